Source: an optimization exercise on an open RTL-to-GDS flow (aim: small area). Production flows keep margins and buffers that such runs may drop.
Only simulation tests tie the RTL to the original design; equivalence was not proved.
Order is by start time. A run may have started before the one above it ended, and the first run may already hold edits.
Some runs may be left out. An edit can pass the tests and still lose a function that they never use.

==> design.v <==
module PC (
    input clk,               
    input rst,               
    input [31:0] pc_i,       
    output reg [31:0] pc_o   
);
    always @(posedge clk or negedge rst) begin
        if (!rst) 
            pc_o <= 32'b0;   
        else 
            pc_o<= pc_i;
    end
endmodule
module Adder (
    input signed [31:0] a,
    input signed [31:0] b,
    output signed [31:0] sum
);
    assign sum = a + b;
endmodule
module Mux2to1 #(
    parameter size = 32
) 
(
    input sel,                       
    input signed [size-1:0] s0,      
    input signed [size-1:0] s1,      
    output signed [size-1:0] out     
);
    assign out = (sel) ? s1 : s0;
endmodule
module Mux3to1 #(
    parameter size = 32
) 
(
    input [1:0] sel,                 
    input signed [size-1:0] s0,      
    input signed [size-1:0] s1,      
    input signed [size-1:0] s2,      
    output signed [size-1:0] out     
);
    assign out = (sel == 2'b00) ? s0 : (sel == 2'b01) ? s1 : (sel == 2'b10) ? s2 : 0;
endmodule
module Control (
    input [6:0] opcode,          
    output reg memRead,          
    output reg [1:0] memtoReg,   
    output reg [2:0] ALUOp,      
    output reg memWrite,         
    output reg ALUSrc1,          
    output reg ALUSrc2,          
    output reg regWrite,         
    output reg PCSel             
);
    always @(*) begin
        memRead = 0;
        memtoReg = 2'b00;
        ALUOp = 3'b000;
        memWrite = 0;
        ALUSrc1 = 0;
        ALUSrc2 = 0;
        regWrite = 0;
        PCSel = 0;
        if (opcode == 7'b0110011) begin
            memRead = 0;
            memtoReg = 2'b00;
            ALUOp = 3'b000;
            memWrite = 0;
            ALUSrc1 = 0;
            ALUSrc2 = 0;
            regWrite = 1;
            PCSel = 0;
        end else if (opcode == 7'b0010011) begin
            memRead = 0;
            memtoReg = 2'b00;
            ALUOp = 3'b001;
            memWrite = 0;
            ALUSrc1 = 0;
            ALUSrc2 = 1;
            regWrite = 1;
            PCSel = 0;
        end else if (opcode == 7'b0000011) begin
            memRead = 1;
            memtoReg = 2'b01;
            ALUOp = 3'b010;
            memWrite = 0;
            ALUSrc1 = 0;
            ALUSrc2 = 1;
            regWrite = 1;
            PCSel = 0;
        end else if (opcode == 7'b0100011) begin
            memRead = 0;
            ALUOp = 3'b011;
            memWrite = 1;
            ALUSrc1 = 0;
            ALUSrc2 = 1;
            regWrite = 0;
            PCSel = 0;
        end else if (opcode == 7'b1100011) begin
            memRead = 0;
            memWrite = 0;
            ALUOp = 3'b100;
            ALUSrc1 = 1;
            ALUSrc2 = 1;
            regWrite = 0;
            PCSel = 1;
        end else if (opcode == 7'b1101111) begin
            memRead = 0;
            memtoReg = 2'b10;
            ALUOp = 3'b101;
            memWrite = 0;
            ALUSrc1 = 1;
            ALUSrc2 = 1;
            regWrite = 1;
            PCSel = 1;
        end else if (opcode == 7'b1100111) begin
            memRead = 0;
            memtoReg = 2'b10;
            ALUOp = 3'b110;
            memWrite = 0;
            ALUSrc1 = 0;
            ALUSrc2 = 1;
            regWrite = 1;
            PCSel = 1;
        end
    end
endmodule
module ALUCtrl (
    input [2:0] ALUOp,           
    input funct7,                
    input [2:0] funct3,          
    output reg [3:0] ALUCtl      
);
    always @(*) begin
        case (ALUOp)
            3'b000: begin  
                case (funct3)
                    3'b000: ALUCtl = funct7 ? 4'b0001 : 4'b0000;  
                    3'b111: ALUCtl = 4'b0010;  
                    3'b110: ALUCtl = 4'b0011;  
                    3'b010: ALUCtl = 4'b0100;  
                    default: ALUCtl = 4'b1111;  
                endcase
            end
            3'b001: begin  
                case (funct3)
                    3'b000: ALUCtl = 4'b0000;  
                    3'b111: ALUCtl = 4'b0010;  
                    3'b110: ALUCtl = 4'b0011;  
                    3'b010: ALUCtl = 4'b0100;  
                    default: ALUCtl = 4'b1111;  
                endcase
            end
            3'b010, 3'b011: ALUCtl = 4'b0000;  
            3'b100: begin  
                case (funct3)
                    3'b000: ALUCtl = 4'b0101;  
                    3'b001: ALUCtl = 4'b0110;  
                    3'b100: ALUCtl = 4'b0111;  
                    3'b101: ALUCtl = 4'b1000;  
                    default: ALUCtl = 4'b1111;  
                endcase
            end
            3'b101: ALUCtl = 4'b0000;  
            3'b110: ALUCtl = 4'b1001;  
            default: ALUCtl = 4'b1111;  
        endcase
    end
endmodule
module ALU (
    input [3:0] ALUctl,                      
    input brLt,                              
    input brEq,                              
    input signed [31:0] A, B,                
    output reg signed [31:0] ALUOut          
);
    always @(*) begin
        case (ALUctl)
            4'b0101: begin   
                if (brEq) 
                    ALUOut = A + B;
                else 
                    ALUOut = A + 32'd4;
            end
            4'b0110: begin   
                if (!brEq) 
                    ALUOut = A + B;
                else 
                    ALUOut = A + 32'd4;
            end
            4'b0111: begin   
                if (brLt) 
                    ALUOut = A + B;
                else 
                    ALUOut = A + 32'd4;
            end
            4'b1000: begin   
                if (!brLt) 
                    ALUOut = A + B;
                else 
                    ALUOut = A + 32'd4;
            end
            4'b0000: ALUOut = A + B;        
            4'b0001: ALUOut = A - B;        
            4'b0010: ALUOut = A & B;        
            4'b0011: ALUOut = A | B;        
            4'b1001: ALUOut = (A + B) & (~1);  
            4'b0100: ALUOut = (A < B) ? 32'd1 : 32'd0;  
            default: ALUOut = 32'd0;        
        endcase
    end
endmodule
module ImmGen (
    input [31:0] inst,                   
    output reg signed [31:0] imm         
);
    wire [6:0] opcode = inst[6:0];
    always @(*) begin
        case(opcode)
            7'b0110111: imm = {inst[31:12], 12'b0};
            7'b0010111: imm = {inst[31:12], 12'b0};
            7'b1101111: imm = { {12{inst[31]}}, inst[19:12], inst[20], inst[30:21], 1'b0 };
            7'b1100111: imm = { {20{inst[31]}}, inst[31:20] };
            7'b1100011: imm = { {19{inst[31]}}, inst[31], inst[7], inst[30:25], inst[11:8], 1'b0 };
            7'b0000011: imm = { {20{inst[31]}}, inst[31:20] };
            7'b0100011: imm = { {20{inst[31]}}, inst[31:25], inst[11:7] };
            7'b0010011: imm = { {20{inst[31]}}, inst[31:20] };
            default: imm = 32'd0;
        endcase
    end
endmodule
module BranchComp(
    input [31:0] rs1,        
    input [31:0] rs2,        
    output brLt,             
    output brEq              
);
    assign brLt = ($signed(rs1) < $signed(rs2));
    assign brEq = (rs1 == rs2); 
endmodule
module Register (
    input clk,                   
    input rst,                   
    input regWrite,              
    input [4:0] readReg1,        
    input [4:0] readReg2,        
    input [4:0] writeReg,        
    input [31:0] writeData,      
    output [31:0] readData1,     
    output [31:0] readData2,     
    output [31:0] reg5Data       
);
    reg [31:0] regs [0:31];
    assign readData1 = regs[readReg1];
    assign readData2 = regs[readReg2];
    assign reg5Data = regs[5];
    always @(posedge clk, negedge rst) begin
        if(~rst) begin
            regs[0] <= 0; regs[1] <= 0; regs[2] <= 32'd128; regs[3] <= 0; 
            regs[4] <= 0; regs[5] <= 0; regs[6] <= 0; regs[7] <= 0; 
            regs[8] <= 0; regs[9] <= 0; regs[10] <= 0; regs[11] <= 0; 
            regs[12] <= 0; regs[13] <= 0; regs[14] <= 0; regs[15] <= 0; 
            regs[16] <= 0; regs[17] <= 0; regs[18] <= 0; regs[19] <= 0; 
            regs[20] <= 0; regs[21] <= 0; regs[22] <= 0; regs[23] <= 0; 
            regs[24] <= 0; regs[25] <= 0; regs[26] <= 0; regs[27] <= 0; 
            regs[28] <= 0; regs[29] <= 0; regs[30] <= 0; regs[31] <= 0;        
        end
        else if(regWrite)
            regs[writeReg] <= (writeReg == 0) ? 0 : writeData;
    end
endmodule
module DataMemory(
	input rst,					 
	input clk,					 
	input memWrite,				 
	input memRead,				 
	input [31:0] address,		 
	input [31:0] writeData,		 
	output reg [31:0] readData	 
);
	reg [7:0] bank0 [0:31];
	reg [7:0] bank1 [0:31];
	reg [7:0] bank2 [0:31];
	reg [7:0] bank3 [0:31];
	wire [1:0] off = address[1:0];
	wire [4:0] row = address[6:2];
	wire [4:0] row0 = row + {4'd0, (off > 2'd0)};
	wire [4:0] row1 = row + {4'd0, (off > 2'd1)};
	wire [4:0] row2 = row + {4'd0, (off > 2'd2)};
	wire [4:0] row3 = row;
	reg [7:0] wb0, wb1, wb2, wb3;
	always @(*) begin
		case (off)
			2'd0: begin wb0 = writeData[7:0];   wb1 = writeData[15:8];  wb2 = writeData[23:16]; wb3 = writeData[31:24]; end
			2'd1: begin wb0 = writeData[31:24]; wb1 = writeData[7:0];   wb2 = writeData[15:8];  wb3 = writeData[23:16]; end
			2'd2: begin wb0 = writeData[23:16]; wb1 = writeData[31:24]; wb2 = writeData[7:0];   wb3 = writeData[15:8];  end
			default: begin wb0 = writeData[15:8]; wb1 = writeData[23:16]; wb2 = writeData[31:24]; wb3 = writeData[7:0]; end
		endcase
	end
	integer i;
	always @(posedge clk, negedge rst) begin
		if (!rst) begin
			for (i = 0; i < 32; i = i + 1) begin
				bank0[i] <= 8'b0;
				bank1[i] <= 8'b0;
				bank2[i] <= 8'b0;
				bank3[i] <= 8'b0;
			end
		end else if (memWrite) begin
			bank0[row0] <= wb0;
			bank1[row1] <= wb1;
			bank2[row2] <= wb2;
			bank3[row3] <= wb3;
		end
	end
	wire [7:0] rb0 = bank0[row0];
	wire [7:0] rb1 = bank1[row1];
	wire [7:0] rb2 = bank2[row2];
	wire [7:0] rb3 = bank3[row3];
	always @(*) begin
		if (memRead) begin
			case (off)
				2'd0: readData = {rb3, rb2, rb1, rb0};
				2'd1: readData = {rb0, rb3, rb2, rb1};
				2'd2: readData = {rb1, rb0, rb3, rb2};
				default: readData = {rb2, rb1, rb0, rb3};
			endcase
		end else begin
			readData = 32'b0;
		end
	end
endmodule
module Multiplexer (
    input  wire [15:0] DataIn,
    input  wire [1:0]  Selector,
    output reg  [3:0]  DataOut
);
    always @(*) begin
        case (Selector)
            2'b00: DataOut = DataIn[3:0];
            2'b01: DataOut = DataIn[7:4];
            2'b10: DataOut = DataIn[11:8];
            default: DataOut = DataIn[15:12];
        endcase
    end
endmodule
`timescale 1ns / 1ps
module SevenSegmentController #(
    parameter ControllerClockCycle   = 100000,  
    parameter ControllerCounterWidth = 16       
) (
    input  wire       Reset,
    input  wire       Clk,
    output reg  [3:0] AN,       
    output reg  [1:0] Selector  
);
    reg [ControllerCounterWidth-1:0] RefreshCounter;  
    reg [1:0] DigitCounter;  
    always @(posedge Clk or posedge Reset) begin
        if (Reset) begin  
            RefreshCounter <= 0;
            DigitCounter <= 0;
            AN <= 4'b1111;      
            Selector <= 2'b00;  
        end else begin  
            if (RefreshCounter == ControllerClockCycle - 1) begin  
                RefreshCounter <= 0;
                DigitCounter <= (DigitCounter == 2'b11) ? 2'b00 : DigitCounter + 1;
            end else begin
                RefreshCounter <= RefreshCounter + 1;
            end
            case (DigitCounter)
                2'b00: begin AN <= 4'b1110; Selector <= 2'b00; end
                2'b01: begin AN <= 4'b1101; Selector <= 2'b01; end
                2'b10: begin AN <= 4'b1011; Selector <= 2'b10; end
                2'b11: begin AN <= 4'b0111; Selector <= 2'b11; end
                default: begin AN <= 4'b1111; Selector <= 2'b00; end
            endcase
        end
    end
endmodule
`timescale 1ns / 1ps
module SevenSegmentDecodar(
    input  wire [3:0] DataIn,  
    output wire [7:0] Segments
);
  reg [7:0] segments;
  assign Segments = segments;
  always @(*) begin
    case (DataIn)
      4'b0000: segments = 8'b00000011;
      4'b0001: segments = 8'b10011111;
      4'b0010: segments = 8'b00100101;
      4'b0011: segments = 8'b00001101;
      4'b0100: segments = 8'b10011001;
      4'b0101: segments = 8'b01001001;
      4'b0110: segments = 8'b01000001;
      4'b0111: segments = 8'b00011111;
      4'b1000: segments = 8'b00000001;
      4'b1001: segments = 8'b00001001;
      4'b1010: segments = 8'b00010001;
      4'b1011: segments = 8'b11000001;
      4'b1100: segments = 8'b01100011;
      4'b1101: segments = 8'b10000101;
      4'b1110: segments = 8'b01100001;
      4'b1111: segments = 8'b01110001;
      default: segments = 8'b11111111;
    endcase
  end
endmodule
`timescale 1ns / 1ps
module SevenSegmentDisplay #(
    parameter ControllerClockCycle   = 1,
    parameter ControllerCounterWidth = 1
) (
    input wire [15:0] DataIn,
    input wire Clk,
    input wire Reset,
    output wire [7:0] Segments,
    output wire [3:0] AN
);
    wire [1:0] Selector;        
    wire [3:0] Digit;            
    SevenSegmentController #(
        .ControllerClockCycle(ControllerClockCycle),
        .ControllerCounterWidth(ControllerCounterWidth)
    ) Controller (
        .Reset(Reset),
        .Clk(Clk),
        .AN(AN),
        .Selector(Selector)
    );
    Multiplexer Mux (
        .DataIn(DataIn),
        .Selector(Selector),
        .DataOut(Digit)
    );
    SevenSegmentDecodar Decoder (
        .DataIn(Digit),
        .Segments(Segments)
    );
endmodule
module SingleCycleCPU (
    input   wire        clk,
    input   wire        start,
    output  wire [31:0] pc,          
    input   wire [31:0] inst,        
    output  wire        wb_we,       
    output  wire [4:0]  wb_rd,       
    output  wire [31:0] wb_data,     
    output  wire [7:0]  segments,
    output  wire [3:0]  an
);
wire [31:0] Result_mumpc;
wire [31:0] Result_mumwrite;
wire [31:0] Result_frombrother;
wire brLt;
wire brEq;
wire [31:0] Read_addr;
wire [31:0] Instruction;
wire memRead;          
wire [1:0] memtoReg;   
wire [2:0] ALUOp;      
wire memWrite;         
wire PCSel;             
wire ALUSrc1;          
wire ALUSrc2;          
wire regWrite;         
wire [31:0] for_sevenSegDis;
wire [31:0] Result_adder1;
PC m_PC(
    .clk(clk),
    .rst(start),
    .pc_i(Result_mumpc),
    .pc_o(Read_addr)
);
Adder m_Adder_1(
    .a(Read_addr),
    .b(32'd4),
    .sum(Result_adder1)
);
assign pc = Read_addr;
assign Instruction = inst;
assign wb_we = regWrite & (Instruction[11:7] != 5'd0);
assign wb_rd = Instruction[11:7];
assign wb_data = Result_mumwrite;
Control m_Control(
    .opcode(Instruction[6:0]),
    .memRead(memRead),
    .memtoReg(memtoReg),
    .ALUOp(ALUOp),
    .memWrite(memWrite),
    .ALUSrc1(ALUSrc1),
    .ALUSrc2(ALUSrc2),
    .regWrite(regWrite),
    .PCSel(PCSel)
);
wire [31:0] rd1;
wire [31:0] rd2;
Register m_Register(
    .clk(clk),
    .rst(start),
    .regWrite(regWrite),
    .readReg1(Instruction[19:15]),
    .readReg2(Instruction[24:20]),
    .writeReg(Instruction[11:7]),
    .writeData(Result_mumwrite),
    .readData1(rd1),
    .readData2(rd2),
    .reg5Data(for_sevenSegDis)  
);
SevenSegmentDisplay sevenSegDis(
    .DataIn(for_sevenSegDis[15:0]),  
    .Clk(clk),
    .Reset(!start),  
    .Segments(segments),
    .AN(an)
);
wire [31:0] Read_frommem;
DataMemory m_DataMemory(
    .rst(start),
    .clk(clk),
    .memWrite(memWrite),
    .memRead(memRead),
    .address(Result_frombrother),
    .writeData(rd2),
    .readData(Read_frommem)
);
wire [31:0] imm_val;
ImmGen m_ImmGen(
    .inst(Instruction),
    .imm(imm_val)
);
Mux2to1 #(.size(32)) m_Mux_PC(
    .sel(PCSel),
    .s0(Result_adder1),
    .s1(Result_frombrother),
    .out(Result_mumpc)
);
wire [31:0] Result_alu1;
Mux2to1 #(.size(32)) m_Mux_ALU_1(
    .sel(ALUSrc1),
    .s0(rd1),
    .s1(Read_addr),
    .out(Result_alu1)
);
wire [31:0] Result_alu2;
Mux2to1 #(.size(32)) m_Mux_ALU_2(
    .sel(ALUSrc2),
    .s0(rd2),
    .s1(imm_val),
    .out(Result_alu2)
);
wire [3:0] result_aluctrl;
ALUCtrl m_ALUCtrl(
    .ALUOp(ALUOp),
    .funct7(Instruction[30]),
    .funct3(Instruction[14:12]),
    .ALUCtl(result_aluctrl)
);
ALU m_ALU(
    .ALUctl(result_aluctrl),
    .brLt(brLt),
    .brEq(brEq),
    .A(Result_alu1),
    .B(Result_alu2),
    .ALUOut(Result_frombrother)
);
Mux3to1 #(.size(32)) m_Mux_WriteData(
    .sel(memtoReg),
    .s0(Result_frombrother),
    .s1(Read_frommem),
    .s2(Result_adder1),
    .out(Result_mumwrite)
);
BranchComp m_BranchComp(
    .rs1(rd1),
    .rs2(rd2),
    .brLt(brLt),
    .brEq(brEq)
);
endmodule
==> run.sh <==
#!/bin/bash
# synth_recipe.tcl (not shown) runs the flow's synth.tcl, then flattens the netlist and writes it again
# the make line also repeats each setting of config.mk as NAME=value (left out here)
make -C /OpenROAD-flow-scripts/flow DESIGN_CONFIG=/design/flow/config.mk WORK_HOME=/design/flow/orfs CLKGATE_MAP_FILE= SYNTH_SCRIPT=/design/flow/synth_recipe.tcl finish
==> config.mk <==
export PLATFORM = sky130hd
export DESIGN_NAME = SingleCycleCPU
export DESIGN_NICKNAME = SingleCycleCPU
export VERILOG_FILES = /design/flow/design.v
export SDC_FILE = /design/flow/constraint.sdc
export NUM_CORES = 4
export LEC_CHECK = 0
export CAP_MARGIN = 20
export CORE_MARGIN = 2
export CORE_UTILIZATION = 30
export PLACE_DENSITY = 0.5
export SLEW_MARGIN = 20
==> constraint.sdc <==
create_clock -name core_clock -period 25.0 [get_ports {clk}]
set_input_delay 5.0000 -clock core_clock [delete_from_list [all_inputs] [get_ports {clk}]]
set_output_delay 5.0000 -clock core_clock [all_outputs]
set_load 0.01 [all_outputs]
==> results.txt, run 1 <==
- RSZ-0062 raised after global routing: false
- Final Core Density: 34.6%
- Final net count: 12300
- Fin Clk Skew: 104 ps
- Rows: 225
- Yosys cell types: 111
- Cts hold-fix bufs: 0
- RePlAce Congestion: 1.06
- Worst Path Arrival: 19600 ps
- Fin crit period: 24600 ps
- Status: timing/DRC/antenna clean
- DR iter-0 viols: 17800
- Clock Root Buffer: clkbuf_16
- Critical path launch point type: input port
- Ys flop type: dfrtp_1
- Post-CTS sizing: 0
- CTS tree: yes
- Worst Path Max Fanout: 24
- Commonest non-fill, non-tap cell in the layout: dfrtp_1
- Final Slew Violations: 0
- Area Growth Syn to Fin: 14.7%
- Post-synthesis register bit count: 2088
- Crit path capture type: output port
- Clk slew on worst S/H paths: 60 ps
- Vias in the first global route: 103000
- Core ar.: 0.376 mm2
- Initial core utilization: 30.2%
- Antenna viol nets, final: 0
- Setup CP Type: in -> out
- Avg Synthesized Cell Area: 9.19 um2
- Commonest cells after routing, fill and taps aside: dfrtp_1, nand2_1, o21ai_0
- Fillers: 38600
- Die W: 619 um
- Placed cell count: 16900
- Setup bufs post-CTS: 0
- Hpwl dp: 433000 um
- Die Span Y: 619 um
- Largest net degree at the start of global routing: 172
- Clock tree buffer depth: 4
- Inserted Clock Buffers: 234
- Critical path's top delay family: compound AO/OA/AOI/OAI gates
- Via density: 6.31
- Fmax: 0.0406 GHz
- CP bufs+invs: 8
- DRT Pass-1 Iters: 10
- Clock sinks: 2088
- Hold Path Class: reg -> reg
- Ys Warns: 15
- CP required: 20000 ps
- Final setup viols: 0
- DIE AREA: 0.384 mm2
- Period utilization: 98.4%
- Max-cap violations: 0
- Hold Vio Cnt, Final: 0
- Synthesized area: 0.114 mm2
- DRC: 0
- Slowest-stage cell, CP: clkdlybuf4s50_1
- Worst slew pin tran: 1340 ps
- Gr usage total: 31.9%
- Setup TNS: 0 ps
- Share of cells above drive strength 1: 15.1%
- Worst skew pair latency: 1000 ps
- H-tree depth: 4
- Grt ovf: 0
- Seq/Total Area, Yosys: 46.0%
- Routed WL: 630000 um
- Slew HR: 10.6%
- WL per Instance: 36.3 um
- Crit-path max cell delay: 810 ps
- Post-synth EDFFs: 0
- Synth Instances: 12400
- DR vias: 110000
- Non-filler cells, final: 17400
- First-pass GRT wire length: 869000 um
- Asr flop ratio synth: 100%
- IO Port Bufs: 114
- I/O pin cnt: 116
- Initial antenna violation count: 40
==> final cells by class <==
class / instances / area (um2) / area share (%)
clock buffers: 331 / 6810 / 5.23
diodes: 23 / 57.6 / 0.0442
well taps: 4994 / 6250 / 4.80
repair buffers: 671 / 5570 / 4.27
inverters: 298 / 1120 / 0.858
multi-input cells: 8863 / 57100 / 43.8
flip-flops and latches: 2088 / 52300 / 40.1
clock inverters: 103 / 1120 / 0.859
==> sequential cells by signal (all words and copies together) (netlist names) <==
name / count
m_DataMemory.bank1: 256
sevenSegDis.Controller.DigitCounter: 2
m_DataMemory.bank0: 256
m_Register.regs: 1024
sevenSegDis.Controller.AN: 4
m_DataMemory.bank3: 256
m_DataMemory.bank2: 256
sevenSegDis.Controller.Selector: 2
m_PC.pc_o: 32
==> per-layer routing <==
metal	vias to the layer above	global-route usage (%)	part of all wire, %
met3	2190	9.35	11
met1	54500	40.4	39
met2	7504	46.8	42
li1	45300	-	-
met5	-	0	0.040
met4	36	21.9	8.4
==> synthesized netlist by cell type, types with 46 or more instances <==
master     number  area share, %
nor2_1        650            2.1
o22ai_1        54           0.30
inv_1         292           0.96
and2_1         65           0.36
mux2_2        571            5.7
ha_1          149            1.6
nand3_1       700            3.1
a22o_1        214            1.6
a211oi_1       63           0.42
a31oi_1       103           0.57
o211ai_1       90           0.59
xnor2_1        46           0.35
clkbuf_1      865            2.9
nand2_1      1740            5.7
nor4_1         94           0.52
dfrtp_1      2083             46
a32oi_1        65           0.50
a221oi_1      212            1.6
buf_2         132           0.58
o31ai_1       339            2.2
buf_1          75           0.25
and3_1        162           0.89
a2111oi_0      51           0.39
or3_1          52           0.29
nor3_1        168           0.74
mux2i_1       267            2.4
a21oi_1       453            2.0
a22oi_1       443            2.9
o21ai_0      1193            5.3
nand4_1       264            1.5
==> per-stage QoR <==
step           instance area, um2  setup slack (ps)  hold WS [ps]
2_1_floorplan              114000              4960           442
3_5_place_dp               122000              1080           462
3_3_place_gp               122000              1110           454
6_report                   130000               398           477
4_1_cts                    130000              1070           476
5_1_grt                    130000               198           496
==> path summary, 6_finish.rpt <==
check / startpoint / endpoint / slack (ps) / cells past startpoint
worst max register to register: m_Register.regs[11][3] / m_Register.regs[5][27] / 11680 / 35
worst min register to register: m_DataMemory.bank1[10][0] / m_DataMemory.bank1[10][0] / 480 / 2
max in group asynchronous: start / m_DataMemory.bank0[2][4] / 16350 / 6
worst max-delay path: inst[23] / wb_data[31] / 400 / 38
min in group asynchronous: start / sevenSegDis.Controller.DigitCounter[1] / 3940 / 1
worst min-delay path: m_DataMemory.bank1[10][0] / m_DataMemory.bank1[10][0] / 480 / 2
==> worst reg2reg max path: cells and delay by family, from the launching register on <==
kind,cells,cell delay [ps]
multiplexers,1,520
flip-flops,1,480
AND/OR/NAND/NOR,12,4030
adder cells (fa/ha/maj),3,1360
AO/OA/AOI/OAI,16,5850
buffers and inverters,3,930
==> kinds of logic after synthesis <==
group,Yosys count,share of synthesized area (%)
adders and majority gates,151,1.68
muxes,858,8.39
AOI/OAI and AO/OA,3718,22.0
and+or+nand+nor,4060,16.4
DFF,2088,46.0
xor gates and xnor gates,75,0.591
buffers and inverters,1415,4.98
other,1,0.00330
Power of run 1 is not shown: the default activity estimate is doubtful for this run.
==> inputs of run 2 (changes only) <==
==> design.v (replaced) <==
module SingleCycleCPU (
    input   wire        clk,
    input   wire        start,
    output  wire [31:0] pc,
    input   wire [31:0] inst,
    output  wire        wb_we,
    output  wire [4:0]  wb_rd,
    output  wire [31:0] wb_data,
    output  wire [7:0]  segments,
    output  wire [3:0]  an
);
    integer i;
    genvar g, k;
    wire [4:0] op  = inst[6:2];
    wire [2:0] f3  = inst[14:12];
    wire [4:0] rd  = inst[11:7];
    wire [4:0] rs1 = inst[19:15];
    wire [4:0] rs2 = inst[24:20];
    wire is_alu  = op[2];                    
    wire is_r    = op[2] & op[3];
    wire is_sw   = ~op[4] & op[3] & ~op[2];
    wire is_br   = op[4] & ~op[0];
    wire is_jal  = op[1];
    wire is_jalr = op[4] & op[0] & ~op[1];
    wire is_jmp  = op[4];                    
    wire is_lw   = ~op[4] & ~op[2];          
    wire reg_write = op[2] | ~op[3] | op[0];
    wire [31:0] imm_i = {{20{inst[31]}}, inst[31:20]};
    wire [31:0] imm_s = {{20{inst[31]}}, inst[31:25], inst[11:7]};
    wire [31:0] imm_b = {{20{inst[31]}}, inst[7], inst[30:25], inst[11:8], 1'b0};
    wire [31:0] imm_j = {{12{inst[31]}}, inst[19:12], inst[20], inst[30:21], 1'b0};
    reg  [31:0] rf [1:31];
    reg  [31:1] rv;
    wire [31:0] wbd;
    assign wb_we = reg_write & (rd != 5'd0);
    always @(posedge clk or negedge start)
        if (!start) rv <= 31'd0;
        else if (wb_we) rv[rd] <= 1'b1;
    generate for (g = 1; g < 32; g = g + 1) begin : rfw
        always @(posedge clk)
            if (reg_write && rd == g) rf[g] <= wbd;
    end endgenerate
    reg [31:0] rs1v, rs2v;
    always @(*) begin
        rs1v = 32'd0;
        rs2v = 32'd0;
        for (i = 1; i < 32; i = i + 1) begin
            rs1v = rs1v | ({32{rs1 == i && rv[i]}} & rf[i]);
            rs2v = rs2v | ({32{rs2 == i && rv[i]}} & rf[i]);
        end
        rs1v[7] = rs1v[7] | (rs1 == 5'd2 && !rv[2]);
        rs2v[7] = rs2v[7] | (rs2 == 5'd2 && !rv[2]);
    end
    wire [31:0] bop = (is_r | is_br) ? rs2v : (is_sw ? imm_s : imm_i);
    wire sub = is_br | (is_alu & (f3[1] | (op[3] & inst[30])));
    wire [31:0] sum = rs1v + (bop ^ {32{sub}}) + {31'd0, sub};
    wire lt = (rs1v[31] ^ bop[31]) ? rs1v[31] : sum[31];
    wire eq = (sum == 32'd0);
    wire taken = (f3[2] ? lt : eq) ^ f3[0];
    wire [31:0] alu = f3[2] ? (f3[0] ? (rs1v & bop) : (rs1v | bop))
                            : (f3[1] ? {31'd0, lt} : sum);
    reg  [31:1] pcr;
    assign pc = {pcr, 1'b0};
    wire [31:0] pc4 = {pcr[31:2] + 30'd1, pcr[1], 1'b0};
    wire [31:0] pcimm = pc + (is_jal ? imm_j : imm_b);
    wire [31:1] npc = is_jalr ? sum[31:1]
                    : (is_jal | (is_br & taken)) ? pcimm[31:1] : pc4[31:1];
    always @(posedge clk or negedge start)
        if (!start) pcr <= 31'd0;
        else pcr <= npc;
    wire [1:0] off = sum[1:0];
    wire [4:0] row = sum[6:2];
    wire [31:0] dec = 32'd1 << row;
    wire [31:0] rsel [0:3];
    assign rsel[3] = dec;
    assign rsel[2] = (off > 2'd2) ? {dec[30:0], dec[31]} : dec;
    assign rsel[1] = (off > 2'd1) ? {dec[30:0], dec[31]} : dec;
    assign rsel[0] = (off > 2'd0) ? {dec[30:0], dec[31]} : dec;
    wire [7:0] wbyte [0:3];      
    wire [63:0] rs2x = {rs2v, rs2v} >> ({off, 3'b000});
    wire [63:0] rs2y = {rs2v, rs2v} << ({off, 3'b000});
    assign wbyte[0] = rs2y[39:32];
    assign wbyte[1] = rs2y[47:40];
    assign wbyte[2] = rs2y[55:48];
    assign wbyte[3] = rs2y[63:56];
    reg  [7:0] mem [0:127];      
    reg  [127:0] mv;
    wire [7:0] rbyte [0:3];
    generate for (k = 0; k < 4; k = k + 1) begin : bank
        for (g = 0; g < 32; g = g + 1) begin : row_
            always @(posedge clk)
                if (is_sw && rsel[k][g]) mem[32*k+g] <= wbyte[k];
            always @(posedge clk or negedge start)
                if (!start) mv[32*k+g] <= 1'b0;
                else if (is_sw && rsel[k][g]) mv[32*k+g] <= 1'b1;
        end
        reg [7:0] rb;
        always @(*) begin
            rb = 8'd0;
            for (i = 0; i < 32; i = i + 1)
                rb = rb | ({8{rsel[k][i] & mv[32*k+i]}} & mem[32*k+i]);
        end
        assign rbyte[k] = rb;
    end endgenerate
    wire [63:0] rw = {rbyte[3], rbyte[2], rbyte[1], rbyte[0],
                      rbyte[3], rbyte[2], rbyte[1], rbyte[0]} >> ({off, 3'b000});
    wire [31:0] ld = rw[31:0];
    assign wbd = is_lw ? ld : (is_jmp ? pc4 : alu);
    assign wb_rd = rd;
    assign wb_data = wbd;
    reg [1:0] sel;
    reg run;
    always @(posedge clk or negedge start)
        if (!start) begin sel <= 2'd0; run <= 1'b0; end
        else begin sel <= run ? sel + 2'd1 : 2'd0; run <= 1'b1; end
    assign an = run ? ~(4'b0001 << sel) : 4'b1111;
    wire [15:0] x5 = rv[5] ? rf[5][15:0] : 16'd0;
    wire [3:0] nib = x5[4*sel +: 4];
    reg [7:0] seg;
    always @(*) begin
        case (nib)
            4'h0: seg = 8'b00000011;
            4'h1: seg = 8'b10011111;
            4'h2: seg = 8'b00100101;
            4'h3: seg = 8'b00001101;
            4'h4: seg = 8'b10011001;
            4'h5: seg = 8'b01001001;
            4'h6: seg = 8'b01000001;
            4'h7: seg = 8'b00011111;
            4'h8: seg = 8'b00000001;
            4'h9: seg = 8'b00001001;
            4'hA: seg = 8'b00010001;
            4'hB: seg = 8'b11000001;
            4'hC: seg = 8'b01100011;
            4'hD: seg = 8'b10000101;
            4'hE: seg = 8'b01100001;
            default: seg = 8'b01110001;
        endcase
    end
    assign segments = seg;
endmodule
==> run 2 against run 1 <==
Effect of this change:
- still clean on timing, DRC and antenna
- final cell count shrank 34%
- synthesized cell count down 45%
- via count decreased by 32%
- register-to-register slack improved by 2500 ps
- critical path depth shrank 6
- die area shrank 16%
- flip-flop and latch count grew 121
- first-iteration DRC count shrank 13%
- fmax rose by 13%
- setup slack better by 2800 ps
- critical path type unchanged
- largest cell class is now registers
==> results.txt, run 2 <==
- Status: timing/DRC/antenna clean
- DRC: 0 (unchanged)
- Via density: 6.51 (+3.2%)
- Avg Synthesized Cell Area: 14.0 um2 (+52%)
- Fin Clk Skew: 150 ps (+46.0 ps)
- Dpl ws: 3450 ps (+2370 ps)
- DR vias: 74600 (-32%)
- I/O pin cnt: 116 (unchanged)
- Worst Path Arrival: 16790 ps (-2810 ps)
- H-tree depth: 4 (unchanged)
- Regs by FF count: mem x1024, rf x992, mv x128
- CP required: 20000 ps (about the same)
- Worst setup margin: 3210 ps (+2810 ps)
- Max reg flops: 1024 (unchanged)
- Worst Path Max Fanout: 32 (+33%)
- Critical path launch point type: input port
- Gr usage total: 26.8% (-5.1 points)
- Worst slew pin tran: 1350 ps (+13.5 ps)
- Initial core utilization: 30.1% (-0.080 points)
- Commonest cells after routing, fill and taps aside: edfxtp_1, a22oi_1, nand2_1
- Area Growth Syn to Fin: 17.0%
- Ranking of synthesized cells by area: edfxtp_1, a22oi_1, dfrtp_1
- Synthesized area: 0.0957 mm2 (-16%)
- Setup TNS: 0 ps (unchanged)
- Final net count: 7195 (-42%)
- Slew HR: 9.95% (-0.69 points)
- Hold Path Class: reg -> reg
- Final setup viols: 0 (unchanged)
- Die W: 569 um (-8.2%)
- CTS tree: yes
- Setup CP Type: in -> out
- Ys flop type: edfxtp_1
- Cts hold-fix bufs: 0 (unchanged)
- Final Slew Violations: 0 (unchanged)
- Seq/Total Area, Yosys: 68.3% (+22 points)
- Synth top area share: 63.3% (+17 points)
- Initial antenna violation count: 24 (-40%)
- DRT Pass-1 Iters: 11 (+1)
- Rows: 207 (-8.0%)
- Synth Instances: 6835 (-45%)
- Largest net degree at the start of global routing: 57 (-67%)
- First-pass GRT wire length: 602000 um (-31%)
- Fin crit period: 21790 ps (-2810 ps)
- Commonest non-fill, non-tap cell in the layout: edfxtp_1
- Asr flop ratio synth: 8.74% (-91 points)
- Post-synth EDFFs: 2016 (+2016)
- Post-synthesis register bit count: 2209 (+5.8%)
- Slowest-stage cell, CP: a2111oi_0
- Hpwl dp: 280000 um (-35%)
- Post-synth top cells: edfxtp_1, a22oi_1, nand2_1
- Non-filler cells, final: 11500 (-34%)
- RSZ-0062 raised after global routing: false
- Die Span Y: 569 um (-8.2%)
- Clock tree buffer depth: 4 (unchanged)
- Ys Warns: 3 (-12)
- Clock Root Buffer: clkbuf_16
- Fmax: 0.0459 GHz (+13%)
- Core ar.: 0.318 mm2 (-16%)
- Vias in the first global route: 69400 (-32%)
- Crit path capture type: output port
- Yosys cell types: 105 (-5.4%)
- DIE AREA: 0.323 mm2 (-16%)
- RePlAce Congestion: 0.980 (-8.0%)
- Synth area leader: edfxtp_1
- Setup bufs post-CTS: 0 (unchanged)
- Clock sinks: 2209 (+5.8%)
- Most Frequent Cell on Critical Path: buf_4
- Most flop-heavy register: mem
- Clk slew on worst S/H paths: 60 ps (about the same)
- WL per Instance: 39.4 um (+8.6%)
- Placed cell count: 11000 (-35%)
- Inserted Clock Buffers: 234 (unchanged)
- Max-cap violations: 0 (unchanged)
- Grt ovf: 0 (unchanged)
- Antenna viol nets, final: 0 (unchanged)
- Hold Vio Cnt, Final: 0 (unchanged)
- Period utilization: 87.2% (-11 points)
- Cell with the most instances after synthesis: edfxtp_1
- Share of cells above drive strength 1: 14.2% (-0.96 points)
- Post-CTS sizing: 0 (unchanged)
- IO Port Bufs: 111 (-2.6%)
- Crit-path max cell delay: 1090 ps (+280 ps)
- DR iter-0 viols: 15500 (-13%)
- Worst hold slack: 457 ps (-19.2 ps)
- Routed WL: 451000 um (-28%)
- Worst skew pair latency: 950 ps (-50 ps)
- Fillers: 30500 (-21%)
run 2: cell count changes in the layout (fill, tap and decap cells not counted), moves of 294 or more:
cell      delta
edfxtp_1  +2016
a21oi_1    -324
o21ai_0   -1082
o31ai_1    -330
nor2_1     -294
nand3_1    -435
mux2_2     -558
dfrtp_1   -1890
nand2_1   -1271
run 2: kinds of logic (layout without fill, tap and decap cells):
group,after synthesis,count (layout),synth area share (%)
other cells,2,15,0.00785
compound gates,1940,1940,16.0
fa+ha+maj,111,111,1.40
flops,2209,2209,68.3
mux,100,100,1.13
buf+inv,503,936,2.05
xor+xnor,114,114,1.05
simple gates,1856,1856,10.0
run 2: final timing paths:
check	start	to	slack, ps	cells past startpoint
min reg2reg	mv[89]	mv[89]	460	1
max reg2reg	rv[30]	rf[7][20]	14130	28
max in group asynchronous	start	rv[10]	19070	3
min in group asynchronous	start	mv[71]	4040	1
max	inst[21]	wb_data[20]	3210	32
min	mv[89]	mv[89]	460	1
run 2: area by class of cell:
class                      count  area (um2)  share of cell area (%)
timing repair buffer         430        3790                    3.39
antenna                       12        30.0                  0.0268
sequential                  2209       65400                    58.4
multi-input combinational   4124       29600                    26.4
tap                         4180        5230                    4.67
clock buffer                 286        6150                    5.50
inverter                      75         282                   0.251
clock inverter               145        1520                    1.36
run 2: per-layer routing:
layer	wire length, um	up-vias	GRT usage, %
met5	96	-	0.119
met4	28600	8	13.5
met3	62600	1518	9.02
met2	191000	6415	39.7
met1	169000	37900	34.7
li1	-	28700	-
run 2: metrics by stage:
step / utilization [%] / area (um2)
2_1_floorplan: - / 95700
3_3_place_gp: 32.7 / 104000
3_5_place_dp: 32.7 / 104000
4_1_cts: 35.1 / 112000
5_1_grt: 35.2 / 112000
6_report: 35.2 / 112000
run 2: critical path: cells and delay by family:
kind	cells	cell delay, ps
compound gates	7	2810
xor+xnor	2	830
fa+ha+maj	1	520
buf+inv	7	2570
mux	1	430
simple gates	14	4460
Power of run 2 is not shown: the default activity estimate is doubtful for this run.
==> inputs of run 3 (changes only) <==
==> design.v (replaced) <==
module SingleCycleCPU (
    input   wire        clk,
    input   wire        start,
    output  wire [31:0] pc,
    input   wire [31:0] inst,
    output  wire        wb_we,
    output  wire [4:0]  wb_rd,
    output  wire [31:0] wb_data,
    output  wire [7:0]  segments,
    output  wire [3:0]  an
);
    genvar g, k, b;
    wire [4:0] op  = inst[6:2];
    wire [2:0] f3  = inst[14:12];
    wire [4:0] rd  = inst[11:7];
    wire [4:0] rs1 = inst[19:15];
    wire [4:0] rs2 = inst[24:20];
    wire is_alu  = op[2];                    
    wire is_r    = op[2] & op[3];
    wire is_sw   = ~op[4] & op[3] & ~op[2];
    wire is_br   = op[4] & ~op[0];
    wire is_jal  = op[1];
    wire is_jalr = op[4] & op[0] & ~op[1];
    wire is_jmp  = op[4];                    
    wire is_lw   = ~op[4] & ~op[2];          
    wire reg_write = op[2] | ~op[3] | op[0];
    wire [31:0] imm_i = {{20{inst[31]}}, inst[31:20]};
    wire [31:0] imm_s = {{20{inst[31]}}, inst[31:25], inst[11:7]};
    wire [31:0] imm_b = {{20{inst[31]}}, inst[7], inst[30:25], inst[11:8], 1'b0};
    wire [31:0] imm_j = {{12{inst[31]}}, inst[19:12], inst[20], inst[30:21], 1'b0};
    wire [31:0] wbd;
    wire [31:0] rf [1:31];
    reg  [31:1] rv;
    assign wb_we = reg_write & (rd != 5'd0);
    wire [3:0] wlo = 4'd1 << rd[1:0];
    wire [7:0] whi = {8{reg_write}} & (8'd1 << rd[4:2]);
    wire [31:0] rwe;
    generate for (g = 1; g < 32; g = g + 1) begin : rfw
        assign rwe[g] = wlo[g % 4] & whi[g / 4];
        reg [31:0] q;
        always @(posedge clk)
            if (rwe[g]) q <= wbd;
        assign rf[g] = q;
    end endgenerate
    assign rwe[0] = 1'b0;
    always @(posedge clk or negedge start)
        if (!start) rv <= 31'd0;
        else rv <= rv | rwe[31:1];
    wire [3:0] lo1 = 4'd1 << rs1[1:0];
    wire [7:0] hi1 = 8'd1 << rs1[4:2];
    wire [3:0] lo2 = 4'd1 << rs2[1:0];
    wire [7:0] hi2 = 8'd1 << rs2[4:2];
    wire [31:1] s1, s2;
    generate for (g = 1; g < 32; g = g + 1) begin : rsel_
        assign s1[g] = rv[g] & lo1[g % 4] & hi1[g / 4];
        assign s2[g] = rv[g] & lo2[g % 4] & hi2[g / 4];
    end endgenerate
    wire x2r1 = ~rv[2] & lo1[2] & hi1[0];
    wire x2r2 = ~rv[2] & lo2[2] & hi2[0];
    wire [31:0] rs1v, rs2v;
    generate for (b = 0; b < 32; b = b + 1) begin : rport
        wire [31:1] d;
        for (g = 1; g < 32; g = g + 1) begin : col
            assign d[g] = rf[g][b];
        end
        if (b == 7) begin : r7
            wire o1, o2;
            sel31 p1 (.d(d), .s(s1), .o(o1));
            sel31 p2 (.d(d), .s(s2), .o(o2));
            assign rs1v[b] = o1 | x2r1;
            assign rs2v[b] = o2 | x2r2;
        end else begin : rn
            sel31 p1 (.d(d), .s(s1), .o(rs1v[b]));
            sel31 p2 (.d(d), .s(s2), .o(rs2v[b]));
        end
    end endgenerate
    wire [31:0] bop = (is_r | is_br) ? rs2v : (is_sw ? imm_s : imm_i);
    wire sub = is_br | (is_alu & (f3[1] | (op[3] & inst[30])));
    wire [31:0] bx = bop ^ {32{sub}};
    wire [31:0] sum;
    wire [32:0] cy;
    wire [31:20] s0;
    wire [32:21] c0;
    wire [31:20] ones;
    assign cy[0] = sub;
    generate for (g = 0; g < 20; g = g + 1) begin : add_
        fadd fa (.a(rs1v[g]), .b(bx[g]), .c(cy[g]), .s(sum[g]), .co(cy[g+1]));
    end endgenerate
    hadd ha20 (.a(rs1v[20]), .b(bx[20]), .s(s0[20]), .co(c0[21]));
    generate for (g = 21; g < 32; g = g + 1) begin : addh_
        fadd fa (.a(rs1v[g]), .b(bx[g]), .c(c0[g]), .s(s0[g]), .co(c0[g+1]));
    end endgenerate
    assign ones[20] = 1'b1;
    generate for (g = 21; g < 32; g = g + 1) begin : inc_
        assign ones[g] = ones[g-1] & s0[g-1];
    end endgenerate
    assign sum[31:20] = s0 ^ ({12{cy[20]}} & ones);
    wire lt = (rs1v[31] ^ bop[31]) ? rs1v[31] : sum[31];
    wire eq = (sum == 32'd0);
    wire taken = (f3[2] ? lt : eq) ^ f3[0];
    wire [31:0] alu = f3[2] ? (f3[0] ? (rs1v & bop) : (rs1v | bop))
                            : (f3[1] ? {31'd0, lt} : sum);
    reg  [31:1] pcr;
    assign pc = {pcr, 1'b0};
    wire [31:0] pimm = is_jal ? imm_j : imm_b;
    wire [31:1] pcimm;
    wire [31:1] pc4;
    wire [31:1] pcy;
    wire [31:3] icy;
    assign pcimm[1] = pcr[1] ^ pimm[1];
    assign pcy[2] = pcr[1] & pimm[1];
    assign pc4[1] = pcr[1];
    assign pc4[2] = ~pcr[2];
    assign icy[3] = pcr[2];
    generate for (g = 2; g < 32; g = g + 1) begin : padd_
        if (g < 31) begin : f
            fadd fa (.a(pcr[g]), .b(pimm[g]), .c(pcy[g]), .s(pcimm[g]), .co(pcy[g+1]));
        end else begin : l
            assign pcimm[g] = pcr[g] ^ pimm[g] ^ pcy[g];
        end
        if (g > 2 && g < 31) begin : h
            hadd ha (.a(pcr[g]), .b(icy[g]), .s(pc4[g]), .co(icy[g+1]));
        end else if (g == 31) begin : hl
            assign pc4[g] = pcr[g] ^ icy[g];
        end
    end endgenerate
    wire [31:1] npc = is_jalr ? sum[31:1]
                    : (is_jal | (is_br & taken)) ? pcimm : pc4;
    always @(posedge clk or negedge start)
        if (!start) pcr <= 31'd0;
        else pcr <= npc;
    wire [1:0] off = sum[1:0];
    wire [4:0] row = sum[6:2];
    wire [1:0] amt = is_sw ? (2'd0 - off) : off;
    wire [3:0] amtd = 4'd1 << amt;
    wire [31:0] x;               
    wire [31:0] rot;
    generate for (k = 0; k < 4; k = k + 1) begin : rot_
        for (b = 0; b < 8; b = b + 1) begin : bit_
            mux4h m (.d0(x[8*k+b]),             .d1(x[8*((k+1)%4)+b]),
                     .d2(x[8*((k+2)%4)+b]),     .d3(x[8*((k+3)%4)+b]),
                     .s(amtd), .o(rot[8*k+b]));
        end
    end endgenerate
    wire [31:0] wdat = rot;
    wire [31:0] ld = rot;
    reg  [127:0] mv;             
    wire [127:0] mwe;
    wire rd_en = ~is_sw;
    generate for (k = 0; k < 4; k = k + 1) begin : bank
        wire [4:0] rk = row + {4'd0, (off > k)};
        wire [3:0] lo = 4'd1 << rk[1:0];
        wire [7:0] hi = 8'd1 << rk[4:2];
        wire [3:0] wlo_ = {4{is_sw}} & lo;
        wire [3:0] rlo_ = {4{rd_en}} & lo;
        wire [32:0] s;
        assign s[32] = is_sw;
        for (g = 0; g < 32; g = g + 1) begin : row_
            assign mwe[32*k+g] = wlo_[g % 4] & hi[g / 4];
            assign s[g] = mv[32*k+g] & rlo_[g % 4] & hi[g / 4];
            reg [7:0] q;
            always @(posedge clk)
                if (mwe[32*k+g]) q <= wdat[8*k +: 8];
        end
        for (b = 0; b < 8; b = b + 1) begin : rb
            wire [32:0] d;
            assign d[32] = rs2v[8*k+b];
            for (g = 0; g < 32; g = g + 1) begin : col
                assign d[g] = row_[g].q[b];
            end
            sel33 p (.d(d), .s(s), .o(x[8*k+b]));
        end
    end endgenerate
    always @(posedge clk or negedge start)
        if (!start) mv <= 128'd0;
        else mv <= mv | mwe;
    assign wbd = is_lw ? ld : (is_jmp ? {pc4, 1'b0} : alu);
    assign wb_rd = rd;
    assign wb_data = wbd;
    reg [1:0] sel;
    reg run;
    always @(posedge clk or negedge start)
        if (!start) begin sel <= 2'd0; run <= 1'b0; end
        else begin sel <= run ? sel + 2'd1 : 2'd0; run <= 1'b1; end
    assign an = run ? ~(4'b0001 << sel) : 4'b1111;
    wire [15:0] x5 = rv[5] ? rf[5][15:0] : 16'd0;
    wire [3:0] nib = x5[4*sel +: 4];
    reg [7:0] seg;
    always @(*) begin
        case (nib)
            4'h0: seg = 8'b00000011;
            4'h1: seg = 8'b10011111;
            4'h2: seg = 8'b00100101;
            4'h3: seg = 8'b00001101;
            4'h4: seg = 8'b10011001;
            4'h5: seg = 8'b01001001;
            4'h6: seg = 8'b01000001;
            4'h7: seg = 8'b00011111;
            4'h8: seg = 8'b00000001;
            4'h9: seg = 8'b00001001;
            4'hA: seg = 8'b00010001;
            4'hB: seg = 8'b11000001;
            4'hC: seg = 8'b01100011;
            4'hD: seg = 8'b10000101;
            4'hE: seg = 8'b01100001;
            default: seg = 8'b01110001;
        endcase
    end
    assign segments = seg;
endmodule
module sel31 (
    input  wire [31:1] d,
    input  wire [31:1] s,
    output wire        o
);
    wire [10:0] y;
    genvar i;
    generate for (i = 0; i < 10; i = i + 1) begin : grp
        aoi222 a (.a0(d[3*i+1]), .s0(s[3*i+1]), .a1(d[3*i+2]), .s1(s[3*i+2]),
                  .a2(d[3*i+3]), .s2(s[3*i+3]), .y(y[i]));
    end endgenerate
    assign y[10] = ~(d[31] & s[31]);
    assign o = ~&y;
endmodule
module sel33 (
    input  wire [32:0] d,
    input  wire [32:0] s,
    output wire        o
);
    wire [10:0] y;
    genvar i;
    generate for (i = 0; i < 11; i = i + 1) begin : grp
        aoi222 a (.a0(d[3*i]), .s0(s[3*i]), .a1(d[3*i+1]), .s1(s[3*i+1]),
                  .a2(d[3*i+2]), .s2(s[3*i+2]), .y(y[i]));
    end endgenerate
    assign o = ~&y;
endmodule
module mux4h (
    input  wire d0, d1, d2, d3,
    input  wire [3:0] s,
    output wire o
);
    assign o = (d0 & s[0]) | (d1 & s[1]) | (d2 & s[2]) | (d3 & s[3]);
endmodule
module aoi222 (
    input  wire a0, s0, a1, s1, a2, s2,
    output wire y
);
    assign y = ~((a0 & s0) | (a1 & s1) | (a2 & s2));
endmodule
module fadd (
    input  wire a, b, c,
    output wire s, co
);
    assign s = a ^ b ^ c;
    assign co = (a & b) | (c & (a ^ b));
endmodule
module hadd (
    input  wire a, b,
    output wire s, co
);
    assign s = a ^ b;
    assign co = a & b;
endmodule
--- a/config.mk
+++ b/config.mk
@@ -7,6 +7,10 @@
 export LEC_CHECK = 0
 export CAP_MARGIN = 20
 export CORE_MARGIN = 2
-export CORE_UTILIZATION = 30
-export PLACE_DENSITY = 0.5
+export CORE_UTILIZATION = 45
+export CTS_BUF_LIST = sky130_fd_sc_hd__clkbuf_16
+export CTS_CLUSTER_DIAMETER = 60
+export CTS_CLUSTER_SIZE = 30
+export PLACE_DENSITY = 0.65
 export SLEW_MARGIN = 20
+export SYNTH_HIERARCHICAL = 1
==> run 3 against run 2 <==
Effect of this change:
- now fails the layout checks on antenna violations
- via count is 20% lower
- global-route usage increased by 2.1 points
- first-iteration DRC count down 10%
- clock skew decreased by 99 ps
- setup slack got worse by 2000 ps
- final cell count shrank 28%
- area after synthesis shrank 7.4%
- design area fell by 11%
- sequential share of layout area up 7.4 points
- routed wire length is 34% lower
- core utilization up 16 points
- largest cell class unchanged
- highest routed layer unchanged
==> results.txt, run 3 <==
- Placed cell count: 8043 (-27%)
- GRT busiest layer: met2
- Commonest cells after routing, fill and taps aside: edfxtp_1, a222oi_1, nor2_1
- Worst Path Max Fanout: 15 (-53%)
- Clock tree buffer depth: 3 (-1)
- Commonest non-fill, non-tap cell in the layout: edfxtp_1
- Fin crit period: 23810 ps (+2020 ps)
- Largest net degree at the start of global routing: 75 (+32%)
- Worst setup margin: 1190 ps (-2020 ps)
- Asr flop ratio synth: 8.74% (unchanged)
- Period utilization: 95.2% (+8.1 points)
- I/O pin cnt: 116 (unchanged)
- WHS Path Cells: 1 (unchanged)
- DR vias: 59800 (-20%)
- Crit-path max cell delay: 790 ps (-300 ps)
- Ranking of synthesized cells by area: edfxtp_1, a222oi_1, dfrtp_1
- First-pass GRT wire length: 415000 um (-31%)
- IO Port Bufs: 111 (unchanged)
- FF-to-FF setup slack: 11580 ps (-2550 ps)
- Synth top area share: 68.4% (+5.1 points)
- Area Growth Syn to Fin: 12.2%
- DRC: 0 (unchanged)
- Fillers: 15800 (-48%)
- Worst skew pair latency: 840 ps (-110 ps)
- Setup TNS: 0 ps (unchanged)
- Via density: 7.19 (+11%)
- Vias in the first global route: 56300 (-19%)
- Most flop-heavy register: bank.row_.q
- Core ar.: 0.195 mm2 (-39%)
- Seq/Total Area, Yosys: 73.8% (+5.5 points)
- Worst Path Arrival: 18810 ps (+2020 ps)
- Critical path launch point type: input port
- Max reg flops: 1024 (unchanged)
- Share of cells above drive strength 1: 12.5% (-1.7 points)
- CP required: 20000 ps (about the same)
- Hold Vio Cnt, Final: 0 (unchanged)
- CTS tree: yes
- Avg Synthesized Cell Area: 17.0 um2 (+21%)
- Cell with the most instances after synthesis: edfxtp_1
- Post-synthesis register bit count: 2209 (unchanged)
- Layout check failures: antenna violations
- H-tree depth: 4 (unchanged)
- Initial antenna violation count: 33 (+38%)
- Met2 usage: 43.4% (+3.6 points)
- Die W: 448 um (-21%)
- Inserted Clock Buffers: 136 (-42%)
- Clock Root Buffer: clkbuf_16
- Fmax: 0.0420 GHz (-8.5%)
- Setup CP Type: in -> out
- Slowest-stage cell, CP: clkdlybuf4s50_1
- Regs by FF count: bank.row_.q x1024, rfw.q x992, mv x128
- Synthesized area: 0.0886 mm2 (-7.4%)
- Non-filler cells, final: 8309 (-28%)
- Worst slew pin tran: 1230 ps (-121 ps)
- Yosys cell types: 73 (-30%)
- Dpl ws: 1530 ps (-1920 ps)
- Synth area leader: edfxtp_1
- RR Startpoint: rv[28]
- Final setup viols: 0 (unchanged)
- Cts hold-fix bufs: 0 (unchanged)
- DIE AREA: 0.200 mm2 (-38%)
- Hold Path Class: reg -> reg
- WL per Instance: 35.8 um (-9.1%)
- Antenna viol nets, final: 1 (+1)
- Post-synth EDFFs: 2016 (unchanged)
- RePlAce Congestion: 0.976 (-0.37%)
- Worst hold endpoint: mv[7]
- DRT Pass-1 Iters: 15 (+4)
- Ys Warns: 7 (+4)
- Worst hold start: mv[7]
- Most Frequent Cell on Critical Path: fa_1
- RSZ-0062 raised after global routing: false
- DR iter-0 viols: 13900 (-10%)
- Worst reg-to-reg path cell count: 33 (+18%)
- Crit path capture type: output port
- Status: failed layout checks
- Setup bufs post-CTS: 0 (unchanged)
- Synth Instances: 5217 (-24%)
- Final Slew Violations: 0 (unchanged)
- Rows: 162 (-22%)
- Max-cap violations: 0 (unchanged)
- Final net count: 5705 (-21%)
- Gr usage total: 28.9% (+2.1 points)
- M3 GR Usage: 8.58% (-0.44 points)
- Ys flop type: edfxtp_1
- R2R Path End: pcr[2]
- Global-route met1 utilization: 38.3% (+3.6 points)
- Fin Clk Skew: 50.7 ps (-99.1 ps)
- Post-route cell area: 0.0994 mm2 (-11%)
- Slew HR: 18.0% (+8.1 points)
- Initial core utilization: 45.4% (+15 points)
- Hpwl dp: 191000 um (-32%)
- Clk slew on worst S/H paths: 80 ps (+20 ps)
- Clock sinks: 2209 (unchanged)
- Post-synth top cells: edfxtp_1, a222oi_1, nor2_1
- Grt ovf: 0 (unchanged)
- Routed WL: 297000 um (-34%)
- Post-DP Area: 0.0946 mm2 (-9.0%)
- Post-CTS sizing: 0 (unchanged)
- Die Span Y: 448 um (-21%)
-- run 3: changes by cell type after synthesis, sizes merged, moves of 69 or more --
cell and change:
a21oi -86, a221oi -100, a222oi +758, a22o -153, a22oi -627, clkbuf -261
mux2i -69, nand2 -223, nand3 -207, nor3 -113, nor4 -80, o21ai -74
-- run 3: layer usage --
layer,routed length [um],share of wire (%),vias up
li1,-,-,24100
met1,107000,36,30400
met2,132000,44,4548
met3,40800,14,733
met4,17200,5.8,30
met5,366,0.12,-
-- run 3: worst max-delay path by stage --
stage                  start     endpoint  slack, ps  depth (start not counted)
finish              inst[23]  wb_data[26]       1190                         36
global route        inst[24]  wb_data[26]       1040                         37
CTS                 inst[23]  wb_data[26]       1480                         35
detailed placement  inst[23]  wb_data[26]       1530                         35
global placement    inst[23]  wb_data[26]       1630                         35
floorplan           inst[23]  wb_data[26]       3080                         34
-- run 3: per-module statistics from Yosys, one instance, submodules excluded, excerpt --
module | times used | cell area (um2) | cells | flip-flops and latches
hadd | 29 | 12.5 | 1 | 0
SingleCycleCPU | 1 | 73900 | 3656 | 2209
aoi222 | 992 | 10.0 | 1 | 0
sel31 | 64 | 27.5 | 4 | 0
fadd | 60 | 20.0 | 1 | 0
sel33 | 32 | 23.8 | 4 | 0
-- run 3: logic make-up after synthesis --
family	Yosys count	share of synthesized area, %
other	2	0.00848
muxes	27	0.376
buffers and inverters	177	0.869
adders and majority gates	131	2.31
AOI/OAI and AO/OA	1426	15.2
xor gates and xnor gates	45	0.445
and+or+nand+nor	1200	6.98
DFF	2209	73.8
-- run 3: metrics by stage --
step                      util [%]  hold slack, ps
after CTS                     50.9             457
after global routing          50.9             472
after global placement        48.4             431
after floorplan                  -             420
after detailed placement      48.5             435
final                         50.9             455
-- run 3: area by class of cell --
cell class	count	area, um2	share of cell area [%]
Tap cell	2624	3280	3.30
Timing Repair Buffer	311	2640	2.66
Sequential cell	2209	65400	65.8
Clock buffer	138	3450	3.47
Inverter	68	255	0.257
Antenna cell	18	45.0	0.0453
Multi-Input combinational cell	2832	23100	23.2
Clock inverter	109	1270	1.28
-- run 3: worst max-delay path, delay by kind of cell --
kind	cells	cell delay (ps)
AOI/OAI and AO/OA	5	2130
xor gates and xnor gates	2	230
adders and majority gates	20	8240
buffers and inverters	3	1670
muxes	1	280
and+or+nand+nor	5	1220
Power of run 3 is not shown: the default activity estimate is doubtful for this run.
==> inputs of run 4 (changes only) <==
==> flow/run.sh (new file) <==
#!/bin/bash
# The standard layout (standard.sh: ORFS synthesis to finish) with two
# changes to how it is built:
#  - ports are buffered with sky130_fd_sc_hd__buf_1 instead of the default
#    buffer cell chosen by buffer_ports;
#  - clock tree synthesis uses clkbuf_16 leaves over larger sink clusters and
#    inserts no dummy loads.
# Everything else (synthesis, floorplan, power grid, taps, placement,
# routing) is the standard flow. Full output goes to standard.log.
set -euo pipefail
export BUFFER_PORTS_ARGS="-buffer_cell sky130_fd_sc_hd__buf_1"
export CTS_ARGS="-sink_clustering_enable -repair_clock_nets -dont_use_dummy_load -sink_clustering_size 30 -sink_clustering_max_diameter 60 -buf_list sky130_fd_sc_hd__clkbuf_16"
bash standard.sh finish > standard.log 2>&1
==> standard.sh (new file) <==
#!/bin/bash
# synth_recipe.tcl (not shown) runs the flow's synth.tcl, then flattens the netlist and writes it again
# the make line also repeats each setting of config.mk as NAME=value (left out here)
make -C /OpenROAD-flow-scripts/flow DESIGN_CONFIG=/design/flow/config.mk WORK_HOME=/design/flow/orfs CLKGATE_MAP_FILE= SYNTH_SCRIPT=/design/flow/synth_recipe.tcl "${@:-finish}"
--- a/config.mk
+++ b/config.mk
@@ -8,9 +8,6 @@
 export CAP_MARGIN = 20
 export CORE_MARGIN = 2
 export CORE_UTILIZATION = 45
-export CTS_BUF_LIST = sky130_fd_sc_hd__clkbuf_16
-export CTS_CLUSTER_DIAMETER = 60
-export CTS_CLUSTER_SIZE = 30
 export PLACE_DENSITY = 0.65
 export SLEW_MARGIN = 20
 export SYNTH_HIERARCHICAL = 1
removed: run.sh
==> run 4 against run 3 <==
Effect of this change:
- count of clock-buffer cells in the layout is the same
- sequential share of layout area up 1.3 points
- die area did not move
- first-iteration DRC count up 1.5%
- now clean on timing, DRC and antenna
- final cell count fell by 1.3%
- non-clock buffer count up 1
- register-to-register slack got worse by 140 ps
- core utilization is 0.99 points lower
- via count down 0.53%
- hold slack barely moved
- clock skew rose by 48 ps
==> results.txt, run 4 <==
- Routed WL: 297000 um (-0.18%)
- Core ar.: 0.195 mm2 (unchanged)
- Asr flop ratio synth: 8.74% (unchanged)
- Area Growth Syn to Fin: 10.0%
- Via density: 7.25 (+0.80%)
- IO Port Bufs: 111 (unchanged)
- Worst hold slack: 455 ps (+0.0350 ps)
- Max-cap violations: 0 (unchanged)
- Avg Synthesized Cell Area: 17.0 um2 (unchanged)
- Regs by FF count: bank.row_.q x1024, rfw.q x992, mv x128
- Share of cells above drive strength 1: 10.9% (-1.6 points)
- Final setup viols: 0 (unchanged)
- Ys Warns: 7 (unchanged)
- Synth Instances: 5217 (unchanged)
- Ys flop type: edfxtp_1
- Worst Path Arrival: 18120 ps (-690 ps)
- Setup TNS: 0 ps (unchanged)
- DIE AREA: 0.200 mm2 (unchanged)
- Period utilization: 92.5% (-2.8 points)
- Clk slew on worst S/H paths: 80 ps (about the same)
- Grt ovf: 0 (unchanged)
- Post-synthesis register bit count: 2209 (unchanged)
- Post-Synth XOR/XNOR Area: 0.445% (unchanged)
- Setup CP Type: in -> out
- H-tree depth: 4 (unchanged)
- Met2 usage: 43.6% (+0.26 points)
- Synth top area share: 68.4% (unchanged)
- Largest family of logic cells by synthesized area: compound AO/OA/AOI/OAI gates
- Synth area leader: edfxtp_1
- Final net count: 5708 (+0.053%)
- DR vias: 59500 (-0.53%)
- Initial core utilization: 45.4% (unchanged)
- Worst skew pair latency: 850 ps (about the same)
- Seq/Total Area, Yosys: 73.8% (unchanged)
- Clock tree buffer depth: 3 (unchanged)
- Die W: 448 um (unchanged)
- Yosys cell types: 73 (unchanged)
- Rows: 162 (unchanged)
- Compound-gate portion of the synthesized area: 15.2% (unchanged)
- Initial antenna violation count: 31 (-6.1%)
- Crit path capture type: output port
- Inserted Clock Buffers: 138 (+1.5%)
- Post-synth EDFFs: 2016 (unchanged)
- Die Span Y: 448 um (unchanged)
- Largest net degree at the start of global routing: 70 (-6.7%)
- Max reg flops: 1024 (unchanged)
- Most flop-heavy register: bank.row_.q
- Slew HR: 22.9% (+4.9 points)
- Setup bufs post-CTS: 0 (unchanged)
- Ranking of synthesized cells by area: edfxtp_1, a222oi_1, dfrtp_1
- Cell with the most instances after synthesis: edfxtp_1
- Clock Root Buffer: clkbuf_16
- Post-DP Area: 0.0939 mm2 (-0.72%)
- I/O pin cnt: 116 (unchanged)
- Slowest-stage cell, CP: o31ai_4
- Mux share of post-synthesis cell area: 0.376% (unchanged)
- Fin Clk Skew: 99.0 ps (+48.3 ps)
- Most Frequent Cell on Critical Path: fa_1
- Critical path launch point type: input port
- Antenna viol nets, final: 0 (-1)
- DRC: 0 (unchanged)
- CP required: 20000 ps (about the same)
- Fin crit period: 23120 ps (-688 ps)
- Worst Path Max Fanout: 32 (+17)
- Hold Vio Cnt, Final: 0 (unchanged)
- Fillers: 16000 (+1.2%)
- Fmax: 0.0432 GHz (+3.0%)
- Cts hold-fix bufs: 0 (unchanged)
- Post-synth top cells: edfxtp_1, a222oi_1, nor2_1
- Clock sinks: 2209 (unchanged)
- First-pass GRT wire length: 414000 um (-0.17%)
- Hold Path Class: reg -> reg
- DRT Pass-1 Iters: 17 (+2)
- Post-route cell area: 0.0974 mm2 (-2.0%)
- Hpwl dp: 189000 um (-0.87%)
- Commonest cells after routing, fill and taps aside: edfxtp_1, a222oi_1, nor2_1
- Synthesized area: 0.0886 mm2 (unchanged)
- RSZ-0062 raised after global routing: false
- Global-route met1 utilization: 38.0% (-0.28 points)
- Simple-gate share of the synthesized area: 6.98% (unchanged)
- DR iter-0 viols: 14100 (+1.5%)
- GRT busiest layer: met2
- Post-CTS sizing: 0 (unchanged)
- CTS tree: yes
- Adder-cell share of the synthesized area: 2.31% (unchanged)
- RePlAce Congestion: 0.961 (-1.6%)
- Final Slew Violations: 0 (unchanged)
- Commonest non-fill, non-tap cell in the layout: edfxtp_1
- Gr usage total: 28.9% (about the same)
- M3 GR Usage: 8.59% (+0.016 points)
- WL per Instance: 36.2 um (+1.2%)
- Status: timing/DRC/antenna clean
- Crit-path max cell delay: 630 ps (-160 ps)
- Vias in the first global route: 56400 (+0.099%)
- Worst slew pin tran: 1150 ps (-75.6 ps)
[run 4: cell count changes in the layout (fill, tap and decap cells not counted), sizes merged]
cell           previous run  this run
inv                     123        67
clkinv                   42         1
buf                     203       309
clkinvlp                  9         0
clkbuf                  138       141
clkdlybuf4s50           108         0
diode                    18        16
bufinv                    3         0
[run 4: cells by family (layout without fill, tap and decap cells)]
logic type / count (synthesis) / count (layout)
other cells: 2 / 19
xor+xnor: 45 / 45
mux: 27 / 27
buf+inv: 177 / 518
fa+ha+maj: 131 / 131
flops: 2209 / 2209
compound gates: 1426 / 1426
simple gates: 1200 / 1200
[run 4: worst paths after layout]
kind | startpoint | end | slack (ps) | cells after the start
max in group asynchronous | start | pcr[8] | 18890 | 3
min in group asynchronous | start | run | 4400 | 2
hold reg to reg | mv[70] | mv[70] | 450 | 1
setup reg to reg | rv[24] | pcr[19] | 11440 | 34
setup / recovery | inst[22] | wb_data[27] | 1880 | 36
hold / removal | mv[70] | mv[70] | 450 | 1
[run 4: final cells by class]
type	instances	area (um2)	share of cell area [%]
antenna	16	40.0	0.0411
clock buffer	138	3450	3.54
inverter	68	255	0.262
multi-input combinational	2832	23100	23.7
sequential	2209	65400	67.1
tap	2624	3280	3.37
timing repair buffer	312	1990	2.04
[run 4: routing by layer]
layer  part of all wire (%)  routed length (um)
met5                   0.11                 332
met4                    5.8               17300
met2                     45              132000
met3                     14               41000
met1                     36              106000
[run 4: worst max-delay path, delay by kind of cell]
family	cells	cell delay, ps
mux	1	270
xor+xnor	2	380
compound gates	4	1750
buf+inv	3	1040
fa+ha+maj	20	8260
simple gates	6	1400
[run 4: per-stage QoR]
stage | utilization [%] | setup WS [ps] | cells
2_1_floorplan | - | 3080 | 5218
3_3_place_gp | 48.1 | 2080 | 8041
3_5_place_dp | 48.1 | 2000 | 8043
4_1_cts | 49.9 | 1950 | 8181
5_1_grt | 49.9 | 1640 | 8188
6_report | 49.9 | 1880 | 8199
[run 4: Yosys stat by module, one instance, submodules excluded]
module | cell area (um2) | times used
hadd | 12.5 | 29
SingleCycleCPU | 73900 | 1
aoi222 | 10.0 | 992
fadd | 20.0 | 60
sel31 | 27.5 | 64
sel33 | 23.8 | 32
mux4h | 18.8 | 32
Power of run 4 is not shown: the default activity estimate is doubtful for this run.
==> inputs of run 5 (changes only) <==
==> flow/run.sh (replaced) <==
#!/bin/bash
# The standard layout (standard.sh: ORFS synthesis to finish) with these
# changes to how it is built:
#  - ports are buffered with sky130_fd_sc_hd__buf_1 instead of the default
#    buffer cell chosen by buffer_ports;
#  - clock tree synthesis uses clkbuf_16 leaves over larger sink clusters and
#    inserts no dummy loads;
#  - extra antenna repair after global routing (30% ratio margin) and after
#    detailed routing if violations remain (flow/post_grt.tcl, post_drt.tcl).
# Everything else (synthesis, floorplan, power grid, taps, placement,
# routing) is the standard flow. Full output goes to standard.log.
set -euo pipefail
HERE=$(cd "$(dirname "$0")" && pwd)
export BUFFER_PORTS_ARGS="-buffer_cell sky130_fd_sc_hd__buf_1"
export CTS_ARGS="-sink_clustering_enable -repair_clock_nets -dont_use_dummy_load -sink_clustering_size 30 -sink_clustering_max_diameter 60 -buf_list sky130_fd_sc_hd__clkbuf_16"
export POST_GLOBAL_ROUTE_TCL="$HERE/post_grt.tcl"
export POST_DETAIL_ROUTE_TCL="$HERE/post_drt.tcl"
bash standard.sh finish > standard.log 2>&1
==> flow/post_drt.tcl (new file) <==
# After detailed routing and the standard antenna loop: if violations remain,
# repair with a ratio margin and route again, a few times at most.
set extra_tries 0
while { [check_antennas] > 0 && $extra_tries < 3 } {
  repair_antennas -ratio_margin 30 -allow_congestion
  detailed_route {*}$::all_args
  incr extra_tries
}
==> flow/post_grt.tcl (new file) <==
# After global routing: repair antennas once more with a 30% ratio margin, so
# that nets close to the limit are fixed (jumpers/diodes) before detailed
# routing, and rewrite the route guides the detailed router reads.
repair_antennas -iterations 5 -ratio_margin 30
check_placement -verbose
write_guides $::env(RESULTS_DIR)/route.guide
==> run 5 against run 4 <==
Effect of this change:
- register-to-register slack is essentially flat
- die area is the same
- design area barely moved
- fmax is 0.13% higher
- global-route usage did not move
- critical path depth stayed put
==> results.txt, run 5 <==
- Status: timing/DRC/antenna clean
- Fin crit period: 23090 ps (-30.6 ps)
- Worst skew pair latency: 850 ps (about the same)
- Post-synthesis register bit count: 2209 (unchanged)
- Ranking of synthesized cells by area: edfxtp_1, a222oi_1, dfrtp_1
- Crit path capture type: output port
- Ys Warns: 7 (unchanged)
- Synthesized area: 0.0886 mm2 (unchanged)
- Seq/Total Area, Yosys: 73.8% (unchanged)
- Setup CP Type: in -> out
- DR vias: 59600 (+0.22%)
- Hold Vio Cnt, Final: 0 (unchanged)
- Crit-path max cell delay: 630 ps (about the same)
- Gr usage total: 28.9% (unchanged)
- CTS tree: yes
- FF-to-FF setup slack: 11450 ps (about the same)
- Via density: 7.27 (+0.18%)
- Setup bufs post-CTS: 0 (unchanged)
- Rows: 162 (unchanged)
- Largest net degree at the start of global routing: 70 (unchanged)
- First-pass GRT wire length: 414000 um (unchanged)
- H-tree depth: 4 (unchanged)
- Clock tree buffer depth: 3 (unchanged)
- Critical Path Sink: wb_data[27]
- Clock sinks: 2209 (unchanged)
- Fmax: 0.0433 GHz (+0.13%)
- Fillers: 16000 (-0.037%)
- DIE AREA: 0.200 mm2 (unchanged)
- Slowest-stage cell, CP: o31ai_4
- Setup TNS: 0 ps (unchanged)
- Inserted Clock Buffers: 138 (unchanged)
- RePlAce Congestion: 0.961 (unchanged)
- Ys flop type: edfxtp_1
- IO Port Bufs: 111 (unchanged)
- Routed WL: 297000 um (about the same)
- Area of the multi-input gates: 0.0231 mm2 (unchanged)
- Clk slew on worst S/H paths: 80 ps (about the same)
- Worst reg-to-reg path cell count: 34 (unchanged)
- Antenna viol nets, final: 0 (unchanged)
- Synth top area share: 68.4% (unchanged)
- Post-synth EDFFs: 2016 (unchanged)
- Initial core utilization: 45.4% (unchanged)
- Final Slew Violations: 0 (unchanged)
- Avg Synthesized Cell Area: 17.0 um2 (unchanged)
- Period utilization: 92.4% (-0.12 points)
- Final net count: 5708 (unchanged)
- Regs by FF count: bank.row_.q x1024, rfw.q x992, mv x128
- Cts hold-fix bufs: 0 (unchanged)
- Most flop-heavy register: bank.row_.q
- Area Growth Syn to Fin: 10.0% (about the same)
- Max-cap violations: 0 (unchanged)
- DR iter-0 viols: 14200 (+1.0%)
- Hold Path Class: reg -> reg
- Post-CTS sizing: 0 (unchanged)
- Die W: 448 um (unchanged)
- WL per Instance: 36.2 um (-0.12%)
- Worst Path Arrival: 18090 ps (-30 ps)
- Synth area leader: edfxtp_1
- I/O pin cnt: 116 (unchanged)
- R2R Path End: pcr[19]
- Grt ovf: 0 (unchanged)
- Post-synth top cells: edfxtp_1, a222oi_1, nor2_1
- Commonest non-fill, non-tap cell in the layout: edfxtp_1
- CP required: 20000 ps (about the same)
- Vias in the first global route: 56400 (unchanged)
- Asr flop ratio synth: 8.74% (unchanged)
- Clock Root Buffer: clkbuf_16
- RR Startpoint: rv[25]
- Core ar.: 0.195 mm2 (unchanged)
- Commonest cells after routing, fill and taps aside: edfxtp_1, a222oi_1, nor2_1
- Fin Clk Skew: 97.0 ps (-2.03 ps)
- Max reg flops: 1024 (unchanged)
- DRC: 0 (unchanged)
- Initial antenna violation count: 31 (unchanged)
- Yosys cell types: 73 (unchanged)
- Hpwl dp: 189000 um (unchanged)
- Critical path launch point type: input port
- Worst slew pin tran: 1160 ps (+11.0 ps)
- FF+latch area: 0.0654 mm2 (unchanged)
- DRT Pass-1 Iters: 14 (-3)
- Share of cells above drive strength 1: 10.9% (unchanged)
- Final setup viols: 0 (unchanged)
- Critical path startpoint: inst[22]
- Slew HR: 22.2% (-0.73 points)
- Cell with the most instances after synthesis: edfxtp_1
- Die Span Y: 448 um (unchanged)
- Synth Instances: 5217 (unchanged)
- Most Frequent Cell on Critical Path: fa_1
- Worst Path Max Fanout: 32 (unchanged)
==> run 5: Yosys stat by module (local to each module, per instance) <==
module / area [um2] / times used
sel31: 27.5 / 64
mux4h: 18.8 / 32
sel33: 23.8 / 32
fadd: 20.0 / 60
aoi222: 10.0 / 992
SingleCycleCPU: 73900 / 1
hadd: 12.5 / 29
==> run 5: routing by layer <==
layer  global-route usage (%)  vias to the layer above  part of all wire (%)  wire, um
met5                        0                        -                 0.065       194
met4                     14.5                       26                   5.9     17500
met3                     8.59                      747                    14     40700
met2                     43.6                     4602                    45    132000
met1                     38.0                    30200                    36    106000
li1                         -                    24000                     -         -
==> run 5: worst min path at each step <==
stage | startpoint | cells past startpoint | to | slack [ps]
after detailed placement | mv[77] | 1 | mv[77] | 440
after global placement | mv[37] | 1 | mv[37] | 430
after CTS | mv[70] | 1 | mv[70] | 450
final | mv[70] | 1 | mv[70] | 460
after floorplan | mv[12] | 1 | mv[12] | 420
==> run 5: layout make-up <==
type,count,share of cell area [%]
Inverter,68,0.262
Clock buffer,138,3.54
Antenna cell,19,0.0488
Sequential cell,2209,67.1
Timing Repair Buffer,312,2.04
Tap cell,2624,3.37
Multi-Input combinational cell,2832,23.7
==> run 5: critical path, delay by kind of cell <==
family | cells | cell delay [ps]
AO/OA/AOI/OAI | 4 | 1730
XOR/XNOR | 2 | 380
adder cells (fa/ha/maj) | 20 | 8260
buffers and inverters | 3 | 1030
multiplexers | 1 | 270
AND/OR/NAND/NOR | 6 | 1390
==> run 5: logic make-up after synthesis <==
group / count (synthesis) / share of synthesized area (%)
AOI/OAI and AO/OA: 1426 / 15.2
xor gates and xnor gates: 45 / 0.445
adders and majority gates: 131 / 2.31
buffers and inverters: 177 / 0.869
DFF: 2209 / 73.8
muxes: 27 / 0.376
other: 2 / 0.00848
and+or+nand+nor: 1200 / 6.98
==> run 5: through the flow <==
stage / hold slack [ps] / setup slack (ps) / instance area, um2 / utilization, % / cells
floorplan: 420 / 3080 / 88600 / - / 5218
global placement: 431 / 2080 / 93900 / 48.1 / 8041
detailed placement: 436 / 2000 / 93900 / 48.1 / 8043
CTS: 454 / 1950 / 97400 / 49.9 / 8181
finish: 457 / 1910 / 97400 / 49.9 / 8202
Power of run 5 is not shown: the default activity estimate is doubtful for this run.
==> inputs of run 6 (changes only) <==
--- a/design.v
+++ b/design.v
@@ -37,9 +37,13 @@
     wire [31:0] rwe;
     generate for (g = 1; g < 32; g = g + 1) begin : rfw
         assign rwe[g] = wlo[g % 4] & whi[g / 4];
+        wire wn = ~(wlo[g % 4] & whi[g / 4]);
         reg [31:0] q;
-        always @(posedge clk)
-            if (rwe[g]) q <= wbd;
+        wire [31:0] nx;
+        for (b = 0; b < 32; b = b + 1) begin : m
+            wmux w (.we(rwe[g]), .wn(wn), .d(wbd[b]), .q(q[b]), .y(nx[b]));
+        end
+        always @(posedge clk) q <= nx;
         assign rf[g] = q;
     end endgenerate
     assign rwe[0] = 1'b0;
@@ -158,9 +162,13 @@
         for (g = 0; g < 32; g = g + 1) begin : row_
             assign mwe[32*k+g] = wlo_[g % 4] & hi[g / 4];
             assign s[g] = mv[32*k+g] & rlo_[g % 4] & hi[g / 4];
+            wire wn = ~(wlo_[g % 4] & hi[g / 4]);
             reg [7:0] q;
-            always @(posedge clk)
-                if (mwe[32*k+g]) q <= wdat[8*k +: 8];
+            wire [7:0] nx;
+            for (b = 0; b < 8; b = b + 1) begin : m
+                wmux w (.we(mwe[32*k+g]), .wn(wn), .d(wdat[8*k+b]), .q(q[b]), .y(nx[b]));
+            end
+            always @(posedge clk) q <= nx;
         end
         for (b = 0; b < 8; b = b + 1) begin : rb
             wire [32:0] d;
@@ -242,6 +250,12 @@
 );
     assign o = (d0 & s[0]) | (d1 & s[1]) | (d2 & s[2]) | (d3 & s[3]);
 endmodule
+module wmux (
+    input  wire we, wn, d, q,
+    output wire y
+);
+    assign y = (we & d) | (wn & q);
+endmodule
 module aoi222 (
     input  wire a0, s0, a1, s1, a2, s2,
     output wire y
==> run 6 against run 5 <==
Effect of this change:
- still clean on timing, DRC and antenna
- synthesized cell count is 41% higher
- register-to-register slack worse by 710 ps
- final cell count is 25% higher
- die area is 2.5% lower
- sequential share of layout area is 20 points lower
- design area is 2.3% lower
- clock skew is 13 ps higher
- global-route usage is 5.0 points higher
==> results.txt, run 6 <==
- Hold Vio Cnt, Final: 0 (unchanged)
- WL per Instance: 34.1 um (-5.6%)
- Synth area leader: dfxtp_1
- Period utilization: 93.5% (+1.2 points)
- DR vias: 77500 (+30%)
- Worst Path Max Fanout: 32 (unchanged)
- Inserted Clock Buffers: 152 (+10%)
- Fmax: 0.0428 GHz (-1.2%)
- H-tree depth: 4 (unchanged)
- Fin crit period: 23380 ps (+292 ps)
- Avg Synthesized Cell Area: 11.7 um2 (-31%)
- Area Growth Syn to Fin: 10.2%
- Synthesized area: 0.0863 mm2 (-2.5%)
- IO Port Bufs: 111 (unchanged)
- Largest net degree at the start of global routing: 66 (-5.7%)
- Final setup viols: 0 (unchanged)
- Ys Warns: 7 (unchanged)
- DRT Pass-1 Iters: 15 (+1)
- Worst skew pair latency: 870 ps (+20 ps)
- Status: timing/DRC/antenna clean
- Most Frequent Cell on Critical Path: fa_1
- I/O pin cnt: 116 (unchanged)
- CTS tree: yes
- Fin Clk Skew: 110 ps (+13.5 ps)
- Critical path launch point type: input port
- Asr flop ratio synth: 8.74% (unchanged)
- Routed WL: 351000 um (+18%)
- Post-synth EDFFs: 0 (-100%)
- Antenna viol nets, final: 0 (unchanged)
- DRC: 0 (unchanged)
- DR iter-0 viols: 16400 (+15%)
- Via density: 7.53 (+3.7%)
- Rows: 160 (-1.2%)
- Slew HR: 21.5% (-0.62 points)
- Initial antenna violation count: 30 (-3.2%)
- Cts hold-fix bufs: 0 (unchanged)
- Vias in the first global route: 73100 (+30%)
- Initial core utilization: 45.4% (about the same)
- Final Slew Violations: 0 (unchanged)
- Gr usage total: 33.9% (+5.0 points)
- Crit path capture type: output port
- Clock sinks: 2209 (unchanged)
- Final net count: 7899 (+38%)
- Setup bufs post-CTS: 0 (unchanged)
- Setup CP Type: in -> out
- CP required: 20000 ps (about the same)
- Hpwl dp: 224000 um (+19%)
- First-pass GRT wire length: 504000 um (+22%)
- Clock tree buffer depth: 3 (unchanged)
- DIE AREA: 0.195 mm2 (-2.5%)
- Worst slew pin tran: 1170 ps (+7.76 ps)
- Max reg flops: 1024 (unchanged)
- Post-synth top cells: a22o_1, dfxtp_1, a222oi_1
- Crit-path max cell delay: 990 ps (+360 ps)
- RePlAce Congestion: 1.00 (+4.5%)
- Clk slew on worst S/H paths: 60 ps (-20 ps)
- Post-synthesis register bit count: 2209 (unchanged)
- Ys flop type: dfxtp_1
- Synth top area share: 46.7% (-22 points)
- Share of cells above drive strength 1: 6.17% (-4.8 points)
- Most flop-heavy register: bank.row_.q
- Core ar.: 0.190 mm2 (-2.5%)
- Max-cap violations: 0 (unchanged)
- Yosys cell types: 69 (-5.5%)
- Cell with the most instances after synthesis: a22o_1
- Slowest-stage cell, CP: a22o_2
- Synth Instances: 7360 (+41%)
- Commonest cells after routing, fill and taps aside: a22o_1, dfxtp_1, a222oi_1
- Regs by FF count: bank.row_.q x1024, rfw.q x992, mv x128
- Setup TNS: 0 ps (unchanged)
- Seq/Total Area, Yosys: 52.3% (-21 points)
- Commonest non-fill, non-tap cell in the layout: a22o_1
- Grt ovf: 0 (unchanged)
- Ranking of synthesized cells by area: dfxtp_1, a22o_1, a222oi_1
- Post-CTS sizing: 0 (unchanged)
- Clock Root Buffer: clkbuf_16
- Die W: 442 um (-1.2%)
- Worst Path Arrival: 18380 ps (+290 ps)
- Die Span Y: 442 um (-1.2%)
- Hold Path Class: reg -> reg
[run 6: cell count changes in the layout (fill, tap and decap cells not counted), sizes merged, moves of 83 or more]
| cell | previous run | this run |
|---|---|---|
| nor2 | 288 | 205 |
| nand2b | 23 | 110 |
| a22o | 8 | 2023 |
| dfxtp | 0 | 2016 |
| inv | 67 | 177 |
| or2 | 126 | 26 |
| edfxtp | 2016 | 0 |
| nand2 | 226 | 356 |
[run 6: area by class of cell]
type                    instances  area (um2)
clock buffers                 152        3800
well taps                    2511        3140
multi-input cells            4863       40100
flip-flops and latches       2209       45200
repair buffers                348        2200
fillers                     16700       95200
diodes                         18        45.0
inverters                     178         668
[run 6: worst max-delay path: cells and delay by family]
family	cells	cell delay, ps
adders and majority gates	20	8110
AOI/OAI and AO/OA	5	2390
and+or+nand+nor	8	1560
buffers and inverters	3	1020
xor gates and xnor gates	2	280
[run 6: per-module statistics from Yosys (local to each module, per instance)]
module / times used / flops+latches / area, um2
SingleCycleCPU: 1 / 2209 / 54100
aoi222: 992 / 0 / 10.0
fadd: 60 / 0 / 20.0
hadd: 29 / 0 / 12.5
mux4h: 32 / 0 / 18.8
sel31: 64 / 0 / 27.5
sel33: 32 / 0 / 23.8
wmux: 2016 / 0 / 8.76
[run 6: logic make-up after synthesis]
family / synth area share (%)
adder cells (fa/ha/maj): 2.29
other: 0.00870
flip-flops: 52.3
multiplexers: 0.346
buffers and inverters: 1.34
AO/OA/AOI/OAI: 35.8
XOR/XNOR: 0.485
AND/OR/NAND/NOR: 7.44
[run 6: through the flow]
stage | instance area [um2] | std cells | setup slack, ps | util [%] | hold WS, ps
finish | 95200 | 10300 | 1620 | 50.0 | 449
CTS | 95100 | 10300 | 1890 | 50.0 | 451
detailed placement | 91300 | 10100 | 1870 | 48.0 | 435
global placement | 91300 | 10100 | 2010 | 48.0 | 429
floorplan | 86300 | 7361 | 2450 | - | 420
[run 6: per-layer routing]
metal	GRT usage (%)	wire, um	up-vias
met5	0	184	-
met4	24.2	28300	28
met3	9.43	43400	1138
met2	49.1	145000	5777
met1	43.5	133000	38100
li1	-	-	32400
[run 6: final timing paths]
path,startpoint,endpoint,slack [ps],depth (start not counted)
max,inst[22],wb_data[28],1620,38
min,mv[20],mv[20],450,1
max in group asynchronous,start,rv[11],18710,3
min in group asynchronous,start,mv[32],4080,1
max reg2reg,rv[16],pcr[28],10740,36
min reg2reg,mv[20],mv[20],450,1
Power of run 6 is not shown: the default activity estimate is doubtful for this run.
==> inputs of run 7 (changes only) <==
--- a/flow/run.sh
+++ b/flow/run.sh
@@ -12,7 +12,7 @@
 set -euo pipefail
 HERE=$(cd "$(dirname "$0")" && pwd)
 export BUFFER_PORTS_ARGS="-buffer_cell sky130_fd_sc_hd__buf_1"
-export CTS_ARGS="-sink_clustering_enable -repair_clock_nets -dont_use_dummy_load -sink_clustering_size 30 -sink_clustering_max_diameter 60 -buf_list sky130_fd_sc_hd__clkbuf_16"
+export CTS_ARGS="-sink_clustering_enable -repair_clock_nets -dont_use_dummy_load -sink_clustering_size 30 -sink_clustering_max_diameter 70 -buf_list sky130_fd_sc_hd__clkbuf_16"
 export POST_GLOBAL_ROUTE_TCL="$HERE/post_grt.tcl"
 export POST_DETAIL_ROUTE_TCL="$HERE/post_drt.tcl"
 bash standard.sh finish > standard.log 2>&1
==> run 7 against run 6 <==
Effect of this change:
- die area did not move
- core utilization fell by 0.40 points
- fmax decreased by 0.13%
- hold slack gained 1.7 ps
- clock skew is 28 ps higher
- synthesized cell count stayed put
- final cell count shrank 0.24%
- highest routed layer unchanged
- still clean
- routed wire length fell by 0.28%
- non-clock buffer count unchanged
- via count shrank 0.19%
- setup slack got worse by 31 ps
- count of clock-buffer cells in the layout shrank 31
==> results.txt, run 7 <==
- Seq/Total Area, Yosys: 52.3% (unchanged)
- Largest net degree at the start of global routing: 66 (unchanged)
- Gr usage total: 33.8% (-0.11 points)
- Critical path startpoint: inst[22]
- Antenna viol nets, final: 0 (unchanged)
- Non-filler cells, final: 10300 (-0.24%)
- Fillers: 16800 (+0.47%)
- Avg Synthesized Cell Area: 11.7 um2 (unchanged)
- DR iter-0 viols: 16500 (+0.82%)
- Max reg flops: 1024 (unchanged)
- FF-to-FF setup slack: 10630 ps (-110 ps)
- DR vias: 77300 (-0.19%)
- Synthesized area: 0.0863 mm2 (unchanged)
- Synth Instances: 7360 (unchanged)
- Post-synth top cells: a22o_1, dfxtp_1, a222oi_1
- Worst slew pin tran: 1150 ps (-26.3 ps)
- I/O pin cnt: 116 (unchanged)
- Clock Root Buffer: clkbuf_16
- Cell with the most instances after synthesis: a22o_1
- WL per Instance: 34.1 um (about the same)
- Die Span Y: 442 um (unchanged)
- Setup bufs post-CTS: 0 (unchanged)
- Critical path launch point type: input port
- Final net count: 7868 (-0.39%)
- Ys flop type: dfxtp_1
- Crit-path max cell delay: 950 ps (-40 ps)
- Worst skew pair latency: 860 ps (about the same)
- Regs by FF count: bank.row_.q x1024, rfw.q x992, mv x128
- Max-cap violations: 0 (unchanged)
- Grt ovf: 0 (unchanged)
- Cts hold-fix bufs: 0 (unchanged)
- Clock sinks: 2209 (unchanged)
- Final Slew Violations: 0 (unchanged)
- RR Startpoint: rv[16]
- Hpwl dp: 224000 um (unchanged)
- Most flop-heavy register: bank.row_.q
- Synth top area share: 46.7% (unchanged)
- Worst Path Arrival: 18410 ps (+30 ps)
- Crit path capture type: output port
- Period utilization: 93.7% (+0.12 points)
- Asr flop ratio synth: 8.74% (unchanged)
- CP required: 20000 ps (about the same)
- Via density: 7.54 (about the same)
- Status: timing/DRC/antenna clean
- Final setup viols: 0 (unchanged)
- Area of the multi-input gates: 0.0401 mm2 (unchanged)
- Clk slew on worst S/H paths: 70 ps (about the same)
- Hold Path Class: reg -> reg
- DRT Pass-1 Iters: 15 (unchanged)
- FF+latch area: 0.0452 mm2 (unchanged)
- Slew HR: 23.4% (+1.9 points)
- Inserted Clock Buffers: 121 (-20%)
- Setup TNS: 0 ps (unchanged)
- DRC: 0 (unchanged)
- Area Growth Syn to Fin: 9.35%
- Core ar.: 0.190 mm2 (unchanged)
- DIE AREA: 0.195 mm2 (unchanged)
- Post-synthesis register bit count: 2209 (unchanged)
- Placed cell count: 10100 (unchanged)
- R2R Path End: pcr[8]
- Commonest cells after routing, fill and taps aside: a22o_1, dfxtp_1, a222oi_1
- Commonest non-fill, non-tap cell in the layout: a22o_1
- Ranking of synthesized cells by area: dfxtp_1, a22o_1, a222oi_1
- Worst reg-to-reg path cell count: 36 (unchanged)
- Synth area leader: dfxtp_1
- Setup CP Type: in -> out
- CTS tree: yes
- Yosys cell types: 69 (unchanged)
- RePlAce Congestion: 1.00 (unchanged)
- Post-CTS sizing: 0 (unchanged)
- Die W: 442 um (unchanged)
- Vias in the first global route: 72800 (-0.33%)
- Routed WL: 350000 um (-0.28%)
- Ys Warns: 7 (unchanged)
- Most Frequent Cell on Critical Path: fa_1
- Critical Path Sink: wb_data[28]
- H-tree depth: 3 (-1)
- Fmax: 0.0427 GHz (-0.13%)
- Clock tree buffer depth: 3 (unchanged)
- IO Port Bufs: 111 (unchanged)
- Fin crit period: 23410 ps (+30.5 ps)
- Share of cells above drive strength 1: 5.79% (-0.38 points)
- Post-synth EDFFs: 0 (unchanged)
- Slowest-stage cell, CP: a22o_2
- Initial antenna violation count: 32 (+6.7%)
- Hold Vio Cnt, Final: 0 (unchanged)
- Worst hold start: mv[70]
- First-pass GRT wire length: 503000 um (-0.15%)
- Worst Path Max Fanout: 32 (unchanged)
- Fin Clk Skew: 139 ps (+28.4 ps)
- Rows: 160 (unchanged)
- Initial core utilization: 45.4% (unchanged)
run 7: cell types whose count changed in the layout (fill, tap and decap cells not counted):
cell	change
clkbuf_16	-31
diode_2	+6
run 7: worst min-delay path by stage:
| stage | cells after the start | slack, ps | to |
|---|---|---|---|
| after floorplan | 1 | 420 | mv[12] |
| after global placement | 1 | 430 | mv[87] |
| after detailed placement | 1 | 440 | mv[94] |
| after CTS | 1 | 450 | mv[94] |
| final | 1 | 450 | mv[70] |
run 7: kinds of logic (layout without fill, tap and decap cells):
group | Yosys count | count (layout) | synth area share [%]
and+or+nand+nor | 1259 | 1259 | 7.44
AOI/OAI and AO/OA | 3406 | 3406 | 35.8
xor gates and xnor gates | 47 | 47 | 0.485
other | 2 | 27 | 0.00870
buffers and inverters | 289 | 647 | 1.34
muxes | 24 | 24 | 0.346
DFF | 2209 | 2209 | 52.3
adders and majority gates | 124 | 124 | 2.29
run 7: final cells by class:
cell class | instances | share of cell area [%]
inverter | 178 | 0.708
sequential | 2209 | 47.9
timing repair buffer | 348 | 2.33
clock buffer | 121 | 3.21
multi-input combinational | 4863 | 42.5
antenna | 24 | 0.0636
tap | 2511 | 3.33
run 7: Yosys stat by module (local to each module, per instance):
module | cell area [um2] | flip-flops and latches | times used
fadd | 20.0 | 0 | 60
hadd | 12.5 | 0 | 29
SingleCycleCPU | 54100 | 2209 | 1
aoi222 | 10.0 | 0 | 992
mux4h | 18.8 | 0 | 32
sel31 | 27.5 | 0 | 64
wmux | 8.76 | 0 | 2016
sel33 | 23.8 | 0 | 32
run 7: per-layer routing:
metal / routed length, um / global-route usage (%)
met5: 131 / 0
met4: 27800 / 22.7
met3: 42400 / 9.15
met1: 134000 / 43.8
met2: 146000 / 49.2
run 7: worst max-delay path: cells and delay by family:
family / cells / cell delay [ps]
buffers and inverters: 3 / 1040
AND/OR/NAND/NOR: 7 / 1600
AO/OA/AOI/OAI: 5 / 2330
adder cells (fa/ha/maj): 20 / 8120
XOR/XNOR: 2 / 280
run 7: through the flow:
stage	utilization [%]	hold WS [ps]	instance area, um2	worst slack, ps
CTS	49.6	451	94300	1890
detailed placement	48.0	435	91300	1870
finish	49.6	451	94400	1590
global placement	48.0	429	91300	2010
floorplan	-	420	86300	2450
Power of run 7 is not shown: the default activity estimate is doubtful for this run.
==> inputs of run 8 (changes only) <==
--- a/flow/run.sh
+++ b/flow/run.sh
@@ -12,7 +12,7 @@
 set -euo pipefail
 HERE=$(cd "$(dirname "$0")" && pwd)
 export BUFFER_PORTS_ARGS="-buffer_cell sky130_fd_sc_hd__buf_1"
-export CTS_ARGS="-sink_clustering_enable -repair_clock_nets -dont_use_dummy_load -sink_clustering_size 30 -sink_clustering_max_diameter 70 -buf_list sky130_fd_sc_hd__clkbuf_16"
+export CTS_ARGS="-sink_clustering_enable -repair_clock_nets -dont_use_dummy_load -sink_clustering_size 30 -sink_clustering_max_diameter 80 -buf_list sky130_fd_sc_hd__clkbuf_16"
 export POST_GLOBAL_ROUTE_TCL="$HERE/post_grt.tcl"
 export POST_DETAIL_ROUTE_TCL="$HERE/post_drt.tcl"
 bash standard.sh finish > standard.log 2>&1
==> run 8 against run 7 <==
Effect of this change:
- still clean on timing, DRC and antenna
- fmax down 0.14%
- routed wire length is 0.35% higher
- global-route usage about the same
- clock skew shrank 29 ps
- sequential share of layout area is 0.076 points higher
- critical path depth is the same
- via count rose by 0.12%
- non-clock buffer count is the same
- first-iteration DRC count up 2.4%
- final cell count hardly changed
- register-to-register slack worse by 60 ps
- core utilization fell by 0.079 points
- critical path type unchanged
- critical endpoint unchanged
==> results.txt, run 8 <==
- Area Growth Syn to Fin: 9.17%
- Setup CP Type: in -> out
- Synth Instances: 7360 (unchanged)
- Dpl ws: 1870 ps (unchanged)
- Crit path capture type: output port
- Max reg flops: 1024 (unchanged)
- Critical path launch point type: input port
- Worst Path Arrival: 18450 ps (+40 ps)
- I/O pin cnt: 116 (unchanged)
- Worst setup margin: 1550 ps (-33.3 ps)
- Asr flop ratio synth: 8.74% (unchanged)
- IO Port Bufs: 111 (unchanged)
- First-pass GRT wire length: 504000 um (about the same)
- Ys flop type: dfxtp_1
- Final Slew Violations: 0 (unchanged)
- H-tree depth: 3 (unchanged)
- Die Span Y: 442 um (unchanged)
- Slew HR: 22.8% (-0.65 points)
- Synth top area share: 46.7% (unchanged)
- DR iter-0 viols: 16900 (+2.4%)
- Rows: 160 (unchanged)
- WL per Instance: 34.2 um (+0.42%)
- Clk slew on worst S/H paths: 80 ps (about the same)
- Core ar.: 0.190 mm2 (unchanged)
- Final setup viols: 0 (unchanged)
- Commonest non-fill, non-tap cell in the layout: a22o_1
- Ys Warns: 7 (unchanged)
- Fillers: 16800 (+0.071%)
- Clock sinks: 2209 (unchanged)
- Seq/Total Area, Yosys: 52.3% (unchanged)
- Initial antenna violation count: 31 (-3.1%)
- DRT Pass-1 Iters: 15 (unchanged)
- Clock Root Buffer: clkbuf_16
- Die W: 442 um (unchanged)
- Most Frequent Cell on Critical Path: fa_1
- Cell with the most instances after synthesis: a22o_1
- Initial core utilization: 45.4% (unchanged)
- Max-cap violations: 0 (unchanged)
- Yosys cell types: 69 (unchanged)
- Antenna viol nets, final: 0 (unchanged)
- Gr usage total: 33.8% (about the same)
- RePlAce Congestion: 1.00 (unchanged)
- Area of the multi-input gates: 0.0401 mm2 (about the same)
- Post-CTS sizing: 0 (unchanged)
- Avg Synthesized Cell Area: 11.7 um2 (unchanged)
- Hold Path Class: reg -> reg
- Slowest-stage cell, CP: a22o_2
- Grt ovf: 0 (unchanged)
- Worst Path Max Fanout: 32 (unchanged)
- DRC: 0 (unchanged)
- FF+latch area: 0.0452 mm2 (unchanged)
- Worst skew pair latency: 840 ps (-20 ps)
- Largest net degree at the start of global routing: 66 (unchanged)
- Cts hold-fix bufs: 0 (unchanged)
- Routed WL: 351000 um (+0.35%)
- Setup bufs post-CTS: 0 (unchanged)
- Share of cells above drive strength 1: 5.73% (-0.060 points)
- Synth area leader: dfxtp_1
- CTS tree: yes
- Hold Vio Cnt, Final: 0 (unchanged)
- Period utilization: 93.8% (+0.13 points)
- DR vias: 77400 (+0.12%)
- Status: timing/DRC/antenna clean
- Fin crit period: 23450 ps (+33.3 ps)
- Post-synth top cells: a22o_1, dfxtp_1, a222oi_1
- Hpwl dp: 224000 um (unchanged)
- DIE AREA: 0.195 mm2 (unchanged)
- Crit-path max cell delay: 970 ps (+20 ps)
- Commonest cells after routing, fill and taps aside: a22o_1, dfxtp_1, a222oi_1
- Post-synth EDFFs: 0 (unchanged)
- Setup TNS: 0 ps (unchanged)
- Fin Clk Skew: 110 ps (-28.8 ps)
- Final net count: 7862 (-0.076%)
- CP required: 20000 ps (about the same)
- Fmax: 0.0426 GHz (-0.14%)
- Synthesized area: 0.0863 mm2 (unchanged)
- Inserted Clock Buffers: 115 (-5.0%)
- Ranking of synthesized cells by area: dfxtp_1, a22o_1, a222oi_1
- Regs by FF count: bank.row_.q x1024, rfw.q x992, mv x128
- Most flop-heavy register: bank.row_.q
- Vias in the first global route: 72900 (+0.029%)
- Via density: 7.55 (+0.18%)
- Clock tree buffer depth: 3 (unchanged)
- Post-synthesis register bit count: 2209 (unchanged)
- Worst slew pin tran: 1150 ps (+7.82 ps)
-- run 8: cell counts after synthesis --
No cell type changed its count.
-- run 8: Yosys stat by module (local to each module, per instance) --
module          copies in the design  flip-flops and latches  cells
aoi222                           992                       0      1
mux4h                             32                       0      3
fadd                              60                       0      1
sel33                             32                       0      4
hadd                              29                       0      1
SingleCycleCPU                     1                    2209   3783
sel31                             64                       0      4
wmux                            2016                       0      1
-- run 8: final cells by class --
| cell class | instances | share of cell area [%] |
|---|---|---|
| diodes | 23 | 0.0611 |
| clock buffers | 115 | 3.05 |
| inverters | 178 | 0.709 |
| multi-input cells | 4863 | 42.6 |
| flip-flops and latches | 2209 | 47.9 |
| well taps | 2511 | 3.33 |
| repair buffers | 348 | 2.34 |
-- run 8: cells by family after synthesis --
| logic type | Yosys count | share of synthesized area [%] |
|---|---|---|
| compound gates | 3406 | 35.8 |
| xor+xnor | 47 | 0.485 |
| fa+ha+maj | 124 | 2.29 |
| buf+inv | 289 | 1.34 |
| flops | 2209 | 52.3 |
| mux | 24 | 0.346 |
| other cells | 2 | 0.00870 |
| simple gates | 1259 | 7.44 |
-- run 8: path summary, 6_finish.rpt --
path	start	endpoint	slack [ps]	cells after the start
worst min-delay path	mv[70]	mv[70]	450	1
worst max register to register	rv[16]	pcr[8]	10570	36
worst max-delay path	inst[22]	wb_data[28]	1550	37
worst min register to register	mv[70]	mv[70]	450	1
max in group asynchronous	start	rv[19]	18700	3
min in group asynchronous	start	mv[32]	4060	1
-- run 8: per-layer routing --
layer  track usage [%]  up-vias  part of all wire [%]
li1                  -    32300                     -
met1              43.8    38200                    38
met2              49.5     5739                    42
met3              8.75     1088                    12
met4              22.7       18                   7.8
met5             0.757        -                 0.089
-- run 8: critical path, delay by kind of cell --
family / cells / cell delay, ps
AO/OA/AOI/OAI: 5 / 2360
buffers and inverters: 3 / 1050
adder cells (fa/ha/maj): 20 / 8120
AND/OR/NAND/NOR: 7 / 1610
XOR/XNOR: 2 / 280
-- run 8: stage by stage --
stage | cell area, um2 | std cells | hold slack [ps] | utilization (%)
finish | 94300 | 10200 | 452 | 49.5
CTS | 94200 | 10200 | 452 | 49.5
detailed placement | 91300 | 10100 | 435 | 48.0
global placement | 91300 | 10100 | 429 | 48.0
floorplan | 86300 | 7361 | 420 | -
Power of run 8 is not shown: the default activity estimate is doubtful for this run.

==> re-timing with driven ports <==
Ports are ideal in the flow. The routed layouts listed here were re-timed in OpenROAD.
Step 1 assumes that a clkbuf_16 drives the clock port and a buf_2 every other input.
Step 2 also shifts input and output timing later by t, the mid clock arrival at the registers, as if the neighbouring blocks saw the same clock.
Slacks: ideal / step 1 / step 2; pairs: ideal / step 1.
run	shift t [ns]	slack for setup (ns)	worst setup path after step 2	latest minus earliest clock arrival (ns)	worst data-port slew with drivers (ns)
run 1	1.059	0.398 / 0.264 / 0.264	input to output	0.104 / 0.104	0.15
run 2	0.979	3.212 / 3.189 / 3.189	input to output	0.150 / 0.150	0.11
run 3	0.904	1.190 / 1.071 / 1.071	input to output	0.051 / 0.050	0.17
run 4	0.889	1.878 / 1.771 / 1.771	input to output	0.099 / 0.099	0.15
run 5	0.889	1.908 / 1.793 / 1.793	input to output	0.097 / 0.097	0.15
run 6	0.913	1.617 / 1.508 / 1.508	input to output	0.110 / 0.110	0.21
run 7	0.875	1.586 / 1.479 / 1.479	input to output	0.139 / 0.139	0.20
run 8	0.875	1.553 / 1.495 / 1.495	input to output	0.110 / 0.110	0.20
The setup slack of run 1, which loses most, moves by -0.134 ns with the drivers and by -0.134 ns with both steps.
